What follows belongs to an exercise in optimizing a design on an open flow for small area; a production flow would make more cautious choices. Only simulation tests tie the RTL to the original design; equivalence was not proved. The runs stand in the order in which they began. Some may have run side by side, so a run need not build on the results above it, and the first need not be the original design. Some runs may be left out. An edit can pass the tests and still lose a function that they never use. Power is estimated from default activity; no workload was simulated.

**flow/design.v**
```verilog
module avance(clk_25, rst, button1, button2, button3, button4, Px, Py, i, centro_x, centro_y,rombo1, rombo2, rombo3, rombo4, rombo5, rombo6, rombo7, rombo8,rombo9, rombo10, rombo11,rombo12, rombo13, rombo14, rombo15, rombo16, rombo17, rombo18, rombo19, rombo20, rombo21, led, lost, ganar);
input clk_25;
input rst;
input button1, button2, button3, button4;
output reg[0:9] Px;
output reg[0:9] Py;
output reg[0:9] i;
output reg[9:0] centro_x;
output reg[9:0] centro_y;
output reg rombo1, rombo2, rombo3, rombo4, rombo5, rombo6, rombo7, rombo8, rombo9, rombo10, rombo11, rombo12, rombo13, rombo14, rombo15, rombo16, rombo17, rombo18, rombo19, rombo20, rombo21;  
output reg [0:6] led;
output reg lost, ganar;
reg [2:0] lives; 
reg button1_last;
reg button2_last;
reg button3_last; 
reg button4_last;
reg state;
reg reinicio;
parameter x = 464;
parameter xa= 484;
parameter xb= 504;
parameter xc= 524;
parameter xd= 544;
parameter xe= 564;
parameter xf= 584;
parameter oa= 444;
parameter ob= 424;
parameter oc= 404;
parameter od= 384;
parameter oe= 364;
parameter of= 344;
parameter ya=100;
parameter yb=120;
parameter yc=140;
parameter yd=160;
parameter ye=180;
parameter yf=200;
parameter yg=220;
parameter yh=240;
parameter yi=260;
parameter yj=280;
parameter yk=300;
parameter yl=320;
parameter ym=340;
reg [0:9] Px_v, Py_v, i_v;
reg [9:0] centro_x_v, centro_y_v;
reg rombo1_v, rombo2_v, rombo3_v, rombo4_v, rombo5_v, rombo6_v, rombo7_v, rombo8_v, rombo9_v, rombo10_v, rombo11_v, rombo12_v, rombo13_v, rombo14_v, rombo15_v, rombo16_v, rombo17_v, rombo18_v, rombo19_v, rombo20_v, rombo21_v;
reg [0:6] led_v;
reg lost_v, ganar_v;
always @(posedge clk_25) begin
  Px_v = Px;
  Py_v = Py;
  i_v = i;
  centro_x_v = centro_x;
  centro_y_v = centro_y;
  rombo1_v = rombo1;
  rombo2_v = rombo2;
  rombo3_v = rombo3;
  rombo4_v = rombo4;
  rombo5_v = rombo5;
  rombo6_v = rombo6;
  rombo7_v = rombo7;
  rombo8_v = rombo8;
  rombo9_v = rombo9;
  rombo10_v = rombo10;
  rombo11_v = rombo11;
  rombo12_v = rombo12;
  rombo13_v = rombo13;
  rombo14_v = rombo14;
  rombo15_v = rombo15;
  rombo16_v = rombo16;
  rombo17_v = rombo17;
  rombo18_v = rombo18;
  rombo19_v = rombo19;
  rombo20_v = rombo20;
  rombo21_v = rombo21;
  led_v = led;
  lost_v = lost;
  ganar_v = ganar;
  if (rst) begin
    Px_v = 0;
    Py_v = 0;
    i_v = 0;
    centro_x_v = x;
    centro_y_v = ya;
	 rombo1_v = 0;
	 rombo2_v = 0;
	 rombo3_v = 0;
	 rombo4_v = 0;
	 rombo5_v = 0;
	 rombo6_v = 0;
	 rombo7_v = 0;
	 rombo8_v = 0;
	 rombo9_v = 0;
	 rombo10_v = 0;
	 rombo11_v = 0;
	 rombo12_v = 0;
	 rombo13_v = 0;
	 rombo14_v = 0;
	 rombo15_v = 0;
	 rombo16_v = 0;
	 rombo17_v = 0;
	 rombo18_v = 0;
	 rombo19_v = 0;
	 rombo20_v = 0;
	 rombo21_v = 0;
    button1_last = 1; 
    button2_last = 1;
    button3_last = 1;
    button4_last = 1;
	 state = 0;
	 lives = 5;
	 ganar_v=0;
	 lost_v =0;
	 reinicio= 0;
  end
  else begin
    if ((Py_v > 100 || Py_v < 400) && ((Py_v % 20) == 0)) begin
        i_v = 0;
    end
    if (Px_v < 800) begin
        Px_v = Px_v + 1;
    end else begin
        Px_v = 0;
        i_v = i_v + 1;
        if (Py_v < 525) begin
            Py_v = Py_v + 1;
        end else begin
            Py_v = 0;
        end
    end
	 if (button1 != button1_last) begin
        button1_last = button1;
        if (button1 == 0) begin
            centro_x_v = centro_x_v + 20;
            centro_y_v = centro_y_v - 40;
        end
    end
    if (button2 != button2_last) begin
        button2_last = button2;
        if (button2 == 0) begin
            centro_x_v = centro_x_v + 20;
            centro_y_v = centro_y_v + 40;
        end
    end
    if (button3 != button3_last) begin
        button3_last = button3;
        if (button3 == 0) begin
            centro_x_v = centro_x_v - 20;
            centro_y_v = centro_y_v + 40;
        end
    end
    if (button4 != button4_last) begin
        button4_last = button4;
        if (button4 == 0) begin
            centro_x_v = centro_x_v - 20;
            centro_y_v = centro_y_v - 40;
        end
    end
	 if(centro_x_v==x && centro_y_v == yb)begin
		state = 1;
		end
	 else if(centro_x_v==oa && centro_y_v == yd)begin
		state = 1;
		end
	 else if(centro_x_v==xa && centro_y_v == yd)begin
		state = 1;
		end
	else if(centro_x_v==ob && centro_y_v == yf)begin
		state = 1;
		end
	else if(centro_x_v==x && centro_y_v == yf)begin
		state = 1;
		end
	else if(centro_x_v==xb && centro_y_v == yf)begin
		state = 1;
		end
	else if(centro_x_v==oc && centro_y_v == yh)begin
		state = 1;
		end
	else if(centro_x_v==oa && centro_y_v == yh)begin
		state = 1;
		end
	else if(centro_x_v==xa && centro_y_v == yh)begin
		state = 1;
		end
	else if(centro_x_v==xc && centro_y_v == yh)begin
		state = 1;
		end
	else if(centro_x_v==od && centro_y_v == yj)begin
		state = 1;
		end
	else if(centro_x_v==ob && centro_y_v == yj)begin
		state = 1;
		end
	else if(centro_x_v==x && centro_y_v == yj)begin
		state = 1;
		end
	else if(centro_x_v==xb && centro_y_v == yj)begin
		state = 1;
		end
	else if(centro_x_v==xd && centro_y_v == yj)begin
		state = 1;
		end
	else if(centro_x_v==oe && centro_y_v == yl)begin
		state = 1;
		end
	else if(centro_x_v==oc && centro_y_v == yl)begin
		state = 1;
		end
	else if(centro_x_v==oa && centro_y_v == yl)begin
		state = 1;
		end
	else if(centro_x_v==xa && centro_y_v == yl)begin
		state = 1;
		end
	else if(centro_x_v==xc && centro_y_v == yl)begin
		state = 1;
		end
	else if(centro_x_v==xe && centro_y_v == yl)begin
		state = 1;
		end
	else begin
		state = 0;
		end
	 if(centro_x_v==x && centro_y_v == yb)begin
		rombo1_v = 1;
		end
	 else begin
		rombo1_v = rombo1_v;
		end
	 if(centro_x_v==oa && centro_y_v == yd)begin
		rombo2_v = 1;
		end
	 else begin
		rombo2_v = rombo2_v;
		end
	 if(centro_x_v==xa && centro_y_v == yd)begin
		rombo3_v = 1;
		end
	 else begin
		rombo3_v = rombo3_v;
		end
	if(centro_x_v==ob && centro_y_v == yf)begin
		rombo4_v = 1;
		end
	 else begin
		rombo4_v = rombo4_v;
		end
	if(centro_x_v==x && centro_y_v == yf)begin
		rombo5_v = 1;
		end
	else begin
		rombo5_v = rombo5_v;
		end
	if(centro_x_v==xb && centro_y_v == yf)begin
		rombo6_v = 1;
		end
	else begin
		rombo6_v = rombo6_v;
		end
	if(centro_x_v==oc && centro_y_v == yh)begin
		rombo7_v = 1;
		end
	else begin
		rombo7_v = rombo7_v;
		end
	if(centro_x_v==oa && centro_y_v == yh)begin
		rombo8_v = 1;
		end
	else begin
		rombo8_v = rombo8_v;
		end
	if(centro_x_v==xa && centro_y_v == yh)begin
		rombo9_v = 1;
		end
	else begin
		rombo9_v = rombo9_v;
		end
	if(centro_x_v==xc && centro_y_v == yh)begin
		rombo10_v = 1;
		end
	else begin
		rombo10_v = rombo10_v;
		end
	if(centro_x_v==od && centro_y_v == yj)begin
		rombo11_v = 1;
		end
	else begin
		rombo11_v = rombo11_v;
		end
	if(centro_x_v==ob && centro_y_v == yj)begin
		rombo12_v = 1;
		end
	else begin
		rombo12_v = rombo12_v;
		end
	if(centro_x_v==x && centro_y_v == yj)begin
		rombo13_v = 1;
		end
	else begin
		rombo13_v = rombo13_v;
		end
	if(centro_x_v==xb && centro_y_v == yj)begin
		rombo14_v = 1;
		end
	else begin
		rombo14_v = rombo14_v;
		end
	if(centro_x_v==xd && centro_y_v == yj)begin
		rombo15_v = 1;
		end
	else begin
		rombo15_v = rombo15_v;
		end
	if(centro_x_v==oe && centro_y_v == yl)begin
		rombo16_v = 1;
		end
	else begin
		rombo16_v = rombo16_v;
		end
	if(centro_x_v==oc && centro_y_v == yl)begin
		rombo17_v = 1;
		end
	else begin
		rombo17_v = rombo17_v;
		end
	if(centro_x_v==oa && centro_y_v == yl)begin
		rombo18_v = 1;
		end
	else begin
		rombo18_v = rombo18_v;
		end
	if(centro_x_v==xa && centro_y_v == yl)begin
		rombo19_v = 1;
		end
	else begin
		rombo19_v = rombo19_v;
		end
	if(centro_x_v==xc && centro_y_v == yl)begin
		rombo20_v = 1;
		end
	else begin
		rombo20_v = rombo20_v;
		end
	if(centro_x_v==xe && centro_y_v == yl)begin
		rombo21_v = 1;
		end
	else begin
		rombo21_v = rombo21_v;
		end
	if(state == 0)begin
		lives = lives-1;
		centro_x_v = x;
		centro_y_v = yb;
		end
	else begin
		lives= lives;
		end
	if (lives < 1) begin
       led_v = 7'b0000001;  
		 lost_v = 1;
		 reinicio =1;
    end
    else if (lives == 1) begin
      led_v = 7'b1001111;  
		lost_v = 0;
    end
    else if (lives == 2) begin
      led_v = 7'b0010010;  
		lost_v = 0;
    end
    else if (lives == 3) begin
      led_v = 7'b0000110;  
		lost_v = 0;
    end
		else if (lives == 5) begin
      led_v = 7'b0000110;  
		lost_v = 0;
		end
    else begin
      led_v = 7'b1111111;
    end
	 if(rombo1_v==1 && rombo2_v==1 && rombo3_v==1 && rombo4_v==1 && rombo5_v==1 && rombo6_v==1 && rombo7_v==1 && rombo8_v==1 && rombo9_v==1 
		 && rombo10_v==1 && rombo11_v==1 && rombo12_v==1 && rombo13_v==1 && rombo14_v==1 && rombo15_v==1 && rombo16_v==1 && rombo17_v==1 
		 && rombo18_v==1 && rombo19_v==1 && rombo20_v==1 && rombo21_v==1 && lives!=0)begin
		 ganar_v = 1;
		 reinicio=1;
		 end
	 end
  Px <= Px_v;
  Py <= Py_v;
  i <= i_v;
  centro_x <= centro_x_v;
  centro_y <= centro_y_v;
  rombo1 <= rombo1_v;
  rombo2 <= rombo2_v;
  rombo3 <= rombo3_v;
  rombo4 <= rombo4_v;
  rombo5 <= rombo5_v;
  rombo6 <= rombo6_v;
  rombo7 <= rombo7_v;
  rombo8 <= rombo8_v;
  rombo9 <= rombo9_v;
  rombo10 <= rombo10_v;
  rombo11 <= rombo11_v;
  rombo12 <= rombo12_v;
  rombo13 <= rombo13_v;
  rombo14 <= rombo14_v;
  rombo15 <= rombo15_v;
  rombo16 <= rombo16_v;
  rombo17 <= rombo17_v;
  rombo18 <= rombo18_v;
  rombo19 <= rombo19_v;
  rombo20 <= rombo20_v;
  rombo21 <= rombo21_v;
  led <= led_v;
  lost <= lost_v;
  ganar <= ganar_v;
end
endmodule
module piramide(clk_25, Px, Py, i, centro_x, centro_y, rombo1, rombo2, rombo3, rombo4, rombo5, rombo6, rombo7, rombo8,rombo9, rombo10, rombo11,rombo12, rombo13, rombo14, rombo15, rombo16, rombo17, rombo18, rombo19, rombo20, rombo21, lost, ganar, sync_h, sync_v, r, g, b);
input clk_25;
input [9:0] Px, Py, i, centro_x, centro_y;
input rombo1, rombo2, rombo3, rombo4, rombo5, rombo6, rombo7, rombo8,rombo9, rombo10, rombo11,rombo12, rombo13, rombo14, rombo15, rombo16, rombo17, rombo18, rombo19, rombo20, rombo21;
input lost, ganar;
output reg sync_h, sync_v;
output reg [3:0] r, g, b;
parameter x = 464;
parameter xa= 484;
parameter xb= 504;
parameter xc= 524;
parameter xd= 544;
parameter xe= 564;
parameter xf= 584;
parameter oa= 444;
parameter ob= 424;
parameter oc= 404;
parameter od= 384;
parameter oe= 364;
parameter of= 344;
parameter ya=100;
parameter yb=120;
parameter yc=140;
parameter yd=160;
parameter ye=180;
parameter yf=200;
parameter yg=220;
parameter yh=240;
parameter yi=260;
parameter yj=280;
parameter yk=300;
parameter yl=320;
parameter ym=340;
wire sync_h_next;
assign sync_h_next =
  ((Px >= 0 && Px <= 96) ? 1'd1 : 1'd0);
wire sync_v_next;
assign sync_v_next =
  ((Py >= 0 && Py <= 2) ? 1'd1 : 1'd0);
wire [3:0] r_next;
assign r_next =
  ((( ( ( Px - centro_x ) * ( Px - centro_x ) ) + ( ( Py - centro_y ) * ( Py - centro_y ) ) < 100 )) ? 4'd15 :
  ((Py >= ya && Py < yb && Px >= ( x - i ) && Px <= ( x + i )) ? 4'd0 :
  ((Py >= yb && Py < yc && Px >= ( ( x - 20 ) + i ) && Px <= ( ( x + 20 ) - i )) ? 4'd0 :
  ((Py >= yc && Py < yd && Px >= ( oa - i ) && Px <= ( oa + i )) ? 4'd0 :
  ((Py >= yd && Py < ye && Px >= ( ( oa - 20 ) + i ) && Px <= ( ( oa + 20 ) - i )) ? 4'd0 :
  ((Py >= yc && Py < yd && Px >= ( xa - i ) && Px <= ( xa + i )) ? 4'd0 :
  ((Py >= yd && Py < ye && Px >= ( ( xa - 20 ) + i ) && Px <= ( ( xa + 20 ) - i )) ? 4'd0 :
  ((Py >= ye && Py < yf && Px >= ( ob - i ) && Px <= ( ob + i )) ? 4'd0 :
  ((Py >= yf && Py < yg && Px >= ( ( ob - 20 ) + i ) && Px <= ( ( ob + 20 ) - i )) ? 4'd0 :
  ((Py >= ye && Py < yf && Px >= ( x - i ) && Px <= ( x + i )) ? 4'd0 :
  ((Py >= yf && Py < yg && Px >= ( ( x - 20 ) + i ) && Px <= ( ( x + 20 ) - i )) ? 4'd0 :
  ((Py >= ye && Py < yf && Px >= ( xb - i ) && Px <= ( xb + i )) ? 4'd0 :
  ((Py >= yf && Py < yg && Px >= ( ( xb - 20 ) + i ) && Px <= ( ( xb + 20 ) - i )) ? 4'd0 :
  ((Py >= yg && Py < yh && Px >= ( oc - i ) && Px <= ( oc + i )) ? 4'd0 :
  ((Py >= yh && Py < yi && Px >= ( ( oc - 20 ) + i ) && Px <= ( ( oc + 20 ) - i )) ? 4'd0 :
  ((Py >= yg && Py < yh && Px >= ( oa - i ) && Px <= ( oa + i )) ? 4'd0 :
  ((Py >= yh && Py < yi && Px >= ( ( oa - 20 ) + i ) && Px <= ( ( oa + 20 ) - i )) ? 4'd0 :
  ((Py >= yg && Py < yh && Px >= ( xa - i ) && Px <= ( xa + i )) ? 4'd0 :
  ((Py >= yh && Py < yi && Px >= ( ( xa - 20 ) + i ) && Px <= ( ( xa + 20 ) - i )) ? 4'd0 :
  ((Py >= yg && Py < yh && Px >= ( xc - i ) && Px <= ( xc + i )) ? 4'd0 :
  ((Py >= yh && Py < yi && Px >= ( ( xc - 20 ) + i ) && Px <= ( ( xc + 20 ) - i )) ? 4'd0 :
  ((Py >= yi && Py < yj && Px >= ( od - i ) && Px <= ( od + i )) ? 4'd0 :
  ((Py >= yj && Py < yk && Px >= ( ( od - 20 ) + i ) && Px <= ( ( od + 20 ) - i )) ? 4'd0 :
  ((Py >= yi && Py < yj && Px >= ( ob - i ) && Px <= ( ob + i )) ? 4'd0 :
  ((Py >= yj && Py < yk && Px >= ( ( ob - 20 ) + i ) && Px <= ( ( ob + 20 ) - i )) ? 4'd0 :
  ((Py >= yi && Py < yj && Px >= ( x - i ) && Px <= ( x + i )) ? 4'd0 :
  ((Py >= yj && Py < yk && Px >= ( ( x - 20 ) + i ) && Px <= ( ( x + 20 ) - i )) ? 4'd0 :
  ((Py >= yi && Py < yj && Px >= ( xb - i ) && Px <= ( xb + i )) ? 4'd0 :
  ((Py >= yj && Py < yk && Px >= ( ( xb - 20 ) + i ) && Px <= ( ( xb + 20 ) - i )) ? 4'd0 :
  ((Py >= yi && Py < yj && Px >= ( xd - i ) && Px <= ( xd + i )) ? 4'd0 :
  ((Py >= yj && Py < yk && Px >= ( ( xd - 20 ) + i ) && Px <= ( ( xd + 20 ) - i )) ? 4'd0 :
  ((Py >= yk && Py < yl && Px >= ( oe - i ) && Px <= ( oe + i )) ? 4'd0 :
  ((Py >= yl && Py < ym && Px >= ( ( oe - 20 ) + i ) && Px <= ( ( oe + 20 ) - i )) ? 4'd0 :
  ((Py >= yk && Py < yl && Px >= ( oc - i ) && Px <= ( oc + i )) ? 4'd0 :
  ((Py >= yl && Py < ym && Px >= ( ( oc - 20 ) + i ) && Px <= ( ( oc + 20 ) - i )) ? 4'd0 :
  ((Py >= yk && Py < yl && Px >= ( oa - i ) && Px <= ( oa + i )) ? 4'd0 :
  ((Py >= yl && Py < ym && Px >= ( ( oa - 20 ) + i ) && Px <= ( ( oa + 20 ) - i )) ? 4'd0 :
  ((Py >= yk && Py < yl && Px >= ( xa - i ) && Px <= ( xa + i )) ? 4'd0 :
  ((Py >= yl && Py < ym && Px >= ( ( xa - 20 ) + i ) && Px <= ( ( xa + 20 ) - i )) ? 4'd0 :
  ((Py >= yk && Py < yl && Px >= ( xc - i ) && Px <= ( xc + i )) ? 4'd0 :
  ((Py >= yl && Py < ym && Px >= ( ( xc - 20 ) + i ) && Px <= ( ( xc + 20 ) - i )) ? 4'd0 :
  ((Py >= yk && Py < yl && Px >= ( xe - i ) && Px <= ( xe + i )) ? 4'd0 :
  ((Py >= yl && Py < ym && Px >= ( ( xe - 20 ) + i ) && Px <= ( ( xe + 20 ) - i )) ? 4'd0 :
  ((Py > yb && Py < yd && Px < x && Px >= oa) ? 4'd10 :
  ((Py > yd && Py < yf && Px < oa && Px >= ob) ? 4'd10 :
  ((Py > yd && Py < yf && Px < xa && Px >= x) ? 4'd10 :
  ((Py > yf && Py < yh && Px < ob && Px >= oc) ? 4'd10 :
  ((Py > yf && Py < yh && Px < x && Px >= oa) ? 4'd10 :
  ((Py > yf && Py < yh && Px < xb && Px >= xa) ? 4'd10 :
  ((Py > yh && Py < yj && Px < oc && Px >= od) ? 4'd10 :
  ((Py > yh && Py < yj && Px < oa && Px >= ob) ? 4'd10 :
  ((Py > yh && Py < yj && Px < xa && Px >= x) ? 4'd10 :
  ((Py > yh && Py < yj && Px < xc && Px >= xb) ? 4'd10 :
  ((Py > yj && Py < yl && Px < od && Px >= oe) ? 4'd10 :
  ((Py > yj && Py < yl && Px < ob && Px >= oc) ? 4'd10 :
  ((Py > yj && Py < yl && Px < x && Px >= oa) ? 4'd10 :
  ((Py > yj && Py < yl && Px < xb && Px >= xa) ? 4'd10 :
  ((Py > yj && Py < yl && Px < xd && Px >= xc) ? 4'd10 :
  ((Py > yl && Py < ym && Px < oe && Px >= of) ? 4'd10 :
  ((Py > yl && Py < ym && Px < oc && Px >= od) ? 4'd10 :
  ((Py > yl && Py < ym && Px < oa && Px >= ob) ? 4'd10 :
  ((Py > yl && Py < ym && Px < xa && Px >= x) ? 4'd10 :
  ((Py > yl && Py < ym && Px < xc && Px >= xb) ? 4'd10 :
  ((Py > yl && Py < ym && Px < xe && Px >= xd) ? 4'd10 :
  ((Py > yb && Py < yd && Px <= xa && Px >= x) ? 4'd5 :
  ((Py > yd && Py < yf && Px <= x && Px >= oa) ? 4'd5 :
  ((Py > yd && Py < yf && Px <= xb && Px >= xa) ? 4'd5 :
  ((Py > yf && Py < yh && Px <= oa && Px >= ob) ? 4'd5 :
  ((Py > yf && Py < yh && Px <= xa && Px >= x) ? 4'd5 :
  ((Py > yf && Py < yh && Px <= xc && Px >= xb) ? 4'd5 :
  ((Py > yh && Py < yj && Px <= ob && Px >= oc) ? 4'd5 :
  ((Py > yh && Py < yj && Px <= x && Px >= oa) ? 4'd5 :
  ((Py > yh && Py < yj && Px <= xb && Px >= xa) ? 4'd5 :
  ((Py > yh && Py < yj && Px <= xd && Px >= xc) ? 4'd5 :
  ((Py > yj && Py < yl && Px <= oc && Px >= od) ? 4'd5 :
  ((Py > yj && Py < yl && Px <= oa && Px >= ob) ? 4'd5 :
  ((Py > yj && Py < yl && Px <= xa && Px >= x) ? 4'd5 :
  ((Py > yj && Py < yl && Px <= xc && Px >= xb) ? 4'd5 :
  ((Py > yj && Py < yl && Px <= xe && Px >= xd) ? 4'd5 :
  ((Py > yl && Py < ym && Px < od && Px >= oe) ? 4'd5 :
  ((Py > yl && Py < ym && Px < ob && Px >= oc) ? 4'd5 :
  ((Py > yl && Py < ym && Px < x && Px >= oa) ? 4'd5 :
  ((Py > yl && Py < ym && Px < xb && Px >= xa) ? 4'd5 :
  ((Py > yl && Py < ym && Px < xd && Px >= xc) ? 4'd5 :
  ((Py > yl && Py < ym && Px < xf && Px >= xe) ? 4'd5 :
  ((Px >= oe && Px <= od && Py > 380 && Py < 460 && ganar == 1) ? 4'd15 :
  ((Px >= oc && Px <= ob && Py > 400 && Py < 460 && ganar == 1) ? 4'd15 :
  ((Px >= oa && Px <= x && Py > 380 && Py < 460 && ganar == 1) ? 4'd15 :
  ((Px > od && Px < oc && Py > 440 && Py < 460 && ganar == 1) ? 4'd15 :
  ((Px > ob && Px < oa && Py > 440 && Py < 460 && ganar == 1) ? 4'd15 :
  ((Px >= ( x + 10 ) && Px <= ( xb - 10 ) && Py > 380 && Py < 460 && ganar == 1) ? 4'd15 :
  ((Px >= xb && Px <= xc && Py > 380 && Py < 460 && ganar == 1) ? 4'd15 :
  ((Px >= xd && Px <= xe && Py > 380 && Py < 460 && ganar == 1) ? 4'd15 :
  ((Px > xc && Px < xd && Py > 380 && Py < 400 && ganar == 1) ? 4'd15 :
  ((Px >= of && Px <= oe && Py > 380 && Py < 460 && lost == 1) ? 4'd15 :
  ((Px >= od && Px <= oc && Py > 380 && Py < 460 && lost == 1) ? 4'd15 :
  ((Px >= ob && Px <= oa && Py > 380 && Py < 460 && lost == 1) ? 4'd15 :
  ((Px > oc && Px < ob && Py > 380 && Py < 400 && lost == 1) ? 4'd15 :
  ((Px > oc && Px < ob && Py > 440 && Py < 460 && lost == 1) ? 4'd15 :
  ((Px >= x && Px <= xb && Py > 380 && Py < 390 && lost == 1) ? 4'd15 :
  ((Px >= x && Px <= xb && Py > 410 && Py < 420 && lost == 1) ? 4'd15 :
  ((Px > x && Px <= xb && Py > 450 && Py <= 460 && lost == 1) ? 4'd15 :
  ((Px >= x && Px <= ( x + 10 ) && Py >= 390 && Py <= 410 && lost == 1) ? 4'd15 :
  ((Px >= ( xb - 10 ) && Px <= xb && Py > 410 && Py <= 450 && lost == 1) ? 4'd15 :
  ((Px >= xc && Px <= xf && Py > 380 && Py < 400 && lost == 1) ? 4'd15 :
  ((Px >= xd && Px <= xe && Py >= 400 && Py < 460 && lost == 1) ? 4'd15 : 4'd0))))))))))))))))))))))))))))))))))))))))))))))))))))))))))))))))))))))))))))))))))))))))))))))))))))))))));
wire [3:0] g_next;
assign g_next =
  ((( ( ( Px - centro_x ) * ( Px - centro_x ) ) + ( ( Py - centro_y ) * ( Py - centro_y ) ) < 100 )) ? 4'd0 :
  ((Py >= ya && Py < yb && Px >= ( x - i ) && Px <= ( x + i )) ? ((rombo1 == 0) ? 4'd15 : 4'd0) :
  ((Py >= yb && Py < yc && Px >= ( ( x - 20 ) + i ) && Px <= ( ( x + 20 ) - i )) ? ((rombo1 == 0) ? 4'd15 : 4'd0) :
  ((Py >= yc && Py < yd && Px >= ( oa - i ) && Px <= ( oa + i )) ? ((rombo2 == 0) ? 4'd15 : 4'd0) :
  ((Py >= yd && Py < ye && Px >= ( ( oa - 20 ) + i ) && Px <= ( ( oa + 20 ) - i )) ? ((rombo2 == 0) ? 4'd15 : 4'd0) :
  ((Py >= yc && Py < yd && Px >= ( xa - i ) && Px <= ( xa + i )) ? ((rombo3 == 0) ? 4'd15 : 4'd0) :
  ((Py >= yd && Py < ye && Px >= ( ( xa - 20 ) + i ) && Px <= ( ( xa + 20 ) - i )) ? ((rombo3 == 0) ? 4'd15 : 4'd0) :
  ((Py >= ye && Py < yf && Px >= ( ob - i ) && Px <= ( ob + i )) ? ((rombo4 == 0) ? 4'd15 : 4'd0) :
  ((Py >= yf && Py < yg && Px >= ( ( ob - 20 ) + i ) && Px <= ( ( ob + 20 ) - i )) ? ((rombo4 == 0) ? 4'd15 : 4'd0) :
  ((Py >= ye && Py < yf && Px >= ( x - i ) && Px <= ( x + i )) ? ((rombo5 == 0) ? 4'd15 : 4'd0) :
  ((Py >= yf && Py < yg && Px >= ( ( x - 20 ) + i ) && Px <= ( ( x + 20 ) - i )) ? ((rombo5 == 0) ? 4'd15 : 4'd0) :
  ((Py >= ye && Py < yf && Px >= ( xb - i ) && Px <= ( xb + i )) ? ((rombo6 == 0) ? 4'd15 : 4'd0) :
  ((Py >= yf && Py < yg && Px >= ( ( xb - 20 ) + i ) && Px <= ( ( xb + 20 ) - i )) ? ((rombo6 == 0) ? 4'd15 : 4'd0) :
  ((Py >= yg && Py < yh && Px >= ( oc - i ) && Px <= ( oc + i )) ? ((rombo7 == 0) ? 4'd15 : 4'd0) :
  ((Py >= yh && Py < yi && Px >= ( ( oc - 20 ) + i ) && Px <= ( ( oc + 20 ) - i )) ? ((rombo7 == 0) ? 4'd15 : 4'd0) :
  ((Py >= yg && Py < yh && Px >= ( oa - i ) && Px <= ( oa + i )) ? ((rombo8 == 0) ? 4'd15 : 4'd0) :
  ((Py >= yh && Py < yi && Px >= ( ( oa - 20 ) + i ) && Px <= ( ( oa + 20 ) - i )) ? ((rombo8 == 0) ? 4'd15 : 4'd0) :
  ((Py >= yg && Py < yh && Px >= ( xa - i ) && Px <= ( xa + i )) ? ((rombo9 == 0) ? 4'd15 : 4'd0) :
  ((Py >= yh && Py < yi && Px >= ( ( xa - 20 ) + i ) && Px <= ( ( xa + 20 ) - i )) ? ((rombo9 == 0) ? 4'd15 : 4'd0) :
  ((Py >= yg && Py < yh && Px >= ( xc - i ) && Px <= ( xc + i )) ? ((rombo10 == 0) ? 4'd15 : 4'd0) :
  ((Py >= yh && Py < yi && Px >= ( ( xc - 20 ) + i ) && Px <= ( ( xc + 20 ) - i )) ? ((rombo10 == 0) ? 4'd15 : 4'd0) :
  ((Py >= yi && Py < yj && Px >= ( od - i ) && Px <= ( od + i )) ? ((rombo11 == 0) ? 4'd15 : 4'd0) :
  ((Py >= yj && Py < yk && Px >= ( ( od - 20 ) + i ) && Px <= ( ( od + 20 ) - i )) ? ((rombo11 == 0) ? 4'd15 : 4'd0) :
  ((Py >= yi && Py < yj && Px >= ( ob - i ) && Px <= ( ob + i )) ? ((rombo12 == 0) ? 4'd15 : 4'd0) :
  ((Py >= yj && Py < yk && Px >= ( ( ob - 20 ) + i ) && Px <= ( ( ob + 20 ) - i )) ? ((rombo12 == 0) ? 4'd15 : 4'd0) :
  ((Py >= yi && Py < yj && Px >= ( x - i ) && Px <= ( x + i )) ? ((rombo13 == 0) ? 4'd15 : 4'd0) :
  ((Py >= yj && Py < yk && Px >= ( ( x - 20 ) + i ) && Px <= ( ( x + 20 ) - i )) ? ((rombo13 == 0) ? 4'd15 : 4'd0) :
  ((Py >= yi && Py < yj && Px >= ( xb - i ) && Px <= ( xb + i )) ? ((rombo14 == 0) ? 4'd15 : 4'd0) :
  ((Py >= yj && Py < yk && Px >= ( ( xb - 20 ) + i ) && Px <= ( ( xb + 20 ) - i )) ? ((rombo14 == 0) ? 4'd15 : 4'd0) :
  ((Py >= yi && Py < yj && Px >= ( xd - i ) && Px <= ( xd + i )) ? ((rombo15 == 0) ? 4'd15 : 4'd0) :
  ((Py >= yj && Py < yk && Px >= ( ( xd - 20 ) + i ) && Px <= ( ( xd + 20 ) - i )) ? ((rombo15 == 0) ? 4'd15 : 4'd0) :
  ((Py >= yk && Py < yl && Px >= ( oe - i ) && Px <= ( oe + i )) ? ((rombo16 == 0) ? 4'd15 : 4'd0) :
  ((Py >= yl && Py < ym && Px >= ( ( oe - 20 ) + i ) && Px <= ( ( oe + 20 ) - i )) ? ((rombo16 == 0) ? 4'd15 : 4'd0) :
  ((Py >= yk && Py < yl && Px >= ( oc - i ) && Px <= ( oc + i )) ? ((rombo17 == 0) ? 4'd15 : 4'd0) :
  ((Py >= yl && Py < ym && Px >= ( ( oc - 20 ) + i ) && Px <= ( ( oc + 20 ) - i )) ? ((rombo17 == 0) ? 4'd15 : 4'd0) :
  ((Py >= yk && Py < yl && Px >= ( oa - i ) && Px <= ( oa + i )) ? ((rombo18 == 0) ? 4'd15 : 4'd0) :
  ((Py >= yl && Py < ym && Px >= ( ( oa - 20 ) + i ) && Px <= ( ( oa + 20 ) - i )) ? ((rombo18 == 0) ? 4'd15 : 4'd0) :
  ((Py >= yk && Py < yl && Px >= ( xa - i ) && Px <= ( xa + i )) ? ((rombo19 == 0) ? 4'd15 : 4'd0) :
  ((Py >= yl && Py < ym && Px >= ( ( xa - 20 ) + i ) && Px <= ( ( xa + 20 ) - i )) ? ((rombo19 == 0) ? 4'd15 : 4'd0) :
  ((Py >= yk && Py < yl && Px >= ( xc - i ) && Px <= ( xc + i )) ? ((rombo20 == 0) ? 4'd15 : 4'd0) :
  ((Py >= yl && Py < ym && Px >= ( ( xc - 20 ) + i ) && Px <= ( ( xc + 20 ) - i )) ? ((rombo20 == 0) ? 4'd15 : 4'd0) :
  ((Py >= yk && Py < yl && Px >= ( xe - i ) && Px <= ( xe + i )) ? ((rombo21 == 0) ? 4'd15 : 4'd0) :
  ((Py >= yl && Py < ym && Px >= ( ( xe - 20 ) + i ) && Px <= ( ( xe + 20 ) - i )) ? ((rombo21 == 0) ? 4'd15 : 4'd0) :
  ((Py > yb && Py < yd && Px < x && Px >= oa) ? 4'd10 :
  ((Py > yd && Py < yf && Px < oa && Px >= ob) ? 4'd10 :
  ((Py > yd && Py < yf && Px < xa && Px >= x) ? 4'd10 :
  ((Py > yf && Py < yh && Px < ob && Px >= oc) ? 4'd10 :
  ((Py > yf && Py < yh && Px < x && Px >= oa) ? 4'd10 :
  ((Py > yf && Py < yh && Px < xb && Px >= xa) ? 4'd10 :
  ((Py > yh && Py < yj && Px < oc && Px >= od) ? 4'd10 :
  ((Py > yh && Py < yj && Px < oa && Px >= ob) ? 4'd10 :
  ((Py > yh && Py < yj && Px < xa && Px >= x) ? 4'd10 :
  ((Py > yh && Py < yj && Px < xc && Px >= xb) ? 4'd10 :
  ((Py > yj && Py < yl && Px < od && Px >= oe) ? 4'd10 :
  ((Py > yj && Py < yl && Px < ob && Px >= oc) ? 4'd10 :
  ((Py > yj && Py < yl && Px < x && Px >= oa) ? 4'd10 :
  ((Py > yj && Py < yl && Px < xb && Px >= xa) ? 4'd10 :
  ((Py > yj && Py < yl && Px < xd && Px >= xc) ? 4'd10 :
  ((Py > yl && Py < ym && Px < oe && Px >= of) ? 4'd10 :
  ((Py > yl && Py < ym && Px < oc && Px >= od) ? 4'd10 :
  ((Py > yl && Py < ym && Px < oa && Px >= ob) ? 4'd10 :
  ((Py > yl && Py < ym && Px < xa && Px >= x) ? 4'd10 :
  ((Py > yl && Py < ym && Px < xc && Px >= xb) ? 4'd10 :
  ((Py > yl && Py < ym && Px < xe && Px >= xd) ? 4'd10 :
  ((Py > yb && Py < yd && Px <= xa && Px >= x) ? 4'd5 :
  ((Py > yd && Py < yf && Px <= x && Px >= oa) ? 4'd5 :
  ((Py > yd && Py < yf && Px <= xb && Px >= xa) ? 4'd5 :
  ((Py > yf && Py < yh && Px <= oa && Px >= ob) ? 4'd5 :
  ((Py > yf && Py < yh && Px <= xa && Px >= x) ? 4'd5 :
  ((Py > yf && Py < yh && Px <= xc && Px >= xb) ? 4'd5 :
  ((Py > yh && Py < yj && Px <= ob && Px >= oc) ? 4'd5 :
  ((Py > yh && Py < yj && Px <= x && Px >= oa) ? 4'd5 :
  ((Py > yh && Py < yj && Px <= xb && Px >= xa) ? 4'd5 :
  ((Py > yh && Py < yj && Px <= xd && Px >= xc) ? 4'd5 :
  ((Py > yj && Py < yl && Px <= oc && Px >= od) ? 4'd5 :
  ((Py > yj && Py < yl && Px <= oa && Px >= ob) ? 4'd5 :
  ((Py > yj && Py < yl && Px <= xa && Px >= x) ? 4'd5 :
  ((Py > yj && Py < yl && Px <= xc && Px >= xb) ? 4'd5 :
  ((Py > yj && Py < yl && Px <= xe && Px >= xd) ? 4'd5 :
  ((Py > yl && Py < ym && Px < od && Px >= oe) ? 4'd5 :
  ((Py > yl && Py < ym && Px < ob && Px >= oc) ? 4'd5 :
  ((Py > yl && Py < ym && Px < x && Px >= oa) ? 4'd5 :
  ((Py > yl && Py < ym && Px < xb && Px >= xa) ? 4'd5 :
  ((Py > yl && Py < ym && Px < xd && Px >= xc) ? 4'd5 :
  ((Py > yl && Py < ym && Px < xf && Px >= xe) ? 4'd5 :
  ((Px >= oe && Px <= od && Py > 380 && Py < 460 && ganar == 1) ? 4'd15 :
  ((Px >= oc && Px <= ob && Py > 400 && Py < 460 && ganar == 1) ? 4'd15 :
  ((Px >= oa && Px <= x && Py > 380 && Py < 460 && ganar == 1) ? 4'd15 :
  ((Px > od && Px < oc && Py > 440 && Py < 460 && ganar == 1) ? 4'd15 :
  ((Px > ob && Px < oa && Py > 440 && Py < 460 && ganar == 1) ? 4'd15 :
  ((Px >= ( x + 10 ) && Px <= ( xb - 10 ) && Py > 380 && Py < 460 && ganar == 1) ? 4'd15 :
  ((Px >= xb && Px <= xc && Py > 380 && Py < 460 && ganar == 1) ? 4'd15 :
  ((Px >= xd && Px <= xe && Py > 380 && Py < 460 && ganar == 1) ? 4'd15 :
  ((Px > xc && Px < xd && Py > 380 && Py < 400 && ganar == 1) ? 4'd15 :
  ((Px >= of && Px <= oe && Py > 380 && Py < 460 && lost == 1) ? 4'd15 :
  ((Px >= od && Px <= oc && Py > 380 && Py < 460 && lost == 1) ? 4'd15 :
  ((Px >= ob && Px <= oa && Py > 380 && Py < 460 && lost == 1) ? 4'd15 :
  ((Px > oc && Px < ob && Py > 380 && Py < 400 && lost == 1) ? 4'd15 :
  ((Px > oc && Px < ob && Py > 440 && Py < 460 && lost == 1) ? 4'd15 :
  ((Px >= x && Px <= xb && Py > 380 && Py < 390 && lost == 1) ? 4'd15 :
  ((Px >= x && Px <= xb && Py > 410 && Py < 420 && lost == 1) ? 4'd15 :
  ((Px > x && Px <= xb && Py > 450 && Py <= 460 && lost == 1) ? 4'd15 :
  ((Px >= x && Px <= ( x + 10 ) && Py >= 390 && Py <= 410 && lost == 1) ? 4'd15 :
  ((Px >= ( xb - 10 ) && Px <= xb && Py > 410 && Py <= 450 && lost == 1) ? 4'd15 :
  ((Px >= xc && Px <= xf && Py > 380 && Py < 400 && lost == 1) ? 4'd15 :
  ((Px >= xd && Px <= xe && Py >= 400 && Py < 460 && lost == 1) ? 4'd15 : 4'd0))))))))))))))))))))))))))))))))))))))))))))))))))))))))))))))))))))))))))))))))))))))))))))))))))))))))));
wire [3:0] b_next;
assign b_next =
  ((( ( ( Px - centro_x ) * ( Px - centro_x ) ) + ( ( Py - centro_y ) * ( Py - centro_y ) ) < 100 )) ? 4'd0 :
  ((Py >= ya && Py < yb && Px >= ( x - i ) && Px <= ( x + i )) ? 4'd15 :
  ((Py >= yb && Py < yc && Px >= ( ( x - 20 ) + i ) && Px <= ( ( x + 20 ) - i )) ? 4'd15 :
  ((Py >= yc && Py < yd && Px >= ( oa - i ) && Px <= ( oa + i )) ? 4'd15 :
  ((Py >= yd && Py < ye && Px >= ( ( oa - 20 ) + i ) && Px <= ( ( oa + 20 ) - i )) ? 4'd15 :
  ((Py >= yc && Py < yd && Px >= ( xa - i ) && Px <= ( xa + i )) ? 4'd15 :
  ((Py >= yd && Py < ye && Px >= ( ( xa - 20 ) + i ) && Px <= ( ( xa + 20 ) - i )) ? 4'd15 :
  ((Py >= ye && Py < yf && Px >= ( ob - i ) && Px <= ( ob + i )) ? 4'd15 :
  ((Py >= yf && Py < yg && Px >= ( ( ob - 20 ) + i ) && Px <= ( ( ob + 20 ) - i )) ? 4'd15 :
  ((Py >= ye && Py < yf && Px >= ( x - i ) && Px <= ( x + i )) ? 4'd15 :
  ((Py >= yf && Py < yg && Px >= ( ( x - 20 ) + i ) && Px <= ( ( x + 20 ) - i )) ? 4'd15 :
  ((Py >= ye && Py < yf && Px >= ( xb - i ) && Px <= ( xb + i )) ? 4'd15 :
  ((Py >= yf && Py < yg && Px >= ( ( xb - 20 ) + i ) && Px <= ( ( xb + 20 ) - i )) ? 4'd15 :
  ((Py >= yg && Py < yh && Px >= ( oc - i ) && Px <= ( oc + i )) ? 4'd15 :
  ((Py >= yh && Py < yi && Px >= ( ( oc - 20 ) + i ) && Px <= ( ( oc + 20 ) - i )) ? 4'd15 :
  ((Py >= yg && Py < yh && Px >= ( oa - i ) && Px <= ( oa + i )) ? 4'd15 :
  ((Py >= yh && Py < yi && Px >= ( ( oa - 20 ) + i ) && Px <= ( ( oa + 20 ) - i )) ? 4'd15 :
  ((Py >= yg && Py < yh && Px >= ( xa - i ) && Px <= ( xa + i )) ? 4'd15 :
  ((Py >= yh && Py < yi && Px >= ( ( xa - 20 ) + i ) && Px <= ( ( xa + 20 ) - i )) ? 4'd15 :
  ((Py >= yg && Py < yh && Px >= ( xc - i ) && Px <= ( xc + i )) ? 4'd15 :
  ((Py >= yh && Py < yi && Px >= ( ( xc - 20 ) + i ) && Px <= ( ( xc + 20 ) - i )) ? 4'd15 :
  ((Py >= yi && Py < yj && Px >= ( od - i ) && Px <= ( od + i )) ? 4'd15 :
  ((Py >= yj && Py < yk && Px >= ( ( od - 20 ) + i ) && Px <= ( ( od + 20 ) - i )) ? 4'd15 :
  ((Py >= yi && Py < yj && Px >= ( ob - i ) && Px <= ( ob + i )) ? 4'd15 :
  ((Py >= yj && Py < yk && Px >= ( ( ob - 20 ) + i ) && Px <= ( ( ob + 20 ) - i )) ? 4'd15 :
  ((Py >= yi && Py < yj && Px >= ( x - i ) && Px <= ( x + i )) ? 4'd15 :
  ((Py >= yj && Py < yk && Px >= ( ( x - 20 ) + i ) && Px <= ( ( x + 20 ) - i )) ? 4'd15 :
  ((Py >= yi && Py < yj && Px >= ( xb - i ) && Px <= ( xb + i )) ? 4'd15 :
  ((Py >= yj && Py < yk && Px >= ( ( xb - 20 ) + i ) && Px <= ( ( xb + 20 ) - i )) ? 4'd15 :
  ((Py >= yi && Py < yj && Px >= ( xd - i ) && Px <= ( xd + i )) ? 4'd15 :
  ((Py >= yj && Py < yk && Px >= ( ( xd - 20 ) + i ) && Px <= ( ( xd + 20 ) - i )) ? 4'd15 :
  ((Py >= yk && Py < yl && Px >= ( oe - i ) && Px <= ( oe + i )) ? 4'd15 :
  ((Py >= yl && Py < ym && Px >= ( ( oe - 20 ) + i ) && Px <= ( ( oe + 20 ) - i )) ? 4'd15 :
  ((Py >= yk && Py < yl && Px >= ( oc - i ) && Px <= ( oc + i )) ? 4'd15 :
  ((Py >= yl && Py < ym && Px >= ( ( oc - 20 ) + i ) && Px <= ( ( oc + 20 ) - i )) ? 4'd15 :
  ((Py >= yk && Py < yl && Px >= ( oa - i ) && Px <= ( oa + i )) ? 4'd15 :
  ((Py >= yl && Py < ym && Px >= ( ( oa - 20 ) + i ) && Px <= ( ( oa + 20 ) - i )) ? 4'd15 :
  ((Py >= yk && Py < yl && Px >= ( xa - i ) && Px <= ( xa + i )) ? 4'd15 :
  ((Py >= yl && Py < ym && Px >= ( ( xa - 20 ) + i ) && Px <= ( ( xa + 20 ) - i )) ? 4'd15 :
  ((Py >= yk && Py < yl && Px >= ( xc - i ) && Px <= ( xc + i )) ? 4'd15 :
  ((Py >= yl && Py < ym && Px >= ( ( xc - 20 ) + i ) && Px <= ( ( xc + 20 ) - i )) ? 4'd15 :
  ((Py >= yk && Py < yl && Px >= ( xe - i ) && Px <= ( xe + i )) ? 4'd15 :
  ((Py >= yl && Py < ym && Px >= ( ( xe - 20 ) + i ) && Px <= ( ( xe + 20 ) - i )) ? 4'd15 :
  ((Py > yb && Py < yd && Px < x && Px >= oa) ? 4'd10 :
  ((Py > yd && Py < yf && Px < oa && Px >= ob) ? 4'd10 :
  ((Py > yd && Py < yf && Px < xa && Px >= x) ? 4'd10 :
  ((Py > yf && Py < yh && Px < ob && Px >= oc) ? 4'd10 :
  ((Py > yf && Py < yh && Px < x && Px >= oa) ? 4'd10 :
  ((Py > yf && Py < yh && Px < xb && Px >= xa) ? 4'd10 :
  ((Py > yh && Py < yj && Px < oc && Px >= od) ? 4'd10 :
  ((Py > yh && Py < yj && Px < oa && Px >= ob) ? 4'd10 :
  ((Py > yh && Py < yj && Px < xa && Px >= x) ? 4'd10 :
  ((Py > yh && Py < yj && Px < xc && Px >= xb) ? 4'd10 :
  ((Py > yj && Py < yl && Px < od && Px >= oe) ? 4'd10 :
  ((Py > yj && Py < yl && Px < ob && Px >= oc) ? 4'd10 :
  ((Py > yj && Py < yl && Px < x && Px >= oa) ? 4'd10 :
  ((Py > yj && Py < yl && Px < xb && Px >= xa) ? 4'd10 :
  ((Py > yj && Py < yl && Px < xd && Px >= xc) ? 4'd10 :
  ((Py > yl && Py < ym && Px < oe && Px >= of) ? 4'd10 :
  ((Py > yl && Py < ym && Px < oc && Px >= od) ? 4'd10 :
  ((Py > yl && Py < ym && Px < oa && Px >= ob) ? 4'd10 :
  ((Py > yl && Py < ym && Px < xa && Px >= x) ? 4'd10 :
  ((Py > yl && Py < ym && Px < xc && Px >= xb) ? 4'd10 :
  ((Py > yl && Py < ym && Px < xe && Px >= xd) ? 4'd10 :
  ((Py > yb && Py < yd && Px <= xa && Px >= x) ? 4'd5 :
  ((Py > yd && Py < yf && Px <= x && Px >= oa) ? 4'd5 :
  ((Py > yd && Py < yf && Px <= xb && Px >= xa) ? 4'd5 :
  ((Py > yf && Py < yh && Px <= oa && Px >= ob) ? 4'd5 :
  ((Py > yf && Py < yh && Px <= xa && Px >= x) ? 4'd5 :
  ((Py > yf && Py < yh && Px <= xc && Px >= xb) ? 4'd5 :
  ((Py > yh && Py < yj && Px <= ob && Px >= oc) ? 4'd5 :
  ((Py > yh && Py < yj && Px <= x && Px >= oa) ? 4'd5 :
  ((Py > yh && Py < yj && Px <= xb && Px >= xa) ? 4'd5 :
  ((Py > yh && Py < yj && Px <= xd && Px >= xc) ? 4'd5 :
  ((Py > yj && Py < yl && Px <= oc && Px >= od) ? 4'd5 :
  ((Py > yj && Py < yl && Px <= oa && Px >= ob) ? 4'd5 :
  ((Py > yj && Py < yl && Px <= xa && Px >= x) ? 4'd5 :
  ((Py > yj && Py < yl && Px <= xc && Px >= xb) ? 4'd5 :
  ((Py > yj && Py < yl && Px <= xe && Px >= xd) ? 4'd5 :
  ((Py > yl && Py < ym && Px < od && Px >= oe) ? 4'd5 :
  ((Py > yl && Py < ym && Px < ob && Px >= oc) ? 4'd5 :
  ((Py > yl && Py < ym && Px < x && Px >= oa) ? 4'd5 :
  ((Py > yl && Py < ym && Px < xb && Px >= xa) ? 4'd5 :
  ((Py > yl && Py < ym && Px < xd && Px >= xc) ? 4'd5 :
  ((Py > yl && Py < ym && Px < xf && Px >= xe) ? 4'd5 :
  ((Px >= oe && Px <= od && Py > 380 && Py < 460 && ganar == 1) ? 4'd15 :
  ((Px >= oc && Px <= ob && Py > 400 && Py < 460 && ganar == 1) ? 4'd15 :
  ((Px >= oa && Px <= x && Py > 380 && Py < 460 && ganar == 1) ? 4'd15 :
  ((Px > od && Px < oc && Py > 440 && Py < 460 && ganar == 1) ? 4'd15 :
  ((Px > ob && Px < oa && Py > 440 && Py < 460 && ganar == 1) ? 4'd15 :
  ((Px >= ( x + 10 ) && Px <= ( xb - 10 ) && Py > 380 && Py < 460 && ganar == 1) ? 4'd15 :
  ((Px >= xb && Px <= xc && Py > 380 && Py < 460 && ganar == 1) ? 4'd15 :
  ((Px >= xd && Px <= xe && Py > 380 && Py < 460 && ganar == 1) ? 4'd15 :
  ((Px > xc && Px < xd && Py > 380 && Py < 400 && ganar == 1) ? 4'd15 :
  ((Px >= of && Px <= oe && Py > 380 && Py < 460 && lost == 1) ? 4'd15 :
  ((Px >= od && Px <= oc && Py > 380 && Py < 460 && lost == 1) ? 4'd15 :
  ((Px >= ob && Px <= oa && Py > 380 && Py < 460 && lost == 1) ? 4'd15 :
  ((Px > oc && Px < ob && Py > 380 && Py < 400 && lost == 1) ? 4'd15 :
  ((Px > oc && Px < ob && Py > 440 && Py < 460 && lost == 1) ? 4'd15 :
  ((Px >= x && Px <= xb && Py > 380 && Py < 390 && lost == 1) ? 4'd15 :
  ((Px >= x && Px <= xb && Py > 410 && Py < 420 && lost == 1) ? 4'd15 :
  ((Px > x && Px <= xb && Py > 450 && Py <= 460 && lost == 1) ? 4'd15 :
  ((Px >= x && Px <= ( x + 10 ) && Py >= 390 && Py <= 410 && lost == 1) ? 4'd15 :
  ((Px >= ( xb - 10 ) && Px <= xb && Py > 410 && Py <= 450 && lost == 1) ? 4'd15 :
  ((Px >= xc && Px <= xf && Py > 380 && Py < 400 && lost == 1) ? 4'd15 :
  ((Px >= xd && Px <= xe && Py >= 400 && Py < 460 && lost == 1) ? 4'd15 : 4'd0))))))))))))))))))))))))))))))))))))))))))))))))))))))))))))))))))))))))))))))))))))))))))))))))))))))))));
always @(posedge clk_25) begin
  sync_h <= sync_h_next;
  sync_v <= sync_v_next;
  r <= r_next;
  g <= g_next;
  b <= b_next;
end
endmodule
module Qbert(sync_v, sync_h, r, g, b, clk, rst, led, button1, button2, button3, button4);
output sync_v, sync_h;
output [0:3] r, g, b;
output [0:6] led;
input clk;
input rst;
input button1, button2, button3, button4;
wire [0:9]Px,Py, i, centro_x, centro_y;
wire rombo1, rombo2, rombo3, rombo4, rombo5, rombo6, rombo7, rombo8,rombo9, rombo10, rombo11,rombo12, rombo13, rombo14, rombo15;
wire rombo16, rombo17, rombo18, rombo19, rombo20, rombo21;
wire lost, ganar;
avance u_avance(clk, rst, button1, button2, button3, button4, Px, Py, i, centro_x, centro_y,rombo1, rombo2, rombo3, rombo4, rombo5, rombo6, rombo7, rombo8,rombo9, rombo10, rombo11,rombo12, rombo13, rombo14, rombo15, rombo16, rombo17, rombo18, rombo19, rombo20, rombo21, led, lost, ganar);
piramide u_piramide(clk, Px, Py, i, centro_x, centro_y, rombo1, rombo2, rombo3, rombo4, rombo5, rombo6, rombo7, rombo8,rombo9, rombo10, rombo11,rombo12, rombo13, rombo14, rombo15, rombo16, rombo17, rombo18, rombo19, rombo20, rombo21, lost, ganar, sync_h, sync_v, r, g, b);
endmodule
```
**flow/run.sh**
```bash
#!/bin/bash
# synth_recipe.tcl (not shown) runs the flow's synth.tcl, then flattens the netlist and writes it again
# the make line also repeats each setting of config.mk as NAME=value (left out here)
make -C /OpenROAD-flow-scripts/flow DESIGN_CONFIG=/design/flow/config.mk WORK_HOME=/design/flow/orfs CLKGATE_MAP_FILE= SYNTH_SCRIPT=/design/flow/synth_recipe.tcl finish
```
**flow/config.mk**
```make
export PLATFORM = sky130hd
export DESIGN_NAME = Qbert
export DESIGN_NICKNAME = Qbert
export VERILOG_FILES = /design/flow/design.v
export SDC_FILE = /design/flow/constraint.sdc
export NUM_CORES = 4
export LEC_CHECK = 0
export CAP_MARGIN = 20
export CORE_MARGIN = 2
export CORE_UTILIZATION = 40
export SLEW_MARGIN = 20
```
**flow/constraint.sdc**
```tcl
create_clock -name core_clock -period 20.0 [get_ports {clk}]
set_input_delay 4.0000 -clock core_clock [delete_from_list [all_inputs] [get_ports {clk}]]
set_output_delay 4.0000 -clock core_clock [all_outputs]
set_load 0.01 [all_outputs]
```
==> results of run 1 <==
flip-flops by register name, indices dropped and copies added (netlist names), 2 cells and up:
signal             flops
u_avance.centro_x      8
u_avance.led           6
u_piramide.b           2
u_avance.lives         3
u_avance.centro_y      8
u_piramide.r           2
u_avance.Px           10
u_avance.Py           10
u_avance.i            10
u_piramide.g           2
cells in the mapped netlist (all sizes together), types with 40 or more instances:
cell type | count | area share
dfxtp | 84 | 0.050
inv | 725 | 0.082
nand2 | 257 | 0.029
ha | 421 | 0.16
nor3 | 62 | 0.0096
a21o | 71 | 0.016
fa | 512 | 0.31
nor2b | 41 | 0.0077
nand3 | 71 | 0.011
nand2b | 40 | 0.0077
o21ai | 122 | 0.018
nor2 | 243 | 0.027
a21oi | 185 | 0.028
xnor2 | 231 | 0.062
clkbuf | 88 | 0.0099
layout make-up:
type | instances | area (µm²) | share of cell area
multi-input combinational | 2930 | 28240 | 0.8034
inverter | 734 | 2755 | 0.07839
sequential | 90 | 1868 | 0.05315
tap | 1070 | 1339 | 0.03809
timing repair buffer | 77 | 638.1 | 0.01816
clock buffer | 9 | 225.2 | 0.006408
clock inverter | 7 | 82.58 | 0.002350
kinds of logic after synthesis:
kind of cell | count (synthesis)
AND/OR/NAND/NOR | 962
adder cells (fa/ha/maj) | 935
buffers and inverters | 854
AO/OA/AOI/OAI | 731
XOR/XNOR | 268
flip-flops | 90
multiplexers | 33
other | 1
through the flow:
step	setup WS (ps)	cell area (µm²)	utilization	hold WS, ps	std cells
4_1_cts	5740	35140	0.4272	520.1	4917
2_1_floorplan	6020	33310	-	438.9	3874
3_5_place_dp	5770	34830	0.4235	498.0	4901
6_report	6203	35150	0.4273	521.6	4917
5_1_grt	5319	35150	0.4273	550.7	4917
3_3_place_gp	6260	34830	0.4235	485.0	4901
path summary, 6_finish.rpt:
kind	depth (start not counted)	start	slack, ps	end
worst min register to register	2	u_avance.rombo9$_SDFF_PP0_	520	u_avance.rombo9$_SDFF_PP0_
worst min-delay path	2	u_avance.rombo9$_SDFF_PP0_	520	u_avance.rombo9$_SDFF_PP0_
worst max register to register	42	u_avance.Px[7]$_SDFF_PP0_	6200	u_piramide.g[1]$_SDFF_PN0_
worst max-delay path	42	u_avance.Px[7]$_SDFF_PP0_	6200	u_piramide.g[1]$_SDFF_PN0_
routing by layer:
metal / track usage / up-vias
met5: 0 / -
li1: - / 12820
met2: 0.3777 / 856
met3: 0.04583 / 123
met4: 0.05866 / 0
met1: 0.3438 / 13580
layout by cell type, fill, tap and decap left out, drive strengths merged, types with 11 or more instances in the layout:
cell	n
nand3	71
a211oi	24
a21boi	20
nor4	28
nor2b	41
or4	11
o21bai	21
o21a	38
buf	52
o31a	13
nor4b	14
clkdlybuf4s50	25
or2	21
fa	512
nor3b	11
o21ai	122
o22ai	21
a21o	71
nand4	38
nor2	243
or3	13
nand2	257
a21oi	185
ha	421
xnor2	231
and3	29
nand2b	40
o211ai	25
dfxtp	84
a31oi	35
xor2	32
a2111oi	12
nor3	62
and2	35
mux2i	29
o31ai	19
inv	729
worst reg2reg max path, delay by kind of cell (launching register included):
| kind | cells | cell delay, ps |
|---|---|---|
| buffers and inverters | 8 | 1360 |
| and+or+nand+nor | 9 | 3070 |
| AOI/OAI and AO/OA | 12 | 2410 |
| DFF | 1 | 300 |
| adders and majority gates | 13 | 6490 |
==> flow_metrics.py, run 1 <==
metrics = {
    "run_status": {
        "status": "complete, no violations",
    },
    "setup_path": {
        "crit_fanout": 22,
        "cp_num_buf_inv": 8,
        "arrival_ps": 14020,
        "critPathMaxStageDelay_ps": 720,
        "crit_slowest_cell": "fa_1",
        "endpoint_kind": "flop",
        "crit_type": "flop to flop",
        "path_delay_family": "adder cells",
        "cpMostUsedCell": "fa_1",
        "cp.required_ps": 20220,
        "startpoint_type": "flop",
    },
    "sta": {
        "finalCritPeriodShare": 0.6899,
        "fmax_mhz": 72.48,
        "rsz0062_at_grt": "no",
        "setup_viol": 0,
        "relSlewSlack": 0.3043,
        "final_max_slew_viol_count": 0,
        "fin_skew_ps": 13.51,
        "worst_pin_slew_ps": 1029,
        "hold_violations": 0,
        "final.setup.tns_ps": 0,
        "period_minus_slack_ps": 13800,
    },
    "die": {
        "die_area_um2": 85590,
        "io-pin-count": 27,
        "die_h_um": 292.6,
        "initial_core_util": 0.4050,
        "fp.dieW_um": 292.6,
        "coreArea_um2": 82240,
        "row_count": 105,
    },
    "clock_network": {
        "clk_root_buffer_cell": "clkbuf_16",
        "holdBufCountCts": 0,
        "clock_sinks": 90,
        "path_clk_slew_ps": 70,
        "cts_inserted_buffers": 9,
        "cts_resized": 0,
        "cts_tree": "done",
        "insertion_delay_ps": 390,
        "h-tree-depth": 3,
        "clock_path_buffers": 2,
        "postCtsSetupBuffers": 0,
    },
    "global_routing": {
        "antenna_found_initial": 1,
        "overflow": 0,
        "grt_max_degree": 56,
        "first_global_vias": 27480,
        "grtUsageTotal": 0.2415,
        "grt_first_pass_wirelength_mm": 160.4,
    },
    "route": {
        "postRouteAntennaNets": 0,
        "dr.max_layer_used": "met4",
        "drt_iter0_drc": 2026,
        "viasPerCell": 5.569,
        "wl_met3_mm": 7.396,
        "wl_met1_mm": 46.43,
        "wirelength_mm": 101.4,
        "dr_total_vias": 27380,
        "met2_length_mm": 45.25,
        "drc": 0,
        "drt_pass1_iterations": 5,
        "wl_per_cell_um": 20.63,
    },
    "min_path": {
        "hold_class": "flop to flop",
    },
    "synth": {
        "yosysWarnings": 2,
        "synthArstFlopShare": 0,
        "synth_compound_area_frac": 0.1492,
        "ys_seq_elements": 90,
        "synth_xor_area_frac": 0.07423,
        "netlist_area_um2": 33310,
        "synth_cells": 3874,
        "synth_top_family_by_area": "adder cells",
        "synth_edf_count": 6,
        "synth-main-ff-cell": "dfxtp_1",
        "synth_adder_area_share": 0.4665,
        "ys_seq_area_frac": 0.05590,
        "netlist-cell-type-count": 115,
        "synth_fp_nets": 4813,
        "synth-simple-area-share": 0.1465,
        "syn_avg_cell_area_um2": 8.598,
        "synthMuxAreaShare": 0.01018,
    },
    "placed_design": {
        "gp_congestion": 0.9546,
        "dpl.hpwl_mm": 84.39,
        "io_buffers": 26,
    },
    "job": {
        "max-cap-violations": 0,
    },
    "layout": {
        "drive_gt1_frac": 0.03977,
        "antenna_cells": 0,
        "fillCellCount": 8236,
        "final_nets": 4781,
        "syn_to_final_growth_pct": 5.519,
    },
}
Power of run 1 is not shown: default switching activity piles up to over one toggle a cycle in this logic, so the estimate is an artifact.
==> run 2, diff against run 1 <==
==> flow/design.v (replaced) <==
module avance(clk, rst, button1, button2, button3, button4,
              Q, m, bp, j, pk, pc, rombo, lives, ganar);
input clk, rst;
input button1, button2, button3, button4;
output reg [5:0] Q;
output reg [4:0] m;
output reg [4:0] bp;
output reg [4:0] j;
output reg [2:0] pk, pc;
output reg [20:0] rombo;
output reg [2:0] lives;
output reg ganar;
reg [3:0] last;
wire eol   = Q[5] & Q[3] & m[4] & ~m[1] & ~m[0];           
wire m_end = m[4] & m[1] & m[0];                          
wire j_end = j[4] & j[1] & j[0];                          
wire eof   = bp[4] & ~bp[3] & bp[2] & bp[0] &
             j[2] & j[0] & ~j[3] & ~j[1];                  
wire [3:0] btn = {button4, button3, button2, button1};
wire [3:0] ev = last & ~btn;
wire [3:0] nk = {1'b0, pk} - ev[0] + ev[1] + ev[2] - ev[3];
wire [2:0] nc = pc + ev[1] - ev[3];
wire valid = ~nk[3] & (nk[2:0] <= 3'd5) & (nc <= nk[2:0]);
reg [20:0] hit;
integer kk, cc;
always @* begin
  hit = 21'd0;
  for (kk = 0; kk < 6; kk = kk + 1)
    for (cc = 0; cc <= kk; cc = cc + 1)
      if (nk[2:0] == kk && nc == cc) hit[kk*(kk+1)/2 + cc] = valid;
end
wire [20:0] rombo_n = rombo | hit;
wire [2:0] lives_n = lives - {2'b00, ~valid};
always @(posedge clk) begin
  if (rst) begin
    Q <= 6'd0;
    m <= 5'd16;
    bp <= 5'd27;
    j <= 5'd0;
    pk <= 3'd0;
    pc <= 3'd6;
    rombo <= 21'd0;
    lives <= 3'd5;
    ganar <= 1'b0;
    last <= 4'b1111;
  end else begin
    if (eol) begin
      Q <= 6'd0;
      m <= 5'd16;
      if (eof) begin
        bp <= 5'd27;
        j <= 5'd0;
      end else if (j_end) begin
        bp <= bp + 5'd1;
        j <= 5'd0;
      end else
        j <= j + 5'd1;
    end else if (m_end) begin
      Q <= Q + 6'd1;
      m <= 5'd0;
    end else
      m <= m + 5'd1;
    last <= btn;
    pk <= valid ? nk[2:0] : 3'd0;
    pc <= valid ? nc : 3'd0;
    rombo <= rombo_n;
    lives <= lives_n;
    ganar <= ganar | ((&rombo_n) & (lives_n != 3'd0));
  end
end
endmodule
module piramide(clk, Q, m, bp, j, pk, pc, rombo, lost, ganar,
                rh, rl, gh, gl, bh, bl);
input clk;
input [5:0] Q;
input [4:0] m;
input [4:0] bp;
input [4:0] j;
input [2:0] pk, pc;
input [20:0] rombo;
input lost, ganar;
output reg rh, rl, gh, gl, bh, bl;
function integer PX(input integer n);
  PX = ((n + 16) / 20) * 32 + (n + 16) % 20;
endfunction
function integer PY(input integer n);
  PY = (n / 20 - 5) * 32 + n % 20;
endfunction
wire [10:0] qm = {Q, m};
wire [9:0] yj = {bp, j};
wire tband = ~bp[4] & ~(bp[3] & bp[2]);       
wire [2:0] k = bp[3:1];
wire lower = bp[0];
wire [5:0] W = Q + {3'b000, k} + 6'd41;       
wire We = ~W[0];
wire [5:0] k2 = {2'b00, k, 1'b0};
wire m0 = (m == 5'd0);
wire j0 = (j == 5'd0);
wire [5:0] mj = m + j;
reg dia, f10, f5;
always @* begin
  dia = 1'b0; f10 = 1'b0; f5 = 1'b0;
  if (tband) begin
    if (!lower) begin
      if (W <= k2 + 6'd1) begin
        if (We) begin
          dia = (mj >= 6'd20);
          f5 = ~dia & (W >= 6'd2);
        end else begin
          dia = (m <= j);
          f10 = ~dia & (W + 6'd1 <= k2);
        end
      end
    end else begin
      if (W <= k2 + 6'd1) begin
        if (We) begin
          dia = (m >= j);
          f10 = ~dia;
        end else begin
          dia = (mj <= 6'd20);
          f5 = ~dia;
        end
      end else if (W == k2 + 6'd2) begin
        dia = m0 & j0;
        f5 = m0 & ~j0 & (k != 3'd5);
      end
    end
  end
end
wire [2:0] cs = W[3:1] - {2'b00, lower & We & m0 & j0 & (W != 6'd0)};
reg vis;
integer kk, cc;
always @* begin
  vis = 1'b0;
  for (kk = 0; kk < 6; kk = kk + 1)
    for (cc = 0; cc <= kk; cc = cc + 1)
      if (k == kk && cs == cc) vis = rombo[kk*(kk+1)/2 + cc];
end
wire [4:0] dxa = We ? 5'd20 - m : m;
wire [4:0] dya = lower ? j : 5'd20 - j;
reg disk;
always @* begin
  disk = 1'b0;
  if (dxa <= 5'd9 && dya <= 5'd9)
    disk = (dxa * dxa + dya * dya) < 100;
end
wire ball = tband & (k == pk) & (W[5:1] == {2'b00, pc}) & disk;
wire lband = (bp >= 5'd14) & (bp <= 5'd18);
wire win =
  (qm >= PX(364) && qm <= PX(384) && yj > PY(380) && yj < PY(460)) ||
  (qm >= PX(404) && qm <= PX(424) && yj > PY(400) && yj < PY(460)) ||
  (qm >= PX(444) && qm <= PX(464) && yj > PY(380) && yj < PY(460)) ||
  (qm >  PX(384) && qm <  PX(404) && yj > PY(440) && yj < PY(460)) ||
  (qm >  PX(424) && qm <  PX(444) && yj > PY(440) && yj < PY(460)) ||
  (qm >= PX(474) && qm <= PX(494) && yj > PY(380) && yj < PY(460)) ||
  (qm >= PX(504) && qm <= PX(524) && yj > PY(380) && yj < PY(460)) ||
  (qm >= PX(544) && qm <= PX(564) && yj > PY(380) && yj < PY(460)) ||
  (qm >  PX(524) && qm <  PX(544) && yj > PY(380) && yj < PY(400));
wire lose =
  (qm >= PX(344) && qm <= PX(364) && yj > PY(380) && yj < PY(460)) ||
  (qm >= PX(384) && qm <= PX(404) && yj > PY(380) && yj < PY(460)) ||
  (qm >= PX(424) && qm <= PX(444) && yj > PY(380) && yj < PY(460)) ||
  (qm >  PX(404) && qm <  PX(424) && yj > PY(380) && yj < PY(400)) ||
  (qm >  PX(404) && qm <  PX(424) && yj > PY(440) && yj < PY(460)) ||
  (qm >= PX(464) && qm <= PX(504) && yj > PY(380) && yj < PY(390)) ||
  (qm >= PX(464) && qm <= PX(504) && yj > PY(410) && yj < PY(420)) ||
  (qm >  PX(464) && qm <= PX(504) && yj > PY(450) && yj <= PY(460)) ||
  (qm >= PX(464) && qm <= PX(474) && yj >= PY(390) && yj <= PY(410)) ||
  (qm >= PX(494) && qm <= PX(504) && yj > PY(410) && yj <= PY(450)) ||
  (qm >= PX(524) && qm <= PX(584) && yj > PY(380) && yj < PY(400)) ||
  (qm >= PX(544) && qm <= PX(564) && yj >= PY(400) && yj < PY(460));
wire letter = lband & ((ganar & win) | (lost & lose));
wire tile = dia & ~ball;
always @(posedge clk) begin
  rh <= ball | f10 | letter;
  rl <= ball | f5 | letter;
  gh <= (tile & ~vis) | f10 | letter;
  gl <= (tile & ~vis) | f5 | letter;
  bh <= tile | f10 | letter;
  bl <= tile | f5 | letter;
end
endmodule
module Qbert(sync_v, sync_h, r, g, b, clk, rst, led, button1, button2, button3, button4);
output sync_v, sync_h;
output [0:3] r, g, b;
output [0:6] led;
input clk;
input rst;
input button1, button2, button3, button4;
wire [5:0] Q;
wire [4:0] m, bp, j;
wire [2:0] pk, pc, lives;
wire [20:0] rombo;
wire ganar;
wire rh, rl, gh, gl, bh, bl;
avance u_avance(clk, rst, button1, button2, button3, button4,
                Q, m, bp, j, pk, pc, rombo, lives, ganar);
wire lost = (lives == 3'd0) | (lives[2] & lives[1]);
piramide u_piramide(clk, Q, m, bp, j, pk, pc, rombo, lost, ganar,
                    rh, rl, gh, gl, bh, bl);
assign r = {rh, rl, rh, rl};
assign g = {gh, gl, gh, gl};
assign b = {bh, bl, bh, bl};
wire [10:0] qm = {Q, m};
assign sync_h = (qm >= 11'd17) & (qm <= 11'd173);
wire px0 = (Q == 6'd0) & (m == 5'd16);
assign sync_v = (bp == 5'd27) & (px0 ? (j >= 5'd1 && j <= 5'd3) : (j <= 5'd2));
reg [0:6] led_r;
always @* begin
  case (lives)
    3'd0: led_r = 7'b0000001;
    3'd1: led_r = 7'b1001111;
    3'd2: led_r = 7'b0010010;
    3'd3: led_r = 7'b0000110;
    3'd5: led_r = 7'b0000110;
    default: led_r = 7'b1111111;
  endcase
end
assign led = led_r;
endmodule
==> run 2 against run 1 <==
Cell count decreased by 78%; register-to-register slack improved by 6800 ps; still clean; clock skew decreased by 7.6 ps; area after synthesis decreased by 80%; sequential share of layout area increased by 12 points; non-clock buffer count decreased by 48; wire length decreased by 83%; die area decreased by 79%; count of clock-buffer cells in the layout unchanged; setup slack improved by 5300 ps.
==> flow_metrics.py, run 2 <==
metrics = {
    "run_status": {
        "status": "complete, no violations",
    },
    "synth": {
        "synth_adder_area_share": 0.1864,
        "synth-main-ff-cell": "dfxtp_1",
        "ys_seq_area_frac": 0.1852,
        "synthMuxAreaShare": 0.02054,
        "synth_top_area_frac": 0.1852,
        "synth-simple-area-share": 0.2387,
        "synth_top_family_by_area": "simple AND/OR/NAND/NOR gates",
        "ys_seq_elements": 62,
        "synth_fp_nets": 959,
        "synth_xor_area_frac": 0.07600,
        "synthArstFlopShare": 0,
        "ys_top_cells_by_count": "ha_1, inv_1, nor2_1",
        "synth_edf_count": 0,
        "netlist-cell-type-count": 80,
        "syn_avg_cell_area_um2": 7.782,
        "netlist_area_um2": 6700,
        "yosysMostFrequentCell": "ha_1",
        "yosys-top-cells-area": "dfxtp_1, ha_1, xnor2_1",
        "synth_cells": 861,
        "yosysWarnings": 3,
        "yosysTopAreaCell": "dfxtp_1",
        "synth_compound_area_frac": 0.2116,
    },
    "die": {
        "coreArea_um2": 16470,
        "die_area_um2": 17800,
        "initial_core_util": 0.4069,
        "io-pin-count": 27,
        "row_count": 47,
        "fp.dieW_um": 133.4,
        "die_h_um": 133.4,
    },
    "layout": {
        "drive_gt1_frac": 0.06768,
        "utilization": 0.4436,
        "regMostFlops": "u_avance.rombo",
        "syn_to_final_growth_pct": 9.020,
        "layout_commonest_cell": "ha_1",
        "layout_common_cells": "ha_1, inv_1, nor2_1",
        "antenna_cells": 0,
        "top_regs": "u_avance.rombo x21, u_avance.Q x6",
        "largest_register_ff_count": 21,
        "final_nets": 950,
        "fillCellCount": 1679,
    },
    "setup_path": {
        "reg2reg_depth": 25,
        "endpoint_kind": "flop",
        "crit_type": "primary input to flop",
        "r2r-end": "u_piramide.bh$_DFF_P_",
        "crit_slowest_cell": "fa_1",
        "cp_num_buf_inv": 4,
        "rrSetupSlack_ps": 12970,
        "critPathMaxStageDelay_ps": 540,
        "arrival_ps": 8710,
        "worstReg2RegStart": "u_avance.bp[1]$_SDFFE_PP1P_",
        "startpoint_type": "primary input",
        "timing.critical_path.cells": "clkdlybuf4s50_1, nand2b_1, fa_1, inv_1, fa_1, inv_1, ha_1, fa_1, inv_1, ha_1, o21ai_1, a32o_1, nand2_1, or4_4, a21oi_2, or4b_1, o32ai_2",
        "cp.required_ps": 20250,
        "crit_fanout": 9,
        "path_delay_family": "adder cells",
    },
    "route": {
        "drt_pass1_iterations": 5,
        "dr_total_vias": 6126,
        "viasPerCell": 5.688,
        "drt_iter0_drc": 354,
        "wirelength_mm": 17.32,
        "postRouteAntennaNets": 0,
        "drc": 0,
        "wl_per_cell_um": 16.08,
    },
    "clock_network": {
        "clock_sinks": 62,
        "cts_tree": "done",
        "postCtsSetupBuffers": 0,
        "insertion_delay_ps": 340,
        "holdBufCountCts": 0,
        "h-tree-depth": 3,
        "clk_root_buffer_cell": "clkbuf_16",
        "cts_inserted_buffers": 9,
        "cts_resized": 0,
        "clock_path_buffers": 2,
        "path_clk_slew_ps": 60,
    },
    "pwr": {
        "power.leakage_uw": 0.003007,
        "ir_worst_vdd_mv": 0.1133,
        "powerDensity_nw_per_um2": 74.42,
        "total_power_uw": 543.6,
    },
    "min_path": {
        "hold_depth": 2,
        "hp-start": "u_avance.rombo[6]$_SDFF_PP0_",
        "hold_class": "flop to flop",
        "min_to": "u_avance.rombo[6]$_SDFF_PP0_",
    },
    "sta": {
        "worst_pin_slew_ps": 922.1,
        "rsz0062_at_grt": "no",
        "setup_viol": 0,
        "finalCritPeriodShare": 0.4229,
        "hold_violations": 0,
        "fin_skew_ps": 5.898,
        "final_max_slew_viol_count": 0,
        "period_minus_slack_ps": 8458,
        "fmax_mhz": 118.2,
        "final.setup.tns_ps": 0,
        "relSlewSlack": 0.3844,
    },
    "global_routing": {
        "grt_first_pass_wirelength_mm": 28.47,
        "grt_max_degree": 45,
        "antenna_found_initial": 0,
        "overflow": 0,
        "grtUsageTotal": 0.1968,
        "first_global_vias": 5465,
    },
    "placed_design": {
        "gp_congestion": 0.9373,
        "io_buffers": 26,
        "dpl.hpwl_mm": 13.29,
    },
    "job": {
        "max-cap-violations": 0,
    },
}
[run 2: tightest hold or removal path: cells and delay by family, from the launching register on]
kind | cells | cell delay (ps)
compound gates | 1 | 50
flops | 1 | 330
buf+inv | 1 | 60
[run 2: report_power, final]
| part | switching, µW | total, µW | internal [µW] |
|---|---|---|---|
| Combinational | 151 | 243 | 92.2 |
| Sequential | 15.2 | 151 | 135 |
| Clock | 64.8 | 150 | 85.3 |
[run 2: metrics by stage]
| step | cells | hold slack [ps] | worst slack [ps] | instance area [µm²] |
|---|---|---|---|---|
| final | 1077 | 482.1 | 11540 | 7305 |
| after global routing | 1077 | 497.2 | 11340 | 7305 |
| after global placement | 1061 | 473.5 | 11280 | 7023 |
| after CTS | 1077 | 485.5 | 11570 | 7305 |
| after detailed placement | 1061 | 473.6 | 11210 | 7023 |
| after floorplan | 861 | 437.8 | 11990 | 6700 |
[run 2: worst max-delay path by stage]
stage,slack [ps],cells after the start,to,from
global placement,11280,17,u_avance.ganar$_SDFF_PP0_,button1
detailed placement,11210,17,u_avance.ganar$_SDFF_PP0_,button1
floorplan,11990,17,u_avance.ganar$_SDFF_PP0_,button1
global route,11340,17,u_avance.ganar$_SDFF_PP0_,button1
CTS,11570,17,u_avance.ganar$_SDFF_PP0_,button1
finish,11540,17,u_avance.ganar$_SDFF_PP0_,button1
[run 2: logic make-up (layout without fill, tap and decap cells)]
group	count (synthesis)	after routing
fa+ha+maj	92	92
mux	12	12
xor+xnor	53	53
simple gates	305	305
compound gates	205	205
flops	62	62
buf+inv	132	128
[run 2: per-layer routing]
| layer | GRT usage | up-vias | routed length [µm] |
|---|---|---|---|
| met2 | 0.3053 | 160 | 7780 |
| met1 | 0.2848 | 2882 | 8568 |
| met3 | 0.03234 | 16 | 755 |
| li1 | - | 3068 | - |
| met5 | 0 | - | 0 |
| met4 | 0.04787 | 0 | 218 |
[run 2: area by class of cell]
class	instances	area, µm²	share of cell area
clock inverters	7	56.30	0.007708
clock buffers	9	225.2	0.03083
multi-input cells	667	4912	0.6725
flip-flops and latches	62	1241	0.1699
inverters	83	311.5	0.04265
repair buffers	29	282.8	0.03871
well taps	220	275.3	0.03768

## what the ideal ports hide
How much do the figures lean on ideal ports? The routed layouts below were timed once more, with nothing changed but the port constraints. Step 1 (the two cells are an assumption about what drives the block):
set clk [get_ports {clk}]
set_driving_cell -lib_cell sky130_fd_sc_hd__clkbuf_16 $clk
set_driving_cell -lib_cell sky130_fd_sc_hd__buf_2 [delete_from_list [all_inputs] $clk]
Step 2 also shifts input and output timing later by t, the mid clock arrival at the registers, as if the neighbouring blocks saw the same clock. a / b / c = no drivers / after step 1 / after step 2; a / b = the first two.
run	shift t [ns]	setup WS [ns]	hold WS [ns]	worst setup path at the end
run 1	0.454	6.203 / 6.203 / 6.203	0.522 / 0.522 / 0.522	register to register
run 2	0.380	11.542 / 11.564 / 11.185	0.482 / 0.482 / 0.482	input to register
After both steps every run listed still meets setup and hold. For run 2, which loses most, drivers alone change the setup slack by +0.022 ns; drivers and shift together by -0.357 ns.
